Background: an optimization exercise with open tools, aiming at small area and a short achievable clock period. Do not read the settings as production practice.
Where RTL was checked, it was by simulation tests only, not by an equivalence proof against the original.
Runs are listed by start time; runs that overlapped did not see each other's results, and the first one shown may already differ from the original design.
Not every run is shown, and edits may drop behaviour that the tests do not exercise.
No functional check of the RTL was part of runs 7 and 11.
Power and IR drop assume default switching activity.

<file path="flow/constraint.sdc">
create_clock -name core_clock -period 6.0 [get_ports {clk}]
set_input_delay 1.2000 -clock core_clock [delete_from_list [all_inputs] [get_ports {clk}]]
set_output_delay 1.2000 -clock core_clock [all_outputs]
set_load 0.01 [all_outputs]
</file>
<file path="flow/config.mk">
export PLATFORM = sky130hd
export DESIGN_NAME = datapathAndControl
export DESIGN_NICKNAME = datapathAndControl
export VERILOG_FILES = /design/flow/design.v
export SDC_FILE = /design/flow/constraint.sdc
export NUM_CORES = 4
export LEC_CHECK = 0
export CAP_MARGIN = 20
export CORE_MARGIN = 2
export CORE_UTILIZATION = 40
export SLEW_MARGIN = 20
</file>
<file path="flow/run.sh">
#!/bin/bash
# synth_recipe.tcl (not shown) runs the flow's synth.tcl, then flattens the netlist and writes it again
# the make line also repeats each setting of config.mk as NAME=value (left out here)
make -C /OpenROAD-flow-scripts/flow DESIGN_CONFIG=/design/flow/config.mk WORK_HOME=/design/flow/orfs CLKGATE_MAP_FILE= SYNTH_SCRIPT=/design/flow/synth_recipe.tcl finish
</file>
<file path="flow/design.v">
`timescale 1ns / 1ps
module ALU(
    input [15:0] valueBits11to8,
    input [15:0] valueBits15to12,
    input [2:0] ALUOp,
    output reg [15:0] dataOut
    );
    always @(*)
        case(ALUOp)
            3'b000: dataOut = valueBits11to8 + valueBits15to12;
            3'b001: dataOut = valueBits11to8 - valueBits15to12;
            3'b010: dataOut = valueBits11to8 & valueBits15to12;
            3'b011: dataOut = valueBits11to8 | valueBits15to12;
            3'b100: dataOut = valueBits11to8 ^ valueBits15to12;
            3'b101: dataOut = valueBits11to8 << valueBits15to12;         
            3'b110: dataOut = valueBits11to8 >> valueBits15to12;         
            3'b111: dataOut = $signed(valueBits11to8) >>> valueBits15to12;        
            default: dataOut = valueBits11to8 + 0;
        endcase
endmodule
`timescale 1ns / 1ps
module PC(
    input clk,
    input rst,               
    input reset,             
    input [15:0] PCin,
    output reg [15:0] PCout
    );
    always @(posedge clk) begin
        if (rst)
            PCout <= 16'h0000;
        else if (reset)
            PCout <= 16'h0040;
        else
            PCout <= PCin;
    end
endmodule
`timescale 1ns / 1ps
module branchUnit(
    input [3:0] controlSignals,
    input [15:0] PCin,
    input [15:0] valueBits11to8,
    input [15:0] valueBits15to12,
    output reg [15:0] PCout
    );
    always @(*)
        begin
            PCout = PCin + 1;        
            case(controlSignals)
                4'b0000:         
                    begin
                        if (valueBits11to8 == 0)
                            PCout = valueBits15to12;
                    end
                4'b0001:         
                    begin
                        PCout = 0;
                    end
                4'b0010:         
                    begin
                        if ($signed(valueBits11to8) < 0)
                            PCout = valueBits15to12;
                    end
                4'b0100:         
                    begin
                        if ($signed(valueBits11to8) >= 0)
                            PCout = valueBits15to12;
                    end
                default:         
                    PCout = PCin + 1;
            endcase
        end
endmodule
`timescale 1ns / 1ps
module controlUnit(
    input [3:0] opcode,
    output reg [3:0] branchUnitSignals,
    output reg shiftUnit,
    output reg dataMemoryFlag,
    output reg [2:0] ALUOp,
    output reg [1:0] mainSelect,
    output reg resetFlag
    );
    always @(*)
    case(opcode)
        4'b0000:     
            begin
                branchUnitSignals = 4'b1000;
                shiftUnit = 1'bx;
                dataMemoryFlag = 1'b1;
                ALUOp = 3'bxxx;
                mainSelect = 2'b00;
                resetFlag = 1'b0;
            end
        4'b0001:     
            begin
                branchUnitSignals = 4'b1000;
                shiftUnit = 1'bx;
                dataMemoryFlag = 1'b0;
                ALUOp = 3'bxxx;
                mainSelect = 2'b00;
                resetFlag = 1'b0;
            end
        4'b0010:     
            begin
                branchUnitSignals = 4'b1000;
                shiftUnit = 1'b1;
                dataMemoryFlag = 1'b0;
                ALUOp = 3'bxxx;
                mainSelect = 2'b01;
                resetFlag = 1'b0;
            end
        4'b0011:     
            begin
                branchUnitSignals = 4'b1000;
                shiftUnit = 1'b0;
                dataMemoryFlag = 1'b0;
                ALUOp = 3'bxxx;
                mainSelect = 2'b01;
                resetFlag = 1'b0;
            end
        4'b0100:     
            begin
                branchUnitSignals = 4'b1000;
                shiftUnit = 1'bx;
                dataMemoryFlag = 1'b0;
                ALUOp = 3'b000;
                mainSelect = 2'b10;
                resetFlag = 1'b0;
            end
        4'b0101:     
            begin
                branchUnitSignals = 4'b1000;
                shiftUnit = 1'bx;
                dataMemoryFlag = 1'b0;
                ALUOp = 3'b001;
                mainSelect = 2'b10;
                resetFlag = 1'b0;
            end
        4'b0110:     
            begin
                branchUnitSignals = 4'b1000;
                shiftUnit = 1'bx;
                dataMemoryFlag = 1'b0;
                ALUOp = 3'b010;
                mainSelect = 2'b10;
                resetFlag = 1'b0;
            end
        4'b0111:     
            begin
                branchUnitSignals = 4'b1000;
                shiftUnit = 1'bx;
                dataMemoryFlag = 1'b0;
                ALUOp = 3'b011;
                mainSelect = 2'b10;
                resetFlag = 1'b0;
            end
        4'b1000:     
            begin
                branchUnitSignals = 4'b1000;
                shiftUnit = 1'bx;
                dataMemoryFlag = 1'b0;
                ALUOp = 3'b100;
                mainSelect = 2'b10;
                resetFlag = 1'b0;
            end
        4'b1001:     
            begin
                branchUnitSignals = 4'b1000;
                shiftUnit = 1'bx;
                dataMemoryFlag = 1'b0;
                ALUOp = 3'b101;
                mainSelect = 2'b10;
                resetFlag = 1'b0;
            end
        4'b1010:    
            begin
                branchUnitSignals = 4'b1000;
                shiftUnit = 1'bx;
                dataMemoryFlag = 1'b0;
                ALUOp = 3'b110;
                mainSelect = 2'b10;
                resetFlag = 1'b0;
            end
        4'b1011:     
            begin
                branchUnitSignals = 4'b1000;
                shiftUnit = 1'bx;
                dataMemoryFlag = 1'b0;
                ALUOp = 3'b111;
                mainSelect = 2'b10;
                resetFlag = 1'b0;
            end
        4'b1100:     
            begin
                branchUnitSignals = 4'b0000;
                shiftUnit = 1'bx;
                dataMemoryFlag = 1'b0;
                ALUOp = 3'bxxx;
                mainSelect = 2'bxx;
                resetFlag = 1'b0;
            end
        4'b1101:     
            begin
                branchUnitSignals = 4'b0010;
                shiftUnit = 1'bx;
                dataMemoryFlag = 1'b0;
                ALUOp = 3'bxxx;
                mainSelect = 2'bxx;
                resetFlag = 1'b0;
            end
        4'b1110:     
            begin
                branchUnitSignals = 4'b0100;
                shiftUnit = 1'bx;
                dataMemoryFlag = 1'b0;
                ALUOp = 3'bxxx;
                mainSelect = 2'bxx;
                resetFlag = 1'b0;
            end
        4'b1111:     
            begin
                branchUnitSignals = 4'b0001;
                shiftUnit = 1'bx;
                dataMemoryFlag = 1'b0;
                ALUOp = 3'bxxx;
                mainSelect = 2'bxx;
                resetFlag = 1'b1;
            end
    endcase
endmodule
`timescale 1ns / 1ps
module mainSelect(
    input [15:0] shiftUnitValue,
    input [15:0] dataMemoryValue,
    input [15:0] ALUValue,
    input [1:0] selectSignal,
    output reg [15:0] valueOut
    );
    always @(*)
        case(selectSignal)
            2'b00:   
                valueOut = dataMemoryValue;
            2'b01:   
                valueOut = shiftUnitValue;
            default:   
                valueOut = ALUValue;
        endcase
endmodule
`timescale 1ns / 1ps
module registerFile(
    input clk,
    input reset,
    input [15:0] instruction,            
    input [15:0] selectedValue,          
    output reg [15:0] valueBits11to8,       
    output reg [15:0] valueBits15to12
    );
    reg [15:0] registers [1:15];         
    wire [3:0] op;
    wire [3:0] bits7to4;
    wire [3:0] bits11to8;
    wire [3:0] bits15to12;
    assign op = instruction[3:0];
    assign bits7to4 = instruction[7:4];
    assign bits11to8 = instruction[11:8];
    assign bits15to12 = instruction[15:12];
    integer i;
    always @(posedge clk)
        begin
            if (reset)       
                begin
                    for (i = 1; i < 16; i = i + 1)
                        registers[i] <= 16'b0;
                end
            else begin
                if (op >= 4'b0010 && op <= 4'b1011)      
                    begin
                        if (bits7to4 != 4'b0000)
                            registers[bits7to4] <= selectedValue;
                    end
                else if (op == 4'b0001)                              
                        begin                                   
                            if (bits15to12 != 4'b0000)
                                registers[bits15to12] <= selectedValue;
                        end
                    end                                              
            end
        always @(*)
            begin
                if (bits11to8 == 4'b0000)
                    valueBits11to8 = 16'b0;
                else
                    valueBits11to8 = registers[bits11to8];
                if (bits15to12 == 4'b0000)
                    valueBits15to12 = 16'b0;
                else
                    valueBits15to12 = registers[bits15to12];
            end
endmodule
`timescale 1ns / 1ps
module shiftUnit(
    input [3:0] bits11to8,
    input [3:0] bits15to12,
    input shiftFlag,
    output reg [15:0] dataOut
    );
    wire [7:0] immValue;
    assign immValue = {bits15to12, bits11to8};
    always @(*)
        begin
            if (shiftFlag)
                dataOut = {immValue, 8'b0};
            else 
                dataOut = {8'b0, immValue};
        end
endmodule
`timescale 1ns / 1ps
module datapathAndControl(
    input reset,
    input clk,
    output [15:0] imem_addr,
    input [15:0] imem_data,
    output [15:0] dmem_addr,
    output [15:0] dmem_wdata,
    output dmem_we,
    input [15:0] dmem_rdata
    );
    wire [15:0] instruction;
    wire [3:0] ctrlToBranchSig;
    wire ctrlToShiftSig;
    wire ctrlToDMSig;
    wire [2:0] ctrlToALUSig;
    wire [1:0] ctrlToMainSelectSig;
    wire ctrlToRegReset;
    wire [15:0] branchToPCIn;
    wire [15:0] PCToInsMemOut;
    wire [15:0] PCToBranchOut;
    wire [15:0] rFOutValBit11to8;
    wire [15:0] rFOutValBit15to12;
    wire [15:0] shiftToMSelect;
    wire [15:0] dMToShiftSelect;
    wire [15:0] ALUToShiftSelect;
    wire [15:0] mSelectToRegFile;
    PC PC(.clk(clk), .rst(reset), .reset(ctrlToRegReset), .PCin(branchToPCIn), .PCout(PCToBranchOut));
    controlUnit controlUnit(.opcode(instruction[3:0]), .branchUnitSignals(ctrlToBranchSig), .shiftUnit(ctrlToShiftSig), .dataMemoryFlag(ctrlToDMSig), 
        .ALUOp(ctrlToALUSig), .mainSelect(ctrlToMainSelectSig), .resetFlag(ctrlToRegReset));
    registerFile registerFile(.clk(clk), .reset(reset | ctrlToRegReset), .instruction(instruction), .selectedValue(mSelectToRegFile), .valueBits11to8(rFOutValBit11to8), 
        .valueBits15to12(rFOutValBit15to12));
    branchUnit branchUnit (.controlSignals(ctrlToBranchSig), .PCin(PCToBranchOut), .valueBits11to8(rFOutValBit11to8), .valueBits15to12(rFOutValBit15to12),
        .PCout(branchToPCIn));
    shiftUnit shiftUnit (.bits11to8(instruction[11:8]), .bits15to12(instruction[15:12]), .shiftFlag(ctrlToShiftSig), .dataOut(shiftToMSelect));
    ALU ALU (.valueBits11to8(rFOutValBit11to8), .valueBits15to12(rFOutValBit15to12), .ALUOp(ctrlToALUSig), .dataOut(ALUToShiftSelect));
    mainSelect mainSelect (.shiftUnitValue(shiftToMSelect), .dataMemoryValue(dMToShiftSelect), .ALUValue(ALUToShiftSelect), .selectSignal(ctrlToMainSelectSig), 
        .valueOut(mSelectToRegFile));
    assign instruction = imem_data;
    assign imem_addr = PCToBranchOut;
    assign dmem_addr = rFOutValBit15to12;
    assign dmem_wdata = rFOutValBit11to8;
    assign dmem_we = ctrlToDMSig;
    assign dMToShiftSelect = dmem_rdata;
endmodule
</file>
==> results.yml, run 1 <==
yosys:
  synth_flop_cell: "edfxtp_1"
  yosys-top-cells-area: "edfxtp_1, mux4_2, nor2_1"
  synth_top_area_share: 0.404
  ys_warn_count: 7
  syn_area_um2: 18100
  async_flop_share: 0
  synth_seq_cells: 259
  synthCells: 1686
  synth-seq-area-share: 0.421
  syn_area_per_cell_um2: 10.7
  synth_largest_area_cell: "edfxtp_1"
  yosysUniqueCellTypes: 94
  synth_edf_count: 243
layout:
  num-nets-final: 1915
  layout_commonest_cell: "nor2_1"
  n_antenna_cell: 0
  drive_above_1_share: 0.207
  area_growth_syn_to_layout_pct: 17.5
  fillerInstances: 4072
  final_cell_mix: "nor2_1, edfxtp_1, buf_4"
  instances_no_fill: 2442
worst_hold_path:
  hp-class: "reg2reg"
critical_path:
  worstSetupStartpoint: "imem_data[15]"
  endpoint: "registerFile.registers[5][12]"
  rrSetupSlack_ns: 0.96
  crit_required_ns: 6.28
  rr_endpoint: "registerFile.registers[5][12]"
  r2r.worst_path.cells: 17
  cp_max_fo: 26
  endpoint_kind: "register"
  worstSetupStartpointType: "primary input"
  arrival_ns: 5.97
  crit_type: "in2reg"
  r2r_start: "registerFile.registers[14][1]"
floorplan:
  core-area_um2: 44400
  die_area_um2: 46900
  die_w_um: 217
  start_util: 0.407
  fp-row-count: 77
  die-height_um: 217
  io_pins: 83
global_routing:
  grt_pass1_wl_mm: 100
  grt_max_degree: 42
  antenna_found_initial: 2
  gr-total-overflow: 0
  grt_pass1_vias: 15125
  track_usage: 0.285
power_and_ir_drop:
  powerDensity_nw_per_um2: 269
  irDropWorstVdd_mv: 0.220
  p_leak_nw: 8.04
route:
  wire_per_inst_um: 27.6
  drt.antenna.violating_nets: 0
  drt_iter0_drc: 1644
  via_count: 15360
  vias_per_cell: 6.29
  drc: 0
  firstDrtPassIters: 5
  wl_mm: 67.4
placement:
  portBuffers: 82
  post-dp-hpwl_mm: 51.1
  gp_congestion: 1.00
  dp.cells: 2386
sta:
  maxSlewViolCount: 0
  rsz0062_at_grt: "no"
  timing.fmax_mhz: 176
  finalCriticalPeriod_ns: 5.69
  clock_skew_ns: 0.0142
  finalSetupViolCount: 0
  fin_crit_sh: 0.948
  hold_viol_final: 0
  tightest_slew_ns: 1.12
  setup_tns_ns: 0
  slew_headroom: 0.252
cts:
  cts_resized: 0
  postCtsSetupBuffers: 0
  h-tree-depth: 1
  clockBufferDepth: 3
  cts_tree: "built"
  clock_latency_ns: 0.56
  clkTransAtPathRegs_ns: 0.06
  hold_buffers: 0
  clock-root-buffer: "clkbuf_16"
  numCtsBuffers: 30
  cts_sinks: 259
run:
  max_cap_violations: 0
outcome:
  status: "complete, no violations"
## synth_stat cells, types with 13 or more instances
cell type and count:
xor2_1 14, nor2b_1 18, o31ai_1 24, dfxtp_1 16, a22o_1 14, nand2b_1 21, ha_1 54, a21oi_1 48
mux4_2 90, nand3_1 25, a22oi_1 37, mux2i_1 72, inv_1 44, o22ai_1 20, o211ai_1 19, o21ai_0 39
edfxtp_1 243, xnor2_1 28, nor2_1 346, buf_6 14, buf_2 35, nor3_1 23, clkbuf_1 62, mux2_2 49
buf_4 13, nand2_1 88, a221oi_1 28
## cell type report
type | count | area [µm²] | area share
clock inverters | 17 | 136 | 0.00642
flip-flops and latches | 259 | 7620 | 0.358
multi-input cells | 1246 | 9650 | 0.454
well taps | 592 | 741 | 0.0348
inverters | 51 | 196 | 0.00924
repair buffers | 238 | 2100 | 0.0990
clock buffers | 39 | 806 | 0.0379
## worst min-delay path by stage
stage / cells past startpoint / to / startpoint / slack, ns
after CTS: 4 / PC.PCout[15] / PC.PCout[15] / 0.67
after floorplan: 4 / PC.PCout[15] / PC.PCout[15] / 0.66
after global routing: 4 / PC.PCout[15] / PC.PCout[15] / 0.74
after detailed placement: 4 / PC.PCout[15] / PC.PCout[15] / 0.64
final: 4 / PC.PCout[15] / PC.PCout[15] / 0.68
after global placement: 4 / PC.PCout[15] / PC.PCout[15] / 0.62
## per-stage QoR
step                utilization  instance area (µm²)  hold WS [ns]  worst slack, ns  power [W]
floorplan                     -                18100         0.663           0.0438    0.00324
global placement          0.457                20300         0.624          -0.0802    0.00394
detailed placement        0.457                20300         0.639           -0.120    0.00396
CTS                       0.479                21300         0.672            0.468    0.00572
global route              0.479                21300         0.738           0.0516    0.00593
finish                    0.479                21300         0.677            0.311    0.00573
## report_power, final
| part | leakage, nW | switching [W] | internal [W] | total, W |
|---|---|---|---|---|
| combinational | 4.91 | 0.00113 | 0.000703 | 0.00183 |
| clock | 0.461 | 0.000738 | 0.00103 | 0.00177 |
| sequential | 2.67 | 0.0000507 | 0.00208 | 0.00213 |
## worst max-delay path: stages
cell             delay [ns]
clkdlybuf4s50_1        0.54
inv_1                  0.14
buf_4                  0.25
nor2_1                 0.11
o31ai_4                0.36
buf_4                  0.21
buf_4                  0.41
mux2i_1                0.57
mux2i_1                0.21
a21bo_1                0.29
a221oi_1               0.59
o21ai_1                0.23
o221ai_2               0.71
nor2_1                 0.13
## cell families (layout without fill, tap and decap cells)
group | after synthesis | in the layout | share of synthesized area
DFF | 259 | 259 | 0.421
muxes | 220 | 220 | 0.188
AOI/OAI and AO/OA | 328 | 328 | 0.135
xor gates and xnor gates | 43 | 43 | 0.0212
adders and majority gates | 55 | 55 | 0.0385
and+or+nand+nor | 597 | 597 | 0.147
buffers and inverters | 183 | 345 | 0.0491
other | 1 | 3 | 0.000207
## sequential cells by signal (all words and copies together), names as in the netlist
signal                  flops
PC.PCout                   16
registerFile.registers    243
## per-layer routing
| layer | wire length [µm] | GRT usage |
|---|---|---|
| met1 | 26800 | 0.377 |
| met2 | 32500 | 0.476 |
| met3 | 5110 | 0.0401 |
| met4 | 2920 | 0.110 |
| met5 | 14 | 0 |
==> run 2, diff against run 1 <==
==> flow/design.v (replaced) <==
`timescale 1ns / 1ps
module ALU(
    input [15:0] A,
    input [15:0] B,
    input sub,
    output [15:0] sum
    );
    assign sum = A + (B ^ {16{sub}}) + {15'b0, sub};
endmodule
`timescale 1ns / 1ps
module PC(
    input clk,
    input rst,
    input stop,
    input [15:0] PCin,
    output reg [15:0] PCout
    );
    always @(posedge clk)
        if (rst)
            PCout <= 16'h0000;
        else if (stop)
            PCout <= 16'h0040;
        else
            PCout <= PCin;
endmodule
`timescale 1ns / 1ps
module branchUnit(
    input [3:0] op,
    input [15:0] pc,
    input [15:0] A,
    input [15:0] B,
    output [15:0] npc
    );
    wire taken = (op == 4'hC && A == 16'h0000) |
                 (op == 4'hD && A[15]) |
                 (op == 4'hE && !A[15]);
    assign npc = taken ? B : pc + 16'd1;
endmodule
`timescale 1ns / 1ps
module controlUnit(
    input reset,
    input [3:0] op,
    input [3:0] rd,
    input [3:0] rb,
    output clear,
    output wen,
    output [3:0] waddr,
    output store
    );
    wire is_load = (op == 4'h1);
    wire writes_rd = (op >= 4'h2) && (op <= 4'hB);
    assign waddr = is_load ? rb : rd;
    assign wen   = is_load | writes_rd;
    assign clear = reset | (op == 4'hF);
    assign store = (op == 4'h0);
endmodule
`timescale 1ns / 1ps
module mainSelect(
    input [3:0] op,
    input [7:0] imm,
    input [15:0] A,
    input [15:0] B,
    input [15:0] rdata,
    output reg [15:0] result
    );
    wire [15:0] sum, sh;
    ALU ALU(.A(A), .B(B), .sub(op[0]), .sum(sum));
    shiftUnit shiftUnit(.A(A), .B(B), .left(op == 4'h9), .arith(op == 4'hB), .dataOut(sh));
    always @(*)
        case (op)
            4'h1: result = rdata;
            4'h2: result = {imm, 8'h00};
            4'h3: result = {8'h00, imm};
            4'h4, 4'h5: result = sum;
            4'h6: result = A & B;
            4'h7: result = A | B;
            4'h8: result = A ^ B;
            4'h9, 4'hA, 4'hB: result = sh;
            default: result = sum;
        endcase
endmodule
`timescale 1ns / 1ps
module registerFile(
    input clk,
    input clear,
    input wen,
    input [3:0] waddr,
    input [15:0] wdata,
    input [3:0] ra,
    input [3:0] rb,
    output [15:0] A,
    output [15:0] B
    );
    wire [15:0] d = wdata & {16{~clear}};
    wire [16*16-1:0] flat;
    assign flat[15:0] = 16'h0000;
    genvar g;
    generate
        for (g = 1; g < 16; g = g + 1) begin : r
            reg [15:0] q;
            wire en = clear | (wen && waddr == g);
            always @(posedge clk)
                if (en)
                    q <= d;
            assign flat[16*g +: 16] = q;
        end
    endgenerate
    assign A = flat[16*ra +: 16];
    assign B = flat[16*rb +: 16];
endmodule
`timescale 1ns / 1ps
module shiftUnit(
    input [15:0] A,
    input [15:0] B,
    input left,
    input arith,
    output [15:0] dataOut
    );
    function [15:0] rev(input [15:0] x);
        integer k;
        for (k = 0; k < 16; k = k + 1) rev[k] = x[15 - k];
    endfunction
    wire fill = arith & A[15];
    wire big = |B[15:4];
    wire [15:0] x = left ? rev(A) : A;
    wire [31:0] ext = {{16{fill}}, x};
    wire [15:0] s = big ? {16{fill}} : (ext >> B[3:0]);
    assign dataOut = left ? rev(s) : s;
endmodule
`timescale 1ns / 1ps
module datapathAndControl(
    input reset,
    input clk,
    output [15:0] imem_addr,
    input [15:0] imem_data,
    output [15:0] dmem_addr,
    output [15:0] dmem_wdata,
    output dmem_we,
    input [15:0] dmem_rdata
    );
    wire [3:0] op = imem_data[3:0];
    wire [3:0] rd = imem_data[7:4];
    wire [3:0] ra = imem_data[11:8];
    wire [3:0] rb = imem_data[15:12];
    wire [15:0] A, B, result, pc, npc;
    wire        clear, wen;
    wire [3:0]  waddr;
    controlUnit controlUnit(.reset(reset), .op(op), .rd(rd), .rb(rb),
        .clear(clear), .wen(wen), .waddr(waddr), .store(dmem_we));
    registerFile registerFile(.clk(clk), .clear(clear), .wen(wen), .waddr(waddr),
        .wdata(result), .ra(ra), .rb(rb), .A(A), .B(B));
    mainSelect mainSelect(.op(op), .imm(imem_data[15:8]), .A(A), .B(B),
        .rdata(dmem_rdata), .result(result));
    branchUnit branchUnit(.op(op), .pc(pc), .A(A), .B(B), .npc(npc));
    PC PC(.clk(clk), .rst(reset), .stop(op == 4'hF), .PCin(npc), .PCout(pc));
    assign imem_addr  = pc;
    assign dmem_addr  = B;
    assign dmem_wdata = A;
endmodule
==> run 2 against run 1 <==
Die area decreased by 12%. Register-to-register slack improved by 0.68 ns. Sequential share of layout area is 4.0 points higher. Clock power fell by 2%. Critical endpoint is now dmem_addr[1]. Largest cell class unchanged. Highest routed layer is now met4.
==> results.yml, run 2 <==
cts:
  numCtsBuffers: 28
  clockBufferDepth: 3
  hold_buffers: 0
  cts_tree: "built"
  postCtsSetupBuffers: 0
  cts_sinks: 256
  cts_resized: 0
  h-tree-depth: 1
  clock-root-buffer: "clkbuf_16"
  clock_latency_ns: 0.58
  clkTransAtPathRegs_ns: 0.06
power_and_ir_drop:
  p_leak_nw: 7.04
  irDropWorstVdd_mv: 0.300
  powerDensity_nw_per_um2: 327
route:
  via_count: 12178
  wl_met2_mm: 25.7
  drt_iter0_drc: 1289
  drt.antenna.violating_nets: 0
  top_layer: "met4"
  wl_met3_mm: 4.00
  drc: 0
  vias_per_cell: 6.37
  wire_per_inst_um: 28.2
  firstDrtPassIters: 6
  wl_met1_mm: 22.3
  wl_mm: 53.8
global_routing:
  grt_pass1_vias: 11729
  grt_max_degree: 43
  antenna_found_initial: 0
  gr-total-overflow: 0
  track_usage: 0.259
  grt_pass1_wl_mm: 79.3
layout:
  final_cell_area_um2: 18900
  final_cell_mix: "edfxtp_1, buf_4, mux4_2"
  drive_above_1_share: 0.237
  layout_commonest_cell: "edfxtp_1"
  num-nets-final: 1447
  regMostFlops: "registerFile.r.q"
  final_util: 0.478
  largest_register_ffs: 240
  area_growth_syn_to_layout_pct: 18.5
  largest_registers: "registerFile.r.q (240), PC.PCout (16)"
yosys:
  async_flop_share: 0
  synthCells: 1235
  synth_largest_area_cell: "edfxtp_1"
  yosysUniqueCellTypes: 76
  synth_flop_cell: "edfxtp_1"
  synth_top_family_by_area: "multiplexers"
  synth_common_cells: "edfxtp_1, mux4_2, nand2_1"
  synthMuxAreaShare: 0.213
  synth-seq-area-share: 0.472
  synth.most_common_cell: "edfxtp_1"
  synth_xor_area_frac: 0.0236
  syn_area_um2: 16000
  synth_seq_cells: 256
  synth_top_area_share: 0.452
  yosys-top-cells-area: "edfxtp_1, mux4_2, mux2i_1"
  ys_warn_count: 4
  synthAdderAreaFrac: 0.0389
  syn_area_per_cell_um2: 12.9
  synth_compound_area_frac: 0.135
  synthSimpleGateAreaFrac: 0.0777
  synth_edf_count: 240
critical_path:
  cp_max_fo: 15
  worstSetupStartpointType: "primary input"
  crit_required_ns: 4.80
  r2r.worst_path.cells: 16
  crit_type: "in2out"
  r2r_start: "registerFile.r[3].q[1]"
  arrival_ns: 4.23
  rr_endpoint: "registerFile.r[2].q[14]"
  endpoint_kind: "output port"
  rrSetupSlack_ns: 1.64
placement:
  placed_cell_area_um2: 18000
  dp_slack_ns: 0.245
  post-dp-hpwl_mm: 38.8
  gp_congestion: 0.995
  portBuffers: 82
run:
  max_cap_violations: 0
floorplan:
  fp-row-count: 73
  die_w_um: 204
  core-area_um2: 39500
  die-height_um: 204
  die_area_um2: 41500
  start_util: 0.403
  io_pins: 83
worst_hold_path:
  whs_path_depth: 1
  hp-class: "reg2reg"
  hold_path_end: "PC.PCout[0]"
  min-delay-start: "PC.PCout[0]"
sta:
  finalCriticalPeriod_ns: 5.43
  rsz0062_at_grt: "no"
  clock_skew_ns: 0.0331
  hold-worst-slack_ns: 0.568
  setup_tns_ns: 0
  timing.final.ws_setup_ns: 0.566
  timing.fmax_mhz: 184
  maxSlewViolCount: 0
  hold_viol_final: 0
  finalSetupViolCount: 0
  tightest_slew_ns: 1.16
  fin_crit_sh: 0.906
  slew_headroom: 0.225
outcome:
  status: "complete, no violations"
run 2: cell count changes after synthesis, moves of 14 or more:
cell and change:
nor2_1 -269, clkbuf_1 -28, a221oi_1 +24, mux2_2 -21
a21oi_1 -15, a22oi_1 -15, a22o_1 -14
run 2: layout make-up:
class | instances | area (µm²)
tap | 525 | 657
clock buffer | 34 | 723
sequential | 256 | 7530
antenna | 1 | 2.50
inverter | 42 | 158
timing repair buffer | 189 | 1710
clock inverter | 17 | 211
multi-input combinational | 847 | 7920
fill | 3487 | 20600
run 2: cells by family after synthesis:
| group | after synthesis |
|---|---|
| adder cells (fa/ha/maj) | 49 |
| XOR/XNOR | 43 |
| buffers and inverters | 132 |
| flip-flops | 256 |
| AND/OR/NAND/NOR | 257 |
| multiplexers | 213 |
| AO/OA/AOI/OAI | 285 |
run 2: stage by stage:
stage	instances	power, W
after floorplan	1235	0.00369
after global placement	1859	0.00444
after detailed placement	1859	0.00446
after CTS	1910	0.00620
after global routing	1910	0.00645
final	1911	0.00619
run 2: worst max path at each step:
stage                     cells past startpoint  slack (ns)     startpoint                        to
final                                         7        0.57  imem_data[14]              dmem_addr[1]
after global routing                          7        0.47  imem_data[14]              dmem_addr[1]
after CTS                                     7        0.59  imem_data[14]              dmem_addr[1]
after detailed placement                     17        0.25  imem_data[14]  registerFile.r[10].q[14]
after global placement                       17        0.25  imem_data[14]  registerFile.r[10].q[14]
after floorplan                              20        0.06  imem_data[12]  registerFile.r[10].q[15]
run 2: routing by layer:
metal	track usage	vias up
met4	0.0785	0
met1	0.361	6174
met3	0.0288	101
met2	0.427	659
li1	-	5244
met5	0	-
run 2: power by group:
group	internal, W	switching [W]	total [W]
sequential	0.00235	0.000137	0.00249
combinational	0.000832	0.00113	0.00197
clock	0.00103	0.000702	0.00173
run 2: critical path, stage by stage:
cell and delay, ns:
clkdlybuf4s50_1 0.57, nor2b_2 0.78, a22oi_1 0.15, o31a_1 0.20
inv_1 0.53, buf_4 0.26, clkdlybuf4s50_1 0.54
==> run 3, diff against run 2 <==
--- a/flow/config.mk
+++ b/flow/config.mk
@@ -8,4 +8,6 @@
 export CAP_MARGIN = 20
 export CORE_MARGIN = 2
 export CORE_UTILIZATION = 40
+export SETUP_SLACK_MARGIN = 2.5
 export SLEW_MARGIN = 20
+export TNS_END_PERCENT = 100
==> run 3 against run 2 <==
Routed wire length grew 17%. Critical endpoint is now registerFile.r[12].q[14]. Still clean on timing, DRC and antenna. Global-route usage grew 3.8 points. Combinational power grew 47%. Clock power shrank 9%. Area after synthesis is the same.
==> results.yml, run 3 <==
cts:
  hold_buffers: 0
  h-tree-depth: 1
  numCtsBuffers: 27
  clkTransAtPathRegs_ns: 0.07
  cts_sinks: 256
  clock_latency_ns: 0.58
  clockBufferDepth: 3
  cts_tree: "built"
  clock-root-buffer: "clkbuf_16"
critical_path:
  endpoint_kind: "register"
  crit_type: "in2reg"
  path_common_cell: "a21oi_2"
  endpoint: "registerFile.r[12].q[14]"
  cpPeakStageDelay_ns: 0.52
  worstSetupStartpointType: "primary input"
  worstSetupStartpoint: "imem_data[12]"
  arrival_ns: 4.80
  r2r.worst_path.cells: 17
  timing.critical_path.slowest_stage_cell: "mux4_2"
  rrSetupSlack_ns: 2.14
  r2r_start: "registerFile.r[14].q[1]"
  path_delay_family: "compound AO/OA/AOI/OAI gates"
  crit_chain: "buf_16 > buf_6 > mux4_2 > a22oi_2 > o31a_1 > buf_6 > xnor2_4 > fa_2 > a21oi_2 > o21ai_2 > a21oi_2 > o21ai_2 > a41oi_2 > a21oi_2 > a31oi_1 > xnor2_1 > a21oi_2 > o22ai_4 > buf_12"
  rr_endpoint: "registerFile.r[12].q[14]"
  crit_buf_inv: 4
  cp_max_fo: 8
  crit_required_ns: 6.44
  worst-path-stages: 19
layout:
  largest_registers: "registerFile.r.q (240), PC.PCout (16)"
  area_growth_syn_to_layout_pct: 44.3
  largest_register_ffs: 240
  layout_commonest_cell: "edfxtp_1"
  num-nets-final: 1638
  drive_above_1_share: 0.487
  final_cell_mix: "edfxtp_1, buf_4, buf_6"
  regMostFlops: "registerFile.r.q"
  final_cell_area_um2: 23000
  n_antenna_cell: 0
  fillerInstances: 3112
global_routing:
  track_usage: 0.297
  antenna_found_initial: 0
  grt_max_degree: 31
  grt_pass1_vias: 13011
  grt_pass1_wl_mm: 89.5
  gr-total-overflow: 0
sta:
  slew_headroom: 0.246
  tightest_slew_ns: 1.13
  clock_skew_ns: 0.0135
  rsz0062_at_grt: "yes"
  maxSlewViolCount: 0
  finalSetupViolCount: 0
  timing.fmax_mhz: 230
  setup_tns_ns: 0
  hold_viol_final: 0
  fin_crit_sh: 0.726
  finalCriticalPeriod_ns: 4.36
power_and_ir_drop:
  p_leak_nw: 8.76
  powerDensity_nw_per_um2: 304
  irDropWorstVdd_mv: 0.294
yosys:
  async_flop_share: 0
  synthCells: 1235
  yosys-top-cells-area: "edfxtp_1, mux4_2, mux2i_1"
  synth_edf_count: 240
  synth-seq-area-share: 0.472
  syn_area_um2: 16000
  yosysUniqueCellTypes: 76
  synth_common_cells: "edfxtp_1, mux4_2, nand2_1"
  synth_flop_cell: "edfxtp_1"
  ys_warn_count: 4
  synth_top_area_share: 0.452
  synth.most_common_cell: "edfxtp_1"
  synth_largest_area_cell: "edfxtp_1"
  synth_seq_cells: 256
  syn_area_per_cell_um2: 12.9
floorplan:
  io_pins: 83
  die_w_um: 204
  start_util: 0.403
  core-area_um2: 39500
  fp-row-count: 73
  die_area_um2: 41500
  die-height_um: 204
outcome:
  status: "complete, no violations"
route:
  drt_iter0_drc: 1519
  firstDrtPassIters: 6
  drt.antenna.violating_nets: 0
  via_count: 13439
  wl_mm: 62.7
  vias_per_cell: 6.40
  wire_per_inst_um: 29.9
  drc: 0
placement:
  placed_cell_area_um2: 18300
  post-dp-hpwl_mm: 39.8
  gp_congestion: 1.03
  portBuffers: 82
run:
  max_cap_violations: 0
worst_hold_path:
  hp-class: "reg2reg"
==> run 3: changes by cell type in the layout (fill, tap and decap cells not counted), moves of 21 or more <==
cell | previous run | this run
a221oi_1 | 52 | 20
buf_12 | 8 | 29
buf_16 | 0 | 21
buf_4 | 102 | 163
buf_6 | 0 | 98
clkdlybuf4s50_1 | 77 | 39
nand2_1 | 88 | 60
nand2_2 | 0 | 22
==> run 3: final cells by class <==
class | instances | area, µm² | share of cell area
well taps | 525 | 657 | 0.0285
multi-input cells | 848 | 9530 | 0.414
clock inverters | 19 | 138 | 0.00598
inverters | 42 | 188 | 0.00815
flip-flops and latches | 256 | 7530 | 0.327
repair buffers | 380 | 4290 | 0.187
clock buffers | 30 | 687 | 0.0298
==> run 3: kinds of logic (layout without fill, tap and decap cells) <==
kind of cell | Yosys count | count (layout) | share of synthesized area
AOI/OAI and AO/OA | 285 | 286 | 0.135
and+or+nand+nor | 257 | 257 | 0.0777
DFF | 256 | 256 | 0.472
muxes | 213 | 213 | 0.213
buffers and inverters | 132 | 471 | 0.0392
adders and majority gates | 49 | 49 | 0.0389
xor gates and xnor gates | 43 | 43 | 0.0236
==> run 3: worst min path at each step <==
stage                           start           to  slack (ns)  cells past startpoint
after floorplan           PC.PCout[0]  PC.PCout[0]        0.53                      1
after global placement    PC.PCout[0]  PC.PCout[0]        0.54                      1
after detailed placement  PC.PCout[0]  PC.PCout[0]        0.55                      1
after CTS                 PC.PCout[0]  PC.PCout[0]        0.56                      1
after global routing      PC.PCout[0]  PC.PCout[0]        0.57                      1
final                     PC.PCout[0]  PC.PCout[0]        0.56                      1
==> run 3: what timing repair did <==
| item | in CTS | in global routing |
|---|---|---|
| buffers inserted | 134 | 32 |
| gates resized for setup | 461 | 121 |
| pin swaps | 67 | 55 |
| gates cloned | 24 | 4 |
| setup endpoints to repair | 374 | 513 |
==> run 3: per-layer routing <==
layer | routed length [µm] | GRT usage | vias to the layer above
met5 | 0 | 0 | -
met4 | 3330 | 0.126 | 0
met3 | 5010 | 0.0390 | 187
met2 | 28700 | 0.468 | 784
met1 | 25700 | 0.415 | 6821
li1 | - | - | 5647
==> run 3: metrics by stage <==
step	total power, W	utilization	hold WS (ns)	setup slack (ns)	instances
global route	0.00723	0.582	0.573	1.54	2100
CTS	0.00678	0.561	0.560	1.73	2064
detailed placement	0.00457	0.463	0.548	0.354	1857
global placement	0.00455	0.463	0.536	0.344	1857
floorplan	0.00381	-	0.530	0.969	1235
finish	0.00699	0.582	0.561	1.64	2100
==> run 3: report_power, final <==
part	leakage (nW)	switching, W	internal [W]	total (W)
Clock	0.401	0.000715	0.000869	0.00158
Sequential	2.62	0.000155	0.00235	0.00251
Combinational	5.74	0.00153	0.00137	0.00290
==> run 4, diff against run 3 <==
--- a/flow/config.mk
+++ b/flow/config.mk
@@ -8,6 +8,6 @@
 export CAP_MARGIN = 20
 export CORE_MARGIN = 2
 export CORE_UTILIZATION = 40
-export SETUP_SLACK_MARGIN = 2.5
+export SETUP_SLACK_MARGIN = 2.0
 export SLEW_MARGIN = 20
 export TNS_END_PERCENT = 100
==> run 4 against run 3 <==
Sequential power about the same. Clock power increased by 21%. Core utilization increased by 0.87 points. Hold slack is essentially flat. Count of clock-buffer cells in the layout is 2 higher. Global-route usage is 0.088 points higher. First-iteration DRC count shrank 6.4%. Critical path type unchanged. Critical endpoint is now registerFile.r[5].q[15].
==> results.yml, run 4 <==
outcome:
  status: "complete, no violations"
sta:
  finalCriticalPeriod_ns: 4.42
  finalSetupViolCount: 0
  timing.final.ws_setup_ns: 1.58
  tightest_slew_ns: 0.855
  slew_headroom: 0.427
  fin_crit_sh: 0.736
  maxSlewViolCount: 0
  setup_tns_ns: 0
  timing.fmax_mhz: 226
  hold_viol_final: 0
  rsz0062_at_grt: "yes"
  clock_skew_ns: 0.0269
route:
  drt.antenna.violating_nets: 0
  wl_met3_mm: 6.20
  via_count: 13745
  drt_iter0_drc: 1422
  top_layer: "met5"
  wl_met2_mm: 30.4
  vias_per_cell: 6.44
  wl_mm: 64.4
  wl_met1_mm: 23.5
  wire_per_inst_um: 30.2
  firstDrtPassIters: 7
  drc: 0
cts:
  clock_latency_ns: 0.59
  numCtsBuffers: 29
  hold_buffers: 0
  cts_tree: "built"
  cts_sinks: 256
  clkTransAtPathRegs_ns: 0.06
  clock-root-buffer: "clkbuf_16"
  h-tree-depth: 1
  clockBufferDepth: 3
critical_path:
  crit_required_ns: 6.34
  crit_type: "in2reg"
  arrival_ns: 4.75
  rrSetupSlack_ns: 2.07
  endpoint_kind: "register"
  worstSetupStartpointType: "primary input"
  cp_max_fo: 8
yosys:
  yosys-top-cells-area: "edfxtp_1, mux4_2, mux2i_1"
  synth_flop_cell: "edfxtp_1"
  syn_area_um2: 16000
  synth.most_common_cell: "edfxtp_1"
  synth_edf_count: 240
  synth_largest_area_cell: "edfxtp_1"
  synth-seq-area-share: 0.472
  ys_warn_count: 4
  synthCells: 1235
  syn_area_per_cell_um2: 12.9
  synth_seq_cells: 256
  async_flop_share: 0
  synth_top_area_share: 0.452
  yosysUniqueCellTypes: 76
  synth_common_cells: "edfxtp_1, mux4_2, nand2_1"
layout:
  layout_commonest_cell: "edfxtp_1"
  fillerInstances: 2952
  regMostFlops: "registerFile.r.q"
  n_antenna_cell: 0
  largest_registers: "registerFile.r.q (240), PC.PCout (16)"
  multi_input_area_um2: 9450
  final_cell_mix: "edfxtp_1, buf_4, mux4_2"
  drive_above_1_share: 0.484
  register_area_um2: 7530
  num-nets-final: 1669
  largest_register_ffs: 240
  area_growth_syn_to_layout_pct: 46.5
floorplan:
  die_area_um2: 41500
  fp-row-count: 73
  core-area_um2: 39500
  die_w_um: 204
  io_pins: 83
  start_util: 0.403
  die-height_um: 204
power_and_ir_drop:
  irDropWorstVdd_mv: 0.260
  p_total_w: 0.00742
  p_leak_nw: 8.98
  powerDensity_nw_per_um2: 317
  p_clk_frac: 0.257
  intPower_w: 0.00493
  seq_power_share: 0.341
  power.switching_w: 0.00249
  swShare: 0.335
  combPwrFrac: 0.402
placement:
  post-dp-hpwl_mm: 39.2
  portBuffers: 82
  gp_congestion: 0.961
  dp_slack_ns: 0.221
worst_hold_path:
  hp-class: "reg2reg"
global_routing:
  grt_pass1_wl_mm: 90.2
  grt_pass1_vias: 13451
  track_usage: 0.298
  antenna_found_initial: 1
  gr-total-overflow: 0
  grt_max_degree: 31
run:
  max_cap_violations: 0
==> run 4: stage by stage <==
stage           util  std cells  hold WS [ns]  area (µm²)
2_1_floorplan      -       1235         0.530       16200
3_3_place_gp   0.457       1857         0.555       18100
3_5_place_dp   0.457       1857         0.557       18100
4_1_cts        0.563       2068         0.564       22300
5_1_grt        0.591       2134         0.579       23400
6_report       0.591       2134         0.561       23400
==> run 4: path summary, 6_finish.rpt <==
path	cells after the start	start	endpoint
worst max-delay path	17	imem_data[9]	registerFile.r[5].q[15]
worst min-delay path	1	PC.PCout[0]	PC.PCout[0]
worst max register to register	15	registerFile.r[6].q[0]	registerFile.r[5].q[15]
worst min register to register	1	PC.PCout[0]	PC.PCout[0]
==> run 4: cell type report <==
class,count,area share
Timing Repair Buffer,409,0.193
Inverter,42,0.00809
Tap cell,525,0.0281
Clock inverter,22,0.0123
Clock buffer,32,0.0315
Multi-Input combinational cell,848,0.405
Sequential cell,256,0.322
==> run 4: power by group through the flow <==
stage | clock network [W] | logic, W | registers [W]
2_1_floorplan | 0 | 0.00127 | 0.00248
3_3_place_gp | 0 | 0.00199 | 0.00252
3_5_place_dp | 0 | 0.00200 | 0.00253
4_1_cts | 0.00193 | 0.00266 | 0.00250
5_1_grt | 0.00200 | 0.00309 | 0.00255
6_report | 0.00191 | 0.00298 | 0.00253
==> run 4: what timing repair did <==
action / 4_1_cts / 5_1_grt
endpoints found under the setup margin: 273 / 270
resized for setup: 403 / 146
pin swaps: 69 / 64
cloned: 20 / 3
setup buffers: 137 / 63
==> run 4: routing by layer <==
layer  GRT usage  up-vias
li1            -     5707
met1       0.370     6898
met2       0.484      877
met3      0.0671      261
met4       0.164        2
met5           0        -
==> run 4: critical path, cell delays in order <==
cell,delay [ns]
buf_16,0.15
buf_16,0.15
buf_4,0.16
buf_16,0.14
mux2i_2,0.22
a221oi_2,0.08
buf_4,0.17
mux4_2,0.55
mux4_2,0.56
buf_6,0.15
mux2_4,0.29
a32oi_4,0.21
a221oi_2,0.11
o21ai_2,0.22
nor3_4,0.08
buf_4,0.14
buf_8,0.13
==> run 4: cell families (layout without fill, tap and decap cells) <==
logic type,Yosys count,after routing,synth area share
AO/OA/AOI/OAI,285,286,0.135
AND/OR/NAND/NOR,257,257,0.0777
flip-flops,256,256,0.472
multiplexers,213,213,0.213
buffers and inverters,132,505,0.0392
adder cells (fa/ha/maj),49,49,0.0389
XOR/XNOR,43,43,0.0236
==> run 5, diff against run 4 <==
--- a/flow/design.v
+++ b/flow/design.v
@@ -5,7 +5,42 @@
     input sub,
     output [15:0] sum
     );
-    assign sum = A + (B ^ {16{sub}}) + {15'b0, sub};
+    wire [15:0] b = B ^ {16{sub}};
+    wire [15:0] p0 = A ^ b;
+    wire [15:0] g0 = A & b;
+    wire [15:0] g1, p1, g2, p2, g3, p3, g4;
+    wire [15:0] gi = {g0[15:1], g0[0] | (p0[0] & sub)};
+    genvar i;
+    generate
+        for (i = 0; i < 16; i = i + 1) begin : ks
+            if (i >= 1) begin
+                assign g1[i] = gi[i] | (p0[i] & gi[i-1]);
+                assign p1[i] = p0[i] & p0[i-1];
+            end else begin
+                assign g1[i] = gi[i];
+                assign p1[i] = p0[i];
+            end
+            if (i >= 2) begin
+                assign g2[i] = g1[i] | (p1[i] & g1[i-2]);
+                assign p2[i] = p1[i] & p1[i-2];
+            end else begin
+                assign g2[i] = g1[i];
+                assign p2[i] = p1[i];
+            end
+            if (i >= 4) begin
+                assign g3[i] = g2[i] | (p2[i] & g2[i-4]);
+                assign p3[i] = p2[i] & p2[i-4];
+            end else begin
+                assign g3[i] = g2[i];
+                assign p3[i] = p2[i];
+            end
+            if (i >= 8)
+                assign g4[i] = g3[i] | (p3[i] & g3[i-8]);
+            else
+                assign g4[i] = g3[i];
+        end
+    endgenerate
+    assign sum = p0 ^ {g4[14:0], sub};
 endmodule
 `timescale 1ns / 1ps
 module PC(
@@ -108,23 +143,19 @@
     assign A = flat[16*ra +: 16];
     assign B = flat[16*rb +: 16];
 endmodule
-`timescale 1ns / 1ps
-module shiftUnit(
-    input [15:0] A,
-    input [15:0] B,
-    input left,
-    input arith,
-    output [15:0] dataOut
-    );
+module shiftUnit(input [15:0] A, input [15:0] B, input left, input arith, output [15:0] dataOut);
     function [15:0] rev(input [15:0] x);
         integer k;
         for (k = 0; k < 16; k = k + 1) rev[k] = x[15 - k];
     endfunction
     wire fill = arith & A[15];
     wire big = |B[15:4];
-    wire [15:0] x = left ? rev(A) : A;
-    wire [31:0] ext = {{16{fill}}, x};
-    wire [15:0] s = big ? {16{fill}} : (ext >> B[3:0]);
+    wire [15:0] x0 = left ? rev(A) : A;
+    wire [15:0] x1 = B[3] ? {{8{fill}}, x0[15:8]} : x0;
+    wire [15:0] x2 = B[2] ? {{4{fill}}, x1[15:4]} : x1;
+    wire [15:0] x3 = B[1] ? {{2{fill}}, x2[15:2]} : x2;
+    wire [15:0] x4 = B[0] ? {fill, x3[15:1]} : x3;
+    wire [15:0] s = big ? {16{fill}} : x4;
     assign dataOut = left ? rev(s) : s;
 endmodule
 `timescale 1ns / 1ps
--- a/flow/config.mk
+++ b/flow/config.mk
@@ -8,6 +8,6 @@
 export CAP_MARGIN = 20
 export CORE_MARGIN = 2
 export CORE_UTILIZATION = 40
-export SETUP_SLACK_MARGIN = 2.0
+export SETUP_SLACK_MARGIN = 2.5
 export SLEW_MARGIN = 20
 export TNS_END_PERCENT = 100
==> run 5 against run 4 <==
Area after synthesis grew 0.61%. Critical path type unchanged. Still clean on timing, DRC and antenna. Highest routed layer is now met4. Cell count grew 2.8%. Final area grew 2.7%. Core utilization grew 1.4 points. Die area grew 0.60%. Sequential cell count is the same. Sequential power shrank 4%. Critical path depth is the same. Combinational power grew 1%. Clock skew grew 0.0050 ns.
==> results.yml, run 5 <==
cts:
  clockBufferDepth: 3
  numCtsBuffers: 27
  cts_tree: "built"
  clock_latency_ns: 0.57
  hold_buffers: 0
  clock-root-buffer: "clkbuf_16"
  h-tree-depth: 1
  clkTransAtPathRegs_ns: 0.06
  cts_sinks: 256
sta:
  timing.fmax_mhz: 220
  maxSlewViolCount: 0
  fin_crit_sh: 0.757
  rsz0062_at_grt: "yes"
  slew_headroom: 0.367
  tightest_slew_ns: 0.943
  setup_tns_ns: 0
  hold_viol_final: 0
  finalCriticalPeriod_ns: 4.54
  clock_skew_ns: 0.0319
  finalSetupViolCount: 0
critical_path:
  r2r_start: "registerFile.r[11].q[1]"
  crit_required_ns: 6.31
  cpPeakStageDelay_ns: 0.54
  r2r.worst_path.cells: 16
  path_common_cell: "a21oi_2"
  rr_endpoint: "registerFile.r[9].q[14]"
  endpoint_kind: "register"
  crit_chain: "buf_16 > mux4_2 > a22oi_2 > o41a_1 > buf_6 > xnor2_4 > fa_2 > a21o_1 > a21oi_4 > o21bai_1 > a21oi_2 > o21bai_4 > a2111oi_4 > nor4_2 > o41ai_2 > a21oi_2 > buf_12"
  timing.critical_path.slowest_stage_cell: "mux4_2"
  cp_max_fo: 15
  crit_type: "in2reg"
  worstSetupStartpointType: "primary input"
  rrSetupSlack_ns: 1.89
  arrival_ns: 4.85
global_routing:
  track_usage: 0.302
  grt_max_degree: 31
  gr-total-overflow: 0
  grt_pass1_wl_mm: 92.6
  antenna_found_initial: 1
  grt_pass1_vias: 13759
route:
  drt.antenna.violating_nets: 0
  via_count: 14281
  wl_mm: 65.0
  vias_per_cell: 6.51
  drc: 0
  firstDrtPassIters: 6
  drt_iter0_drc: 1735
  wire_per_inst_um: 29.6
run:
  max_cap_violations: 0
yosys:
  yosysUniqueCellTypes: 76
  synth.most_common_cell: "edfxtp_1"
  synth_seq_cells: 256
  synthCells: 1292
  synth_common_cells: "edfxtp_1, mux2_2, mux4_2"
  syn_area_um2: 16000
  async_flop_share: 0
  synth_largest_area_cell: "edfxtp_1"
  synth-seq-area-share: 0.469
  syn_area_per_cell_um2: 12.4
  synth_top_area_share: 0.449
  yosys-top-cells-area: "edfxtp_1, mux4_2, mux2_2"
  synth_edf_count: 240
  ys_warn_count: 4
  synth_flop_cell: "edfxtp_1"
worst_hold_path:
  whs_path_depth: 1
  hold_path_end: "PC.PCout[0]"
  min-delay-start: "PC.PCout[0]"
  hp-class: "reg2reg"
floorplan:
  die_w_um: 204
  die_area_um2: 41700
  io_pins: 83
  core-area_um2: 39600
  start_util: 0.405
  fp-row-count: 73
  die-height_um: 204
layout:
  largest_registers: "registerFile.r.q (240), PC.PCout (16)"
  largest_register_ffs: 240
  drive_above_1_share: 0.528
  final_cell_mix: "edfxtp_1, buf_4, buf_6"
  regMostFlops: "registerFile.r.q"
  area_growth_syn_to_layout_pct: 49.4
  num-nets-final: 1730
  fillerInstances: 3002
  layout_commonest_cell: "edfxtp_1"
  final_cell_area_um2: 24000
power_and_ir_drop:
  p_total_w: 0.00704
  p_leak_nw: 9.02
  powerDensity_nw_per_um2: 294
  irDropWorstVdd_mv: 0.221
placement:
  placed_cell_area_um2: 18500
  portBuffers: 82
  gp_congestion: 1.02
  post-dp-hpwl_mm: 41.3
outcome:
  status: "complete, no violations"
## run 5: cell count changes after synthesis, moves of 12 or more
cell and delta:
mux2_2 +74, mux2i_1 -52, nand2_1 -38, a221oi_1 -30, o22ai_1 +22, a21oi_1 +16
mux4_2 -14, o2111ai_1 +13, o221ai_1 +13, mux2_1 -12
## run 5: critical path, delay by kind of cell
kind	cells	cell delay, ns
AO/OA/AOI/OAI	10	2.14
multiplexers	1	0.54
buffers and inverters	3	0.44
adder cells (fa/ha/maj)	1	0.37
AND/OR/NAND/NOR	1	0.09
XOR/XNOR	1	0.07
## run 5: repair_timing
item | 4_1_cts | 5_1_grt
pin swaps | 78 | 58
gates resized for setup | 503 | 147
endpoints found under the setup margin | 481 | 344
setup buffers | 155 | 61
cloned | 19 | 4
## run 5: worst max-delay path by stage
stage	from	end	slack, ns	depth (start not counted)
after floorplan	imem_data[12]	registerFile.r[10].q[14]	0.86	19
after global placement	imem_data[12]	registerFile.r[10].q[13]	0.40	12
after detailed placement	imem_data[9]	registerFile.r[9].q[14]	0.36	17
after CTS	imem_data[15]	dmem_addr[15]	1.54	6
after global routing	imem_data[12]	registerFile.r[13].q[14]	1.37	17
final	imem_data[12]	registerFile.r[9].q[14]	1.46	17
## run 5: layout make-up
type | count | area, µm² | area share
Antenna cell | 2 | 5.00 | 0.000209
Inverter | 42 | 263 | 0.0110
Clock buffer | 33 | 698 | 0.0291
Sequential cell | 256 | 7530 | 0.314
Multi-Input combinational cell | 899 | 10000 | 0.419
Clock inverter | 15 | 110 | 0.00459
Tap cell | 525 | 657 | 0.0274
Timing Repair Buffer | 421 | 4680 | 0.195
## run 5: logic make-up after synthesis
kind of cell             share of synthesized area
XOR/XNOR                                    0.0213
buffers and inverters                       0.0391
adder cells (fa/ha/maj)                     0.0387
multiplexers                                 0.196
AND/OR/NAND/NOR                             0.0821
AO/OA/AOI/OAI                                0.154
flip-flops                                   0.469
## run 5: through the flow
stage,instances,util,hold slack [ns],setup slack (ns)
detailed placement,1904,0.467,0.528,0.361
global placement,1904,0.467,0.517,0.401
floorplan,1292,-,0.542,0.857
finish,2193,0.605,0.534,1.46
CTS,2126,0.576,0.537,1.54
global route,2191,0.605,0.550,1.37
## run 5: layer usage
metal	track usage	vias to the layer above	wire, µm
li1	-	5941	-
met1	0.408	7165	25500
met2	0.472	945	29400
met3	0.0595	230	6580
met4	0.137	0	3520
met5	0	-	0
## run 5: power by group
part           switching [W]  internal [W]  leakage (nW)
clock network       0.000710      0.000870         0.391
logic                0.00159       0.00142          6.00
registers           0.000138       0.00230          2.62
total                0.00244       0.00460          9.02
==> run 6, diff against run 5 <==
--- a/flow/config.mk
+++ b/flow/config.mk
@@ -8,6 +8,6 @@
 export CAP_MARGIN = 20
 export CORE_MARGIN = 2
 export CORE_UTILIZATION = 40
-export SETUP_SLACK_MARGIN = 2.5
+export SETUP_SLACK_MARGIN = 1.5
 export SLEW_MARGIN = 20
 export TNS_END_PERCENT = 100
==> run 6 against run 5 <==
Maximum frequency shrank 1.0%. Synthesized cell count is the same. Combinational power shrank 22%. Sequential cell count is the same. Total power shrank 8.0%. Largest cell class unchanged. Highest routed layer unchanged.
==> results.yml, run 6 <==
outcome:
  status: "complete, no violations"
yosys:
  synthCells: 1292
  synth_seq_cells: 256
  synth_common_cells: "edfxtp_1, mux2_2, mux4_2"
  synth_flop_cell: "edfxtp_1"
  synthMuxAreaShare: 0.196
  synth_xor_area_frac: 0.0213
  synthSimpleGateAreaFrac: 0.0821
  synth_compound_area_frac: 0.154
  synthAdderAreaFrac: 0.0387
  synth-seq-area-share: 0.469
  ys_warn_count: 4
  synth_top_family_by_area: "multiplexers"
  yosys-top-cells-area: "edfxtp_1, mux4_2, mux2_2"
  syn_area_per_cell_um2: 12.4
  async_flop_share: 0
  synth_edf_count: 240
  synth_largest_area_cell: "edfxtp_1"
  synth_top_area_share: 0.449
  yosysUniqueCellTypes: 76
  synth.most_common_cell: "edfxtp_1"
  syn_area_um2: 16000
critical_path:
  cp_max_fo: 15
  rrSetupSlack_ns: 1.89
  rr_endpoint: "registerFile.r[9].q[14]"
  crit_chain: "buf_16 > buf_12 > buf_6 > mux4_2 > a22oi_2 > o31ai_4 > xor2_1 > ha_1 > a21o_1 > a21o_1 > a21o_1 > a21o_1 > nand3_1 > nand2_1 > a41o_2 > a221o_1 > a21oi_4 > buf_12"
  timing.critical_path.slowest_stage_cell: "mux4_2"
  r2r_start: "registerFile.r[12].q[0]"
  worstSetupStartpointType: "primary input"
  crit_buf_inv: 4
  r2r.worst_path.cells: 16
  endpoint_kind: "register"
  path_delay_family: "compound AO/OA/AOI/OAI gates"
  path_common_cell: "a21o_1"
  worstSetupStartpoint: "imem_data[12]"
  cpPeakStageDelay_ns: 0.56
  crit_required_ns: 6.41
  crit_type: "in2reg"
  arrival_ns: 5.00
layout:
  layout_commonest_cell: "edfxtp_1"
  largest_registers: "registerFile.r.q (240), PC.PCout (16)"
  regMostFlops: "registerFile.r.q"
  drive_above_1_share: 0.380
  multi_input_area_um2: 8800
  fillerInstances: 3340
  num-nets-final: 1587
  register_area_um2: 7530
  area_growth_syn_to_layout_pct: 29.9
  largest_register_ffs: 240
  final_cell_mix: "edfxtp_1, buf_4, mux2_2"
  n_antenna_cell: 0
floorplan:
  die-height_um: 204
  core-area_um2: 39600
  die_w_um: 204
  io_pins: 83
  die_area_um2: 41700
  fp-row-count: 73
  start_util: 0.405
power_and_ir_drop:
  intPower_w: 0.00429
  seq_power_share: 0.377
  irDropWorstVdd_mv: 0.214
  p_total_w: 0.00648
  swShare: 0.337
  p_leak_nw: 7.76
  p_clk_frac: 0.260
  power.switching_w: 0.00218
  powerDensity_nw_per_um2: 311
  combPwrFrac: 0.363
sta:
  timing.fmax_mhz: 218
  setup_tns_ns: 0
  tightest_slew_ns: 0.996
  slew_headroom: 0.332
  rsz0062_at_grt: "yes"
  finalSetupViolCount: 0
  clock_skew_ns: 0.0356
  hold_viol_final: 0
  maxSlewViolCount: 0
  fin_crit_sh: 0.765
  finalCriticalPeriod_ns: 4.59
cts:
  clockBufferDepth: 3
  clock-root-buffer: "clkbuf_16"
  cts_sinks: 256
  clkTransAtPathRegs_ns: 0.09
  clock_latency_ns: 0.58
  h-tree-depth: 1
  cts_tree: "built"
  numCtsBuffers: 27
worst_hold_path:
  min-delay-start: "PC.PCout[0]"
  whs_path_depth: 1
  hold_path_end: "PC.PCout[0]"
  hp-class: "reg2reg"
placement:
  gp_congestion: 0.998
  post-dp-hpwl_mm: 42.5
  portBuffers: 82
route:
  drt_iter0_drc: 1596
  drc: 0
  wl_mm: 59.6
  vias_per_cell: 6.47
  wire_per_inst_um: 29.1
  via_count: 13265
  firstDrtPassIters: 6
  drt.antenna.violating_nets: 0
global_routing:
  track_usage: 0.281
  grt_max_degree: 31
  antenna_found_initial: 0
  grt_pass1_wl_mm: 85.9
  grt_pass1_vias: 12628
  gr-total-overflow: 0
run:
  max_cap_violations: 0
run 6: cell counts after synthesis:
No cell type changed its count.
run 6: kinds of logic after synthesis:
logic type	Yosys count
AOI/OAI and AO/OA	346
and+or+nand+nor	261
DFF	256
muxes	204
buffers and inverters	137
adders and majority gates	49
xor gates and xnor gates	39
run 6: power groups by stage:
stage / registers, W / logic (W) / clock network (W)
2_1_floorplan: 0.00242 / 0.00123 / 0
3_3_place_gp: 0.00246 / 0.00201 / 0
3_5_place_dp: 0.00247 / 0.00199 / 0
4_1_cts: 0.00243 / 0.00220 / 0.00171
5_1_grt: 0.00246 / 0.00247 / 0.00179
6_report: 0.00244 / 0.00235 / 0.00169
run 6: final cells by class:
type / instances / share of cell area
Timing Repair Buffer: 277 / 0.135
Clock inverter: 21 / 0.00948
Inverter: 42 / 0.00870
Clock buffer: 29 / 0.0328
Tap cell: 525 / 0.0315
Multi-Input combinational cell: 900 / 0.422
Sequential cell: 256 / 0.361
run 6: worst register-to-register path: cells and delay by family, from the launching register on:
family,cells,cell delay (ns)
AOI/OAI and AO/OA,10,1.84
muxes,3,0.92
DFF,1,0.40
buffers and inverters,2,0.40
adders and majority gates,1,0.35
run 6: through the flow:
stage | utilization | area (µm²) | hold WS (ns) | instances | setup slack, ns
after global routing | 0.526 | 20800 | 0.552 | 2050 | 1.34
after CTS | 0.510 | 20200 | 0.518 | 2021 | 1.41
after detailed placement | 0.464 | 18400 | 0.506 | 1934 | 0.168
final | 0.526 | 20800 | 0.524 | 2050 | 1.41
after floorplan | - | 16300 | 0.530 | 1292 | 0.857
after global placement | 0.464 | 18400 | 0.505 | 1934 | 0.140
run 6: metal layers:
metal | track usage | wire, µm
met2 | 0.457 | 27700
met4 | 0.115 | 2710
met1 | 0.377 | 23500
met5 | 0 | 0
met3 | 0.0430 | 5710
run 6: how the worst max path moves through the flow:
stage,endpoint,slack (ns),cells after the start
2_1_floorplan,registerFile.r[10].q[14],0.86,19
3_3_place_gp,registerFile.r[15].q[14],0.14,16
3_5_place_dp,registerFile.r[9].q[14],0.17,16
4_1_cts,registerFile.r[2].q[14],1.41,18
5_1_grt,registerFile.r[9].q[14],1.34,17
6_report,registerFile.r[13].q[13],1.41,18
run 6: timing repair:
item	in CTS	in global routing
pin swaps	15	26
hold endpoints to repair	0	0
setup buffers	33	26
setup endpoints to repair	257	239
resized for setup	137	72
hold buffers	0	0
cloned	4	3
==> run 7, diff against run 6 <==
--- a/flow/design.v
+++ b/flow/design.v
@@ -85,17 +85,15 @@
     wire is_load = (op == 4'h1);
     wire writes_rd = (op >= 4'h2) && (op <= 4'hB);
     assign waddr = is_load ? rb : rd;
-    assign wen   = is_load | writes_rd;
+    assign wen   = (is_load | writes_rd) && (waddr != 4'h0);
     assign clear = reset | (op == 4'hF);
     assign store = (op == 4'h0);
 endmodule
 `timescale 1ns / 1ps
 module mainSelect(
     input [3:0] op,
-    input [7:0] imm,
     input [15:0] A,
     input [15:0] B,
-    input [15:0] rdata,
     output reg [15:0] result
     );
     wire [15:0] sum, sh;
@@ -103,15 +101,12 @@
     shiftUnit shiftUnit(.A(A), .B(B), .left(op == 4'h9), .arith(op == 4'hB), .dataOut(sh));
     always @(*)
         case (op)
-            4'h1: result = rdata;
-            4'h2: result = {imm, 8'h00};
-            4'h3: result = {8'h00, imm};
             4'h4, 4'h5: result = sum;
             4'h6: result = A & B;
             4'h7: result = A | B;
             4'h8: result = A ^ B;
             4'h9, 4'hA, 4'hB: result = sh;
-            default: result = sum;
+            default: result = A;       
         endcase
 endmodule
 `timescale 1ns / 1ps
@@ -140,8 +135,10 @@
             assign flat[16*g +: 16] = q;
         end
     endgenerate
-    assign A = flat[16*ra +: 16];
-    assign B = flat[16*rb +: 16];
+    wire fa = wen && (waddr == ra);
+    wire fb = wen && (waddr == rb);
+    assign A = fa ? wdata : flat[16*ra +: 16];
+    assign B = fb ? wdata : flat[16*rb +: 16];
 endmodule
 module shiftUnit(input [15:0] A, input [15:0] B, input left, input arith, output [15:0] dataOut);
     function [15:0] rev(input [15:0] x);
@@ -173,17 +170,32 @@
     wire [3:0] rd = imem_data[7:4];
     wire [3:0] ra = imem_data[11:8];
     wire [3:0] rb = imem_data[15:12];
-    wire [15:0] A, B, result, pc, npc;
+    wire [15:0] A, B, res, pc, npc;
     wire        clear, wen;
     wire [3:0]  waddr;
+    reg         pv;
+    reg  [3:0]  pd;
+    reg  [3:0]  pk;
+    reg  [15:0] pa, pb;
     controlUnit controlUnit(.reset(reset), .op(op), .rd(rd), .rb(rb),
         .clear(clear), .wen(wen), .waddr(waddr), .store(dmem_we));
-    registerFile registerFile(.clk(clk), .clear(clear), .wen(wen), .waddr(waddr),
-        .wdata(result), .ra(ra), .rb(rb), .A(A), .B(B));
-    mainSelect mainSelect(.op(op), .imm(imem_data[15:8]), .A(A), .B(B),
-        .rdata(dmem_rdata), .result(result));
+    registerFile registerFile(.clk(clk), .clear(clear), .wen(pv), .waddr(pd),
+        .wdata(res), .ra(ra), .rb(rb), .A(A), .B(B));
+    mainSelect mainSelect(.op(pk), .A(pa), .B(pb), .result(res));
     branchUnit branchUnit(.op(op), .pc(pc), .A(A), .B(B), .npc(npc));
     PC PC(.clk(clk), .rst(reset), .stop(op == 4'hF), .PCin(npc), .PCout(pc));
+    always @(posedge clk) begin
+        pv <= wen & ~clear;
+        pd <= waddr;
+        pk <= op;
+        pb <= B;
+        case (op)
+            4'h1:    pa <= dmem_rdata;
+            4'h2:    pa <= {imem_data[15:8], 8'h00};
+            4'h3:    pa <= {8'h00, imem_data[15:8]};
+            default: pa <= A;
+        endcase
+    end
     assign imem_addr  = pc;
     assign dmem_addr  = B;
     assign dmem_wdata = A;
==> run 7 against run 6 <==
Maximum frequency down 8.5%. Largest cell class unchanged. Critical path depth is 5 lower. Sequential power rose by 13%. Final area increased by 9.1%. Area after synthesis increased by 9.4%. Sequential share of layout area increased by 0.66 points. Routed wire length is 6.5% higher. Global-route usage is 0.12 points lower. Worst setup slack lost 0.42 ns. Clock power is about 20% higher. Count of clock-buffer cells in the layout grew 13. Cell count increased by 8.6%.
==> results.yml, run 7 <==
outcome:
  status: "complete, no violations"
route:
  via_count: 14031
  drt_iter0_drc: 1534
  firstDrtPassIters: 5
  drt.antenna.violating_nets: 0
  vias_per_cell: 6.30
  wl_mm: 63.5
  wire_per_inst_um: 28.5
  drc: 0
layout:
  final_cell_mix: "edfxtp_1, buf_4, mux4_2"
  num-nets-final: 1698
  regMostFlops: "registerFile.r.q"
  fillerInstances: 3667
  area_growth_syn_to_layout_pct: 29.5
  largest_register_ffs: 240
  drive_above_1_share: 0.385
  layout_commonest_cell: "edfxtp_1"
critical_path:
  cp_max_fo: 4
  r2r_start: "pk[0]"
  arrival_ns: 3.82
  crit_required_ns: 4.80
  timing.critical_path.slowest_stage_cell: "dfxtp_4"
  rr_endpoint: "PC.PCout[14]"
  rrSetupSlack_ns: 1.37
  crit_type: "reg2out"
  crit_chain: "buf_16 > mux2_4 > fa_2 > a211o_1 > a21o_1 > o2111ai_2 > a31oi_2 > buf_4 > a31oi_4 > and3_4 > o32ai_4 > a21oi_4 > buf_6"
  endpoint_kind: "output port"
  r2r.worst_path.cells: 21
  worstSetupStartpointType: "register"
  cpPeakStageDelay_ns: 0.39
floorplan:
  die_w_um: 214
  die_area_um2: 45600
  die-height_um: 214
  fp-row-count: 76
  io_pins: 83
  core-area_um2: 43200
  start_util: 0.407
sta:
  setup_tns_ns: 0
  clock_skew_ns: 0.0213
  timing.fmax_mhz: 199
  maxSlewViolCount: 0
  hold_viol_final: 0
  finalSetupViolCount: 0
  finalCriticalPeriod_ns: 5.02
  tightest_slew_ns: 1.10
  slew_headroom: 0.265
  fin_crit_sh: 0.836
  rsz0062_at_grt: "yes"
yosys:
  synth_top_family_by_area: "multiplexers"
  async_flop_share: 0
  synth_edf_count: 240
  synth_flop_cell: "edfxtp_1"
  synth_common_cells: "edfxtp_1, mux4_2, nand2_1"
  synth_top_area_share: 0.410
  syn_area_per_cell_um2: 12.6
  synth_xor_area_frac: 0.0249
  synthCells: 1391
  synth.most_common_cell: "edfxtp_1"
  synthMuxAreaShare: 0.216
  synth-seq-area-share: 0.475
  synthSimpleGateAreaFrac: 0.0933
  synth_seq_cells: 297
  syn_area_um2: 17600
  synth_compound_area_frac: 0.122
  synth_largest_area_cell: "edfxtp_1"
  ys_warn_count: 5
  yosysUniqueCellTypes: 89
  yosys-top-cells-area: "edfxtp_1, mux4_2, dfxtp_1"
  synthAdderAreaFrac: 0.0346
cts:
  numCtsBuffers: 35
  h-tree-depth: 2
  clockBufferDepth: 3
  clkTransAtPathRegs_ns: 0.06
  clock_latency_ns: 0.56
  clock-root-buffer: "clkbuf_16"
  hold_buffers: 0
  cts_tree: "built"
  cts_sinks: 297
power_and_ir_drop:
  powerDensity_nw_per_um2: 327
  p_leak_nw: 8.37
  irDropWorstVdd_mv: 0.245
  power.switching_w: 0.00254
  swShare: 0.342
  intPower_w: 0.00490
  p_clk_frac: 0.271
  combPwrFrac: 0.357
  p_total_w: 0.00744
  seq_power_share: 0.372
placement:
  portBuffers: 82
  gp_congestion: 1.08
  post-dp-hpwl_mm: 42.2
global_routing:
  track_usage: 0.280
  grt_max_degree: 38
  grt_pass1_vias: 13868
  grt_pass1_wl_mm: 91.8
  antenna_found_initial: 0
  gr-total-overflow: 0
worst_hold_path:
  hold_path_end: "PC.PCout[15]"
  hp-class: "reg2reg"
  whs_path_depth: 3
  min-delay-start: "PC.PCout[15]"
run:
  max_cap_violations: 0
run 7: changes by cell type after synthesis, moves of 20 or more:
cell	previous run	this run
mux2_2	102	28
mux4_2	78	133
nand2_1	50	98
dfxtp_1	16	57
nor2_1	72	97
a21oi_1	49	73
mux2i_1	23	47
a211oi_1	28	8
run 7: power by group through the flow:
stage	combinational, W	clock [W]	sequential, W
after global placement	0.00196	0	0.00277
after global routing	0.00278	0.00213	0.00279
final	0.00266	0.00202	0.00276
after detailed placement	0.00198	0	0.00279
after CTS	0.00241	0.00205	0.00275
after floorplan	0.00123	0	0.00271
run 7: logic make-up after synthesis:
logic type | Yosys count
muxes | 209
xor gates and xnor gates | 50
buffers and inverters | 142
AOI/OAI and AO/OA | 309
and+or+nand+nor | 336
DFF | 297
adders and majority gates | 48
run 7: how the worst max path moves through the flow:
stage / from / endpoint / slack, ns / cells after the start
finish: pk[0] / dmem_wdata[14] / 0.98 / 13
global route: pk[0] / dmem_wdata[13] / 0.88 / 15
global placement: imem_data[8] / dmem_wdata[12] / 0.58 / 8
floorplan: pb[1] / dmem_wdata[10] / 1.50 / 15
CTS: pk[0] / dmem_wdata[14] / 1.06 / 13
detailed placement: imem_data[8] / dmem_wdata[12] / 0.56 / 8
run 7: cell type report:
type / count / area, µm² / area share
multi-input combinational: 952 / 9740 / 0.428
sequential: 297 / 8360 / 0.368
timing repair buffer: 284 / 2670 / 0.117
clock buffer: 42 / 912 / 0.0401
tap: 585 / 732 / 0.0322
inverter: 46 / 173 / 0.00759
clock inverter: 19 / 149 / 0.00655
antenna: 1 / 2.50 / 0.000110
run 7: layer usage:
metal  track usage  up-vias  part of all wire
met3        0.0480      221             0.075
met2         0.460      778              0.48
li1              -     5975                 -
met4         0.171        0             0.070
met1         0.347     7057              0.37
met5             0        -                 0
run 7: worst max-delay path: cells and delay by family, from the launching register on:
kind	cells	cell delay [ns]
buf+inv	3	0.46
flops	1	0.39
fa+ha+maj	1	0.36
simple gates	1	0.22
mux	1	0.29
compound gates	7	1.54
run 7: metrics by stage:
step / worst slack [ns] / utilization / instances / hold WS, ns / instance area [µm²]
final: 0.984 / 0.527 / 2226 / 0.587 / 22700
after global routing: 0.883 / 0.527 / 2225 / 0.620 / 22700
after CTS: 1.06 / 0.515 / 2201 / 0.589 / 22200
after detailed placement: 0.562 / 0.451 / 2049 / 0.567 / 19500
after global placement: 0.583 / 0.451 / 2049 / 0.573 / 19500
after floorplan: 1.50 / - / 1391 / 0.607 / 17600
run 7: what timing repair did:
item,CTS,global route
endpoints found under the setup margin,48,48
hold endpoints to repair,0,0
pin swaps,80,52
gates resized for setup,320,72
setup buffers,87,24
gates cloned,4,0
==> run 8, diff against run 7 <==
==> flow/design.v: back to that of run 5 <==
--- a/flow/config.mk
+++ b/flow/config.mk
@@ -8,6 +8,6 @@
 export CAP_MARGIN = 20
 export CORE_MARGIN = 2
 export CORE_UTILIZATION = 40
-export SETUP_SLACK_MARGIN = 1.5
+export SETUP_SLACK_MARGIN = 1.0
 export SLEW_MARGIN = 20
 export TNS_END_PERCENT = 100
==> run 8 against run 7 <==
Clock skew down 0.011 ns. Die area down 8.4%. Non-clock buffer count down 87. Synthesized cell count down 7.1%. Via count down 9.1%. Critical path type is now in2out. Largest cell class unchanged.
==> results.yml, run 8 <==
cts:
  clockBufferDepth: 3
  clock_latency_ns: 0.56
  clock-root-buffer: "clkbuf_16"
  cts_tree: "built"
  numCtsBuffers: 29
  hold_buffers: 0
  h-tree-depth: 1
  cts_sinks: 256
  clkTransAtPathRegs_ns: 0.05
yosys:
  syn_area_um2: 16000
  async_flop_share: 0
  synth_flop_cell: "edfxtp_1"
  synth-seq-area-share: 0.469
  synth_edf_count: 240
  synthCells: 1292
  yosysUniqueCellTypes: 76
  synth_largest_area_cell: "edfxtp_1"
  synth_top_area_share: 0.449
  syn_area_per_cell_um2: 12.4
  synth_seq_cells: 256
  synth.most_common_cell: "edfxtp_1"
  synth_common_cells: "edfxtp_1, mux2_2, mux4_2"
  yosys-top-cells-area: "edfxtp_1, mux4_2, mux2_2"
  ys_warn_count: 4
critical_path:
  rr_endpoint: "registerFile.r[8].q[14]"
  worstSetupStartpointType: "primary input"
  endpoint_kind: "output port"
  worstSetupStartpoint: "imem_data[8]"
  arrival_ns: 3.79
  rrSetupSlack_ns: 1.70
  crit_required_ns: 4.80
  cp_max_fo: 26
  crit_type: "in2out"
  r2r.worst_path.cells: 16
  r2r_start: "registerFile.r[14].q[0]"
  endpoint: "dmem_wdata[15]"
worst_hold_path:
  whs_path_depth: 1
  hp-class: "reg2reg"
power_and_ir_drop:
  intPower_w: 0.00408
  power.switching_w: 0.00200
  seq_power_share: 0.401
  irDropWorstVdd_mv: 0.207
  p_clk_frac: 0.266
  powerDensity_nw_per_um2: 315
  p_leak_nw: 6.97
  combPwrFrac: 0.334
  swShare: 0.329
  p_total_w: 0.00608
sta:
  finalSetupViolCount: 0
  clock_skew_ns: 0.0106
  hold_viol_final: 0
  rsz0062_at_grt: "yes"
  maxSlewViolCount: 0
  slew_headroom: 0.310
  finalCriticalPeriod_ns: 4.99
  tightest_slew_ns: 1.03
  timing.fmax_mhz: 200
  setup_tns_ns: 0
  fin_crit_sh: 0.831
placement:
  post-dp-hpwl_mm: 41.7
  gp_congestion: 1.02
  portBuffers: 82
layout:
  layout_commonest_cell: "edfxtp_1"
  area_growth_syn_to_layout_pct: 20.1
  final_cell_mix: "edfxtp_1, buf_4, mux2_2"
  regMostFlops: "registerFile.r.q"
  num-nets-final: 1508
  n_antenna_cell: 0
  largest_registers: "registerFile.r.q (240), PC.PCout (16)"
  drive_above_1_share: 0.290
  largest_register_ffs: 240
floorplan:
  die_w_um: 204
  die-height_um: 204
  start_util: 0.405
  io_pins: 83
  core-area_um2: 39600
  die_area_um2: 41700
  fp-row-count: 73
route:
  firstDrtPassIters: 6
  drt_iter0_drc: 1556
  drt.antenna.violating_nets: 0
  wl_mm: 58.2
  vias_per_cell: 6.48
  drc: 0
  wire_per_inst_um: 29.6
  via_count: 12760
global_routing:
  track_usage: 0.277
  antenna_found_initial: 0
  gr-total-overflow: 0
  grt_pass1_vias: 12479
  grt_max_degree: 34
  grt_pass1_wl_mm: 84.2
run:
  max_cap_violations: 0
outcome:
  status: "complete, no violations"
==> run 8: cell types whose count changed in the layout (fill, tap and decap cells not counted), moves of 19 or more <==
cell             change
nand2_1             -45
mux4_2              -55
mux2_2              +74
a211oi_1            +21
buf_6               -34
dfxtp_1             -36
clkdlybuf4s50_1     +30
mux2i_1             -21
buf_4               -64
nor2_1              -19
o22ai_1             +21
==> run 8: power groups by stage <==
stage	Combinational (W)	Sequential [W]	Clock, W
after floorplan	0.00122	0.00242	0
after global placement	0.00191	0.00246	0
after detailed placement	0.00192	0.00246	0
after CTS	0.00195	0.00243	0.00165
after global routing	0.00215	0.00246	0.00171
final	0.00203	0.00243	0.00161
==> run 8: timing repair <==
item,in CTS,in global routing
pin swaps,2,2
cloned,0,1
buffers inserted,2,3
endpoints found under the setup margin,86,173
gates resized for setup,19,24
==> run 8: worst min path at each step <==
stage	start	end	slack [ns]
finish	PC.PCout[0]	PC.PCout[0]	0.51
global route	PC.PCout[0]	PC.PCout[0]	0.54
CTS	PC.PCout[0]	PC.PCout[0]	0.51
detailed placement	PC.PCout[0]	PC.PCout[0]	0.50
global placement	PC.PCout[0]	PC.PCout[0]	0.50
floorplan	PC.PCout[0]	PC.PCout[0]	0.53
==> run 8: layout make-up <==
cell class | count | area (µm²)
fillers | 3497 | 20400
clock inverters | 13 | 97.6
inverters | 42 | 166
clock buffers | 37 | 756
multi-input cells | 899 | 8220
well taps | 525 | 657
flip-flops and latches | 256 | 7530
repair buffers | 197 | 1860
==> run 8: logic make-up (layout without fill, tap and decap cells) <==
family	after synthesis	count (layout)	share of synthesized area
AO/OA/AOI/OAI	346	346	0.154
AND/OR/NAND/NOR	261	261	0.0821
flip-flops	256	256	0.469
multiplexers	204	204	0.196
buffers and inverters	137	289	0.0391
adder cells (fa/ha/maj)	49	49	0.0387
XOR/XNOR	39	39	0.0213
==> run 8: stage by stage <==
| step | util | instance area (µm²) | setup WS, ns | hold WS, ns | instances |
|---|---|---|---|---|---|
| 2_1_floorplan | - | 16200 | 0.857 | 0.530 | 1292 |
| 3_3_place_gp | 0.458 | 18200 | 0.242 | 0.497 | 1913 |
| 3_5_place_dp | 0.458 | 18200 | 0.196 | 0.501 | 1913 |
| 4_1_cts | 0.482 | 19100 | 1.00 | 0.513 | 1965 |
| 5_1_grt | 0.486 | 19300 | 0.981 | 0.540 | 1969 |
| 6_report | 0.486 | 19300 | 1.01 | 0.512 | 1969 |
==> run 8: critical path: stages <==
cell             delay [ns]
clkbuf_4               0.23
buf_12                 0.22
nand2b_1               0.30
buf_4                  0.24
o22ai_1                0.31
nor3_1                 0.09
nor2_1                 0.47
inv_1                  0.18
clkdlybuf4s50_1        0.52
==> run 8: per-layer routing <==
layer  vias to the layer above  GRT usage  share of wire
met5                         -          0              0
met4                         0      0.115          0.044
met3                       131     0.0448          0.097
met2                       737      0.418           0.44
met1                      6395      0.397           0.42
li1                       5497          -              -
==> run 9, diff against run 8 <==
==> flow/flow/run.sh (new file) <==
#!/bin/bash
# Own layout flow: the standard ORFS flow, with only the ABC technology-mapping script
# replaced (flow/abc_speed.script). Registers are mapped before ABC runs, so they are the
# standard synthesis's. Each tool's output goes to a log of its own in this folder and under
# orfs/logs/.
set -euo pipefail
WORK="$(cd "$(dirname "${BASH_SOURCE[0]}")/.." && pwd)"
cd "$WORK"
rm -rf "$WORK/scripts_own"
cp -r "$FLOW_HOME/scripts" "$WORK/scripts_own"
cp "$WORK/flow/abc_speed.script" "$WORK/scripts_own/abc_speed.script"
bash "$WORK/standard.sh" "SCRIPTS_DIR=$WORK/scripts_own" finish > "$WORK/make_finish.log" 2>&1
test -s "$WORK/out/final.def"
==> flow/flow/abc_speed.script (new file) <==
strash
&get -n
&syn2
&dch
&put
map -D 1500
topo
buffer
upsize
dnsize
==> flow/standard.sh (new file) <==
#!/bin/bash
# synth_recipe.tcl (not shown) runs the flow's synth.tcl, then flattens the netlist and writes it again
# the make line also repeats each setting of config.mk as NAME=value (left out here)
make -C /OpenROAD-flow-scripts/flow DESIGN_CONFIG=/design/flow/config.mk WORK_HOME=/design/flow/orfs CLKGATE_MAP_FILE= SYNTH_SCRIPT=/design/flow/synth_recipe.tcl "${@:-finish}"
--- a/flow/config.mk
+++ b/flow/config.mk
@@ -8,6 +8,6 @@
 export CAP_MARGIN = 20
 export CORE_MARGIN = 2
 export CORE_UTILIZATION = 40
-export SETUP_SLACK_MARGIN = 1.0
+export SETUP_SLACK_MARGIN = 1.5
 export SLEW_MARGIN = 20
 export TNS_END_PERCENT = 100
removed: flow/run.sh
==> run 9 against run 8 <==
Sequential share of layout area down 0.10 points. Still clean. Synthesized cell count up 30%. Cell count up 21%. Critical path depth up 13. Global-route usage up 0.85 points. Combinational power down 15%. Total power down 2.5%. Core utilization up 1.5 points. Worst setup slack better by 0.49 ns.
==> results.yml, run 9 <==
critical_path:
  worstSetupStartpoint: "imem_data[13]"
  endpoint_kind: "register"
  crit_type: "in2reg"
  cpPeakStageDelay_ns: 0.35
  arrival_ns: 4.93
  path_delay_family: "compound AO/OA/AOI/OAI gates"
  crit_buf_inv: 4
  worstSetupStartpointType: "primary input"
  crit_chain: "buf_8 > buf_6 > nor2_2 > buf_6 > a22oi_1 > o221ai_1 > a21oi_1 > nand3_2 > xor2_1 > ha_1 > a21oi_1 > o21bai_1 > a221o_1 > a21o_1 > nand2_2 > a21boi_2 > a31oi_1 > o21ai_2 > a21oi_2 > o21ai_2 > a31oi_4 > clkbuf_16"
  worst-path-stages: 22
  crit_required_ns: 6.44
  r2r.worst_path.cells: 19
  cp_max_fo: 7
  timing.critical_path.slowest_stage_cell: "ha_1"
  r2r_start: "registerFile.r[4].q[1]"
  rrSetupSlack_ns: 2.21
layout:
  largest_register_ffs: 240
  fillerInstances: 3608
  final_util: 0.501
  regMostFlops: "registerFile.r.q"
  n_antenna_cell: 0
  num-nets-final: 1929
  multi_input_area_um2: 7160
  area_growth_syn_to_layout_pct: 24.0
  register_area_um2: 7530
  final_cell_mix: "nand2_1, edfxtp_1, nand3_1"
  layout_commonest_cell: "nand2_1"
  largest_registers: "registerFile.r.q (240), PC.PCout (16)"
  drive_above_1_share: 0.171
power_and_ir_drop:
  irDropWorstVdd_mv: 0.213
  seq_power_share: 0.411
  powerDensity_nw_per_um2: 306
  intPower_w: 0.00398
  p_total_w: 0.00592
  p_leak_nw: 7.35
  power.switching_w: 0.00194
  combPwrFrac: 0.292
  swShare: 0.328
  p_clk_frac: 0.297
yosys:
  synth_edf_count: 240
  synth_flop_cell: "edfxtp_1"
  yosys-top-cells-area: "edfxtp_1, nand2_1, nand3_1"
  ys_warn_count: 4
  synth_top_area_share: 0.462
  async_flop_share: 0
  synth-seq-area-share: 0.483
  synth_seq_cells: 256
  synth.most_common_cell: "nand2_1"
  syn_area_um2: 15600
  syn_area_per_cell_um2: 9.27
  synth_largest_area_cell: "edfxtp_1"
  synth_common_cells: "nand2_1, edfxtp_1, nand3_1"
  synthCells: 1682
  yosysUniqueCellTypes: 56
sta:
  setup_tns_ns: 0
  fin_crit_sh: 0.749
  tightest_slew_ns: 0.675
  finalSetupViolCount: 0
  hold_viol_final: 0
  maxSlewViolCount: 0
  rsz0062_at_grt: "no"
  timing.final.ws_setup_ns: 1.50
  timing.fmax_mhz: 222
  hold-worst-slack_ns: 0.481
  slew_headroom: 0.550
  clock_skew_ns: 0.0314
  finalCriticalPeriod_ns: 4.50
cts:
  numCtsBuffers: 28
  clock-root-buffer: "clkbuf_16"
  cts_tree: "built"
  h-tree-depth: 1
  cts_sinks: 256
  clock_latency_ns: 0.58
  hold_buffers: 0
  clockBufferDepth: 3
  clkTransAtPathRegs_ns: 0.06
route:
  drt.antenna.violating_nets: 0
  wl_mm: 60.8
  firstDrtPassIters: 6
  drc: 0
  vias_per_cell: 6.18
  drt_iter0_drc: 1575
  wire_per_inst_um: 25.5
  via_count: 14735
floorplan:
  fp-row-count: 72
  die_area_um2: 40600
  die_w_um: 201
  die-height_um: 201
  start_util: 0.404
  core-area_um2: 38600
  io_pins: 83
global_routing:
  gr-total-overflow: 0
  track_usage: 0.285
  grt_max_degree: 73
  grt_pass1_wl_mm: 87.5
  antenna_found_initial: 0
  grt_pass1_vias: 13764
outcome:
  status: "complete, no violations"
worst_hold_path:
  hp-class: "reg2reg"
  whs_path_depth: 1
  min-delay-start: "PC.PCout[0]"
placement:
  portBuffers: 82
  post-dp-hpwl_mm: 38.9
  gp_congestion: 0.957
  dp_slack_ns: 0.181
run:
  max_cap_violations: 0
## run 9: layout make-up
cell class	instances	share of cell area
Sequential cell	256	0.389
Multi-Input combinational cell	1176	0.370
Timing Repair Buffer	245	0.128
Clock buffer	34	0.0374
Tap cell	518	0.0335
Inverter	139	0.0302
Clock inverter	17	0.0107
## run 9: cells by family after synthesis
logic type | Yosys count | share of synthesized area
compound gates | 505 | 0.206
fa+ha+maj | 49 | 0.0398
buf+inv | 250 | 0.0733
simple gates | 589 | 0.179
xor+xnor | 33 | 0.0185
flops | 256 | 0.483
## run 9: worst reg2reg max path: stages, from the launching register on
cell,delay (ns)
edfxtp_1,0.32
inv_1,0.06
a22oi_1,0.18
o221ai_1,0.15
a21oi_1,0.20
nand3_2,0.16
xor2_2,0.20
fa_2,0.43
a21oi_2,0.17
o21ai_2,0.08
a221o_1,0.33
a21o_1,0.18
nand2_2,0.07
a21boi_2,0.07
a31oi_1,0.20
o21ai_2,0.11
a21oi_2,0.17
o21ai_2,0.10
a31oi_4,0.30
clkbuf_16,0.22
## run 9: per-layer routing
layer  share of wire  global-route usage  routed length [µm]
met1            0.39               0.377               23700
met2            0.46               0.465               27700
met3            0.10              0.0408                6260
met4           0.050               0.132                3020
met5               0                   0                   0
## run 9: power by group through the flow
stage	clock network [W]	logic (W)	registers, W
2_1_floorplan	0	0.000952	0.00243
3_3_place_gp	0	0.00154	0.00246
3_5_place_dp	0	0.00155	0.00246
4_1_cts	0.00179	0.00162	0.00242
5_1_grt	0.00185	0.00186	0.00245
6_report	0.00176	0.00173	0.00243
## run 9: repair_timing
item,4_1_cts,5_1_grt
pin swaps,11,23
endpoints found under the setup margin,272,112
resized for setup,76,45
setup buffers,19,25
gates cloned,4,5
## run 9: path summary, 6_finish.rpt
check / end
min reg2reg: PC.PCout[0]
min: PC.PCout[0]
max reg2reg: registerFile.r[9].q[14]
max: registerFile.r[9].q[14]
## run 9: metrics by stage
stage	cell area (µm²)	std cells
detailed placement	17500	2281
CTS	18900	2355
finish	19300	2385
global placement	17500	2281
global route	19300	2385
floorplan	15700	1682
==> run 10, diff against run 9 <==
==> flow/flow/run.sh (replaced) <==
#!/bin/bash
# Own layout flow: the standard ORFS flow (hierarchical synthesis), with only the ABC
# technology mapping changed. The arithmetic modules (ALU, shiftUnit) are mapped with
# flow/abc_fast.script, which keeps their parallel structure; every other module with
# flow/abc_speed.script. Registers are mapped before ABC runs, so they are the standard
# synthesis's. Each tool's output goes to a log of its own in this folder and under orfs/logs/.
set -euo pipefail
WORK="$(cd "$(dirname "${BASH_SOURCE[0]}")/.." && pwd)"
cd "$WORK"
rm -rf "$WORK/scripts_own"
cp -r "$FLOW_HOME/scripts" "$WORK/scripts_own"
cp "$WORK/flow/abc_speed.script" "$WORK/scripts_own/abc_speed.script"
cp "$WORK/flow/abc_fast.script" "$WORK/scripts_own/abc_fast.script"
# map the arithmetic modules first with the structure-keeping script, then the rest
python3 - "$WORK/scripts_own/synth.tcl" <<'PY'
import sys
p = sys.argv[1]
s = open(p).read()
old = "  log_cmd abc {*}$abc_args\n"
assert s.count(old) == 1
new = ("  set fast_args [lreplace $abc_args 1 1 $::env(SCRIPTS_DIR)/abc_fast.script]\n"
       "  foreach m {ALU shiftUnit} {\n"
       "    if {[llength [tee -q -s result.string select -list $m]] > 0} { log_cmd abc {*}$fast_args $m }\n"
       "  }\n"
       + old)
open(p, "w").write(s.replace(old, new))
PY
bash "$WORK/standard.sh" "SCRIPTS_DIR=$WORK/scripts_own" finish > "$WORK/make_finish.log" 2>&1
test -s "$WORK/out/final.def"
==> flow/flow/abc_fast.script (new file) <==
strash
map -D 1500
topo
buffer
upsize
dnsize
--- a/flow/config.mk
+++ b/flow/config.mk
@@ -10,4 +10,5 @@
 export CORE_UTILIZATION = 40
 export SETUP_SLACK_MARGIN = 1.5
 export SLEW_MARGIN = 20
+export SYNTH_HIERARCHICAL = 1
 export TNS_END_PERCENT = 100
==> run 10 against run 9 <==
Sequential cell count did not move. Synthesized cell count rose by 8.0%. Non-clock buffer count fell by 21. Worst setup slack got worse by 0.024 ns. Critical path type unchanged. Still clean. Combinational power barely moved. Core utilization fell by 0.21 points.
==> results.yml, run 10 <==
floorplan:
  core-area_um2: 39800
  start_util: 0.407
  die-height_um: 205
  fp-row-count: 73
  io_pins: 83
  die_w_um: 205
  die_area_um2: 42100
power_and_ir_drop:
  powerDensity_nw_per_um2: 299
  irDropWorstVdd_mv: 0.239
  p_leak_nw: 7.71
sta:
  clock_skew_ns: 0.0407
  maxSlewViolCount: 0
  setup_tns_ns: 0
  timing.fmax_mhz: 221
  rsz0062_at_grt: "yes"
  finalCriticalPeriod_ns: 4.52
  hold_viol_final: 0
  slew_headroom: 0.466
  tightest_slew_ns: 0.800
  finalSetupViolCount: 0
  fin_crit_sh: 0.753
yosys:
  synth-seq-area-share: 0.465
  synthAdderAreaFrac: 0.0391
  synthCells: 1817
  synth.most_common_cell: "edfxtp_1"
  yosysUniqueCellTypes: 62
  synth_seq_cells: 256
  synthMuxAreaShare: 0.0281
  async_flop_share: 0
  synth_top_family_by_area: "compound AO/OA/AOI/OAI gates"
  syn_area_per_cell_um2: 8.92
  synth_edf_count: 240
  yosys-top-cells-area: "edfxtp_1, a21oi_1, nand2_1"
  ys_warn_count: 10
  synth_xor_area_frac: 0.0232
  synth_top_area_share: 0.445
  synth_common_cells: "edfxtp_1, nand2_1, a21oi_1"
  synthSimpleGateAreaFrac: 0.152
  synth_compound_area_frac: 0.222
  synth_flop_cell: "edfxtp_1"
  synth_largest_area_cell: "edfxtp_1"
  syn_area_um2: 16200
cts:
  clock-root-buffer: "clkbuf_16"
  cts_tree: "built"
  cts_sinks: 256
  clkTransAtPathRegs_ns: 0.06
  h-tree-depth: 1
  numCtsBuffers: 29
  clockBufferDepth: 3
  clock_latency_ns: 0.59
  hold_buffers: 0
critical_path:
  rrSetupSlack_ns: 2.31
  worstSetupStartpointType: "primary input"
  timing.critical_path.slowest_stage_cell: "nor4_1"
  r2r.worst_path.cells: 15
  endpoint_kind: "register"
  crit_required_ns: 6.41
  crit_type: "in2reg"
  arrival_ns: 4.93
  endpoint: "registerFile.r[3].q[10]"
  cp_max_fo: 24
  r2r_start: "registerFile.r[7].q[4]"
  worstSetupStartpoint: "imem_data[13]"
  cpPeakStageDelay_ns: 0.48
  crit_chain: "buf_2 > buf_12 > inv_4 > bufbuf_16 > a31oi_1 > nand3_1 > a32o_2 > nor4_1 > nand3_1 > inv_1 > buf_4 > a21oi_1 > mux2i_1 > nand2_1 > a41oi_2 > inv_1 > nor2_2 > buf_6"
  rr_endpoint: "registerFile.r[3].q[10]"
layout:
  regMostFlops: "registerFile.r.q"
  final_cell_mix: "edfxtp_1, nand2_1, a21oi_1"
  layout_commonest_cell: "edfxtp_1"
  num-nets-final: 2026
  drive_above_1_share: 0.160
  largest_register_ffs: 240
  final_util: 0.499
  instances_no_fill: 2488
  n_antenna_cell: 0
  area_growth_syn_to_layout_pct: 22.7
  largest_registers: "registerFile.r.q (240), PC.PCout (16)"
global_routing:
  grt_pass1_wl_mm: 89.9
  grt_max_degree: 99
  grt_pass1_vias: 14446
  gr-total-overflow: 0
  track_usage: 0.286
  antenna_found_initial: 0
route:
  drc: 0
  wire_per_inst_um: 25.1
  firstDrtPassIters: 6
  drt_iter0_drc: 1944
  vias_per_cell: 6.23
  via_count: 15501
  wl_mm: 62.4
  drt.antenna.violating_nets: 0
run:
  max_cap_violations: 0
placement:
  post-dp-hpwl_mm: 36.9
  portBuffers: 82
  dp.cells: 2393
  gp_congestion: 0.966
outcome:
  status: "complete, no violations"
worst_hold_path:
  hp-class: "reg2reg"
[run 10: critical path, delay by kind of cell]
family / cells / cell delay, ns
compound gates: 4 / 0.88
buf+inv: 8 / 1.44
mux: 1 / 0.19
simple gates: 5 / 1.19
[run 10: logic make-up (layout without fill, tap and decap cells)]
kind of cell / Yosys count / after routing
xor+xnor: 43 / 43
fa+ha+maj: 50 / 50
buf+inv: 271 / 417
compound gates: 582 / 582
flops: 256 / 256
mux: 43 / 43
simple gates: 572 / 572
[run 10: per-stage QoR]
step | worst slack [ns] | power (W) | hold slack (ns) | instance area [µm²]
detailed placement | 0.221 | 0.00399 | 0.612 | 18000
global placement | 0.313 | 0.00397 | 0.612 | 18000
floorplan | 1.50 | 0.00335 | 0.610 | 16200
finish | 1.48 | 0.00594 | 0.622 | 19900
global route | 1.45 | 0.00618 | 0.669 | 19900
CTS | 1.50 | 0.00586 | 0.622 | 19500
[run 10: worst min-delay path by stage]
stage	start	endpoint	slack [ns]	cells past startpoint
after detailed placement	PC.PCout[0]	PC.PCout[0]	0.61	3
after CTS	PC.PCout[0]	PC.PCout[0]	0.62	3
after global routing	PC.PCout[11]	PC.PCout[11]	0.67	4
after global placement	PC.PCout[11]	PC.PCout[11]	0.61	4
after floorplan	PC.PCout[11]	PC.PCout[11]	0.61	4
final	PC.PCout[11]	PC.PCout[11]	0.62	4
[run 10: metal layers]
metal / part of all wire / global-route usage
met1: 0.39 / 0.373
met4: 0.054 / 0.148
met2: 0.45 / 0.453
met5: 0 / 0
met3: 0.11 / 0.0538
[run 10: where the power goes]
| part | leakage [nW] | internal [W] | switching, W | total [W] |
|---|---|---|---|---|
| combinational | 4.62 | 0.000654 | 0.00109 | 0.00175 |
| clock | 0.474 | 0.00106 | 0.000743 | 0.00181 |
| sequential | 2.62 | 0.00227 | 0.000112 | 0.00238 |
| total | 7.71 | 0.00399 | 0.00195 | 0.00594 |
[run 10: Yosys stat by module, one instance, submodules excluded]
module | cell area (µm²) | cells | flip-flops and latches | times used
ALU | 952 | 131 | 0 | 1
mainSelect | 1520 | 252 | 0 | 1
PC | 474 | 51 | 16 | 1
shiftUnit | 1170 | 204 | 0 | 1
controlUnit | 98.8 | 9 | 0 | 1
datapathAndControl | 11.3 | 3 | 0 | 1
registerFile | 11400 | 1073 | 240 | 1
branchUnit | 520 | 94 | 0 | 1
[run 10: timing repair]
item                       in CTS  in global routing
setup buffers                  19                 16
hold endpoints to repair        0                  0
gates resized for setup        66                 49
gates cloned                    5                  3
setup endpoints to repair     279                253
pin swaps                      11                 23
[run 10: layout make-up]
| class | instances | area, µm² |
|---|---|---|
| fill | 3681 | 19900 |
| multi-input combinational | 1290 | 7750 |
| sequential | 256 | 7530 |
| timing repair buffer | 224 | 2430 |
| clock buffer | 33 | 741 |
| tap | 525 | 657 |
| inverter | 140 | 557 |
| clock inverter | 19 | 218 |
| timing repair inverter | 1 | 8.76 |
==> run 11, diff against run 10 <==
--- a/flow/design.v
+++ b/flow/design.v
@@ -123,12 +123,12 @@
     input [15:0] wdata,
     input [3:0] ra,
     input [3:0] rb,
-    output [15:0] A,
-    output [15:0] B
+    output reg [15:0] A,
+    output reg [15:0] B
     );
     wire [15:0] d = wdata & {16{~clear}};
-    wire [16*16-1:0] flat;
-    assign flat[15:0] = 16'h0000;
+    wire [16*16-1:0] qs;
+    assign qs[15:0] = 16'h0000;
     genvar g;
     generate
         for (g = 1; g < 16; g = g + 1) begin : r
@@ -137,11 +137,33 @@
             always @(posedge clk)
                 if (en)
                     q <= d;
-            assign flat[16*g +: 16] = q;
+            assign qs[16*g +: 16] = q;
         end
     endgenerate
-    assign A = flat[16*ra +: 16];
-    assign B = flat[16*rb +: 16];
+    wire [15:0] sa, sb;
+    generate
+        for (g = 0; g < 16; g = g + 1) begin : dec
+            assign sa[g] = (ra == g);
+            assign sb[g] = (rb == g);
+        end
+    endgenerate
+    function [15:0] sel15(input [15:0] s, input [16*16-1:0] v);
+        integer j, t;
+        reg [15:0] grp;
+        begin
+            sel15 = 16'h0;
+            for (t = 0; t < 5; t = t + 1) begin
+                grp = 16'h0;
+                for (j = 1; j <= 3; j = j + 1)
+                    grp = grp | (v[16*(3*t+j) +: 16] & {16{s[3*t+j]}});
+                sel15 = sel15 | grp;
+            end
+        end
+    endfunction
+    always @(*) begin
+        A = sel15(sa, qs);
+        B = sel15(sb, qs);
+    end
 endmodule
 module shiftUnit(input [15:0] A, input [15:0] B, input left, input arith, output [15:0] dataOut);
     function [15:0] rev(input [15:0] x);
==> flow/flow/run.sh (replaced) <==
#!/bin/bash
# Own layout flow: the standard ORFS flow (hierarchical synthesis), with only the ABC
# technology mapping changed: the register file is mapped with
# flow/abc_struct.script, which keeps its one-hot AND-OR read selects; every other module
# with flow/abc_speed.script. Registers are mapped before ABC runs, so they are the standard
# synthesis's. Each tool's output goes to a log of its own in this folder and under orfs/logs/.
set -euo pipefail
WORK="$(cd "$(dirname "${BASH_SOURCE[0]}")/.." && pwd)"
cd "$WORK"
rm -rf "$WORK/scripts_own"
cp -r "$FLOW_HOME/scripts" "$WORK/scripts_own"
cp "$WORK/flow/abc_speed.script" "$WORK/scripts_own/abc_speed.script"
cp "$WORK/flow/abc_struct.script" "$WORK/scripts_own/abc_struct.script"
# map the register file first with the structure-keeping script, then the rest
python3 - "$WORK/scripts_own/synth.tcl" <<'PY'
import sys
p = sys.argv[1]
s = open(p).read()
old = "  log_cmd abc {*}$abc_args\n"
assert s.count(old) == 1
new = ("  set struct_args [lreplace $abc_args 1 1 $::env(SCRIPTS_DIR)/abc_struct.script]\n"
       "  foreach m {registerFile} {\n"
       "    if {[llength [tee -q -s result.string select -list $m]] > 0} { log_cmd abc {*}$struct_args $m }\n"
       "  }\n"
       + old)
open(p, "w").write(s.replace(old, new))
PY
bash "$WORK/standard.sh" "SCRIPTS_DIR=$WORK/scripts_own" finish > "$WORK/make_finish.log" 2>&1
test -s "$WORK/out/final.def"
==> flow/flow/abc_struct.script (new file) <==
strash
&get -n
&nf
&put
topo
buffer
upsize
dnsize
--- a/flow/config.mk
+++ b/flow/config.mk
@@ -8,6 +8,8 @@
 export CAP_MARGIN = 20
 export CORE_MARGIN = 2
 export CORE_UTILIZATION = 40
+export CTS_BUF_LIST = sky130_fd_sc_hd__clkbuf_4 sky130_fd_sc_hd__clkbuf_8
+export CTS_CLUSTER_SIZE = 20
 export SETUP_SLACK_MARGIN = 1.5
 export SLEW_MARGIN = 20
 export SYNTH_HIERARCHICAL = 1
removed: flow/flow/abc_fast.script
==> run 11 against run 10 <==
Die area decreased by 9.5%. Via count decreased by 9.3%. Sequential power increased by 3%. Synthesized cell count decreased by 27%. Combinational power increased by 29%. Routed wire length decreased by 5.9%. Area after synthesis decreased by 9.7%. Cell count decreased by 14%. Largest cell class is now sequential cells. Count of clock-buffer cells in the layout increased by 21. Critical endpoint is now registerFile.r[6].q[12]. Sequential share of layout area decreased by 1.1 points.
==> results.yml, run 11 <==
outcome:
  status: "complete, no violations"
layout:
  layout_commonest_cell: "edfxtp_1"
  num-nets-final: 1710
  register_area_um2: 7530
  largest_register_ffs: 240
  n_antenna_cell: 0
  final_util: 0.564
  final_cell_area_um2: 20500
  multi_input_area_um2: 7480
  final_cell_mix: "edfxtp_1, buf_4, a222oi_1"
  regMostFlops: "registerFile.r.q"
  largest_registers: "registerFile.r.q (240), PC.PCout (16)"
  area_growth_syn_to_layout_pct: 40.1
  drive_above_1_share: 0.348
  fillerInstances: 2970
floorplan:
  io_pins: 83
  start_util: 0.402
  die-height_um: 195
  fp-row-count: 70
  die_w_um: 195
  core-area_um2: 36300
  die_area_um2: 38100
global_routing:
  track_usage: 0.296
  grt_pass1_wl_mm: 84.8
  gr-total-overflow: 0
  grt_max_degree: 46
  grt_pass1_vias: 13259
  antenna_found_initial: 0
yosys:
  async_flop_share: 0
  syn_area_per_cell_um2: 11.1
  synth_seq_cells: 256
  synth_common_cells: "edfxtp_1, a222oi_1, nand2_1"
  synth_largest_area_cell: "edfxtp_1"
  synth-seq-area-share: 0.515
  ys_warn_count: 10
  synthCells: 1320
  yosysUniqueCellTypes: 72
  synth_flop_cell: "edfxtp_1"
  synth.most_common_cell: "edfxtp_1"
  synth_edf_count: 240
  synth_top_area_share: 0.493
  yosys-top-cells-area: "edfxtp_1, a222oi_1, ha_1"
  syn_area_um2: 14600
sta:
  rsz0062_at_grt: "yes"
  setup_tns_ns: 0
  fin_crit_sh: 0.782
  slew_headroom: 0.275
  timing.fmax_mhz: 213
  finalCriticalPeriod_ns: 4.69
  maxSlewViolCount: 0
  hold_viol_final: 0
  tightest_slew_ns: 1.09
  finalSetupViolCount: 0
  clock_skew_ns: 0.0528
route:
  via_count: 14065
  firstDrtPassIters: 8
  drt.antenna.violating_nets: 0
  drc: 0
  wl_mm: 58.7
  drt_iter0_drc: 2640
  wire_per_inst_um: 27.6
  vias_per_cell: 6.60
cts:
  clockBufferDepth: 3
  h-tree-depth: 2
  hold_buffers: 0
  clkTransAtPathRegs_ns: 0.06
  cts_tree: "built"
  numCtsBuffers: 44
  cts_sinks: 256
  clock-root-buffer: "clkbuf_8"
  clock_latency_ns: 0.58
power_and_ir_drop:
  irDropWorstVdd_mv: 0.177
  p_leak_nw: 7.95
  powerDensity_nw_per_um2: 314
placement:
  portBuffers: 82
  post-dp-hpwl_mm: 35.7
  placed_cell_area_um2: 16800
  gp_congestion: 0.988
critical_path:
  endpoint_kind: "register"
  arrival_ns: 5.01
  cp_max_fo: 8
  crit_required_ns: 6.32
  crit_type: "in2reg"
  worstSetupStartpointType: "primary input"
worst_hold_path:
  hp-class: "reg2reg"
run:
  max_cap_violations: 0
[run 11: worst max-delay path, stage by stage]
cell and delay (ns):
buf_8 0.13, buf_16 0.14, buf_4 0.14, and4bb_4 0.27, a222oi_1 0.36, and3_1 0.26, nand3_2 0.17, or4_4 0.57
nor2_4 0.15, inv_2 0.08, nor2_4 0.17, inv_2 0.09, nor2_2 0.12, nor2_2 0.07, o21ai_4 0.09, o21ai_2 0.11
a32oi_1 0.19, buf_4 0.16, a31oi_4 0.08, nor2b_4 0.16, buf_6 0.14, buf_12 0.12
[run 11: worst paths after layout]
path	start	to	slack [ns]	cells after the start
max	imem_data[12]	registerFile.r[6].q[12]	1.31	22
min	PC.PCout[0]	PC.PCout[0]	0.64	3
max reg2reg	registerFile.r[3].q[15]	registerFile.r[6].q[12]	2.16	18
min reg2reg	PC.PCout[0]	PC.PCout[0]	0.64	3
[run 11: per-stage QoR]
step	worst slack (ns)	cells	hold slack [ns]	total power (W)
final	1.31	2130	0.642	0.00643
after global routing	1.22	2130	0.667	0.00667
after CTS	1.35	2108	0.646	0.00617
after detailed placement	-0.127	1912	0.626	0.00417
after global placement	-0.141	1912	0.610	0.00414
after floorplan	1.43	1320	0.610	0.00341
[run 11: final cells by class]
class                   instances  area share
flip-flops and latches        256       0.367
inverters                      87      0.0168
clock buffers                  54      0.0332
multi-input cells             900       0.365
clock inverters                28      0.0132
repair buffers                337       0.176
well taps                     468      0.0286
[run 11: kinds of logic after synthesis]
family / count (synthesis) / synth area share
muxes: 8 / 0.00719
DFF: 256 / 0.515
adders and majority gates: 50 / 0.0433
and+or+nand+nor: 435 / 0.155
buffers and inverters: 171 / 0.0536
xor gates and xnor gates: 41 / 0.0246
AOI/OAI and AO/OA: 359 / 0.202
[run 11: modules after synthesis, one instance, submodules excluded]
module	cell area (µm²)	cells inside
shiftUnit	1100	214
branchUnit	520	94
registerFile	10000	584
datapathAndControl	11.3	3
PC	474	51
ALU	873	113
mainSelect	1520	252
controlUnit	98.8	9
[run 11: what timing repair did]
item                                    CTS  global route
setup buffers                            92            22
endpoints found under the hold margin     0             0
endpoints found under the setup margin  288           251
gates cloned                             22             0
gates resized for setup                 287           104
pin swaps                                96            76
[run 11: report_power, final]
part | switching, W | internal, W | leakage (nW)
logic | 0.00126 | 0.000998 | 4.83
registers | 0.000147 | 0.00231 | 2.62
clock network | 0.000737 | 0.000978 | 0.501
total | 0.00215 | 0.00428 | 7.95
[run 11: layer usage]
| metal | vias up | routed length (µm) | track usage | share of wire |
|---|---|---|---|---|
| met1 | 6753 | 21400 | 0.383 | 0.36 |
| li1 | 5944 | - | - | - |
| met2 | 1136 | 26900 | 0.483 | 0.46 |
| met5 | - | 0 | 0 | 0 |
| met3 | 232 | 6950 | 0.0509 | 0.12 |
| met4 | 0 | 3470 | 0.144 | 0.059 |
==> run 12, diff against run 11 <==
--- a/flow/design.v
+++ b/flow/design.v
@@ -123,12 +123,12 @@
     input [15:0] wdata,
     input [3:0] ra,
     input [3:0] rb,
-    output reg [15:0] A,
-    output reg [15:0] B
+    output [15:0] A,
+    output [15:0] B
     );
     wire [15:0] d = wdata & {16{~clear}};
-    wire [16*16-1:0] qs;
-    assign qs[15:0] = 16'h0000;
+    wire [16*16-1:0] flat;
+    assign flat[15:0] = 16'h0000;
     genvar g;
     generate
         for (g = 1; g < 16; g = g + 1) begin : r
@@ -137,33 +137,11 @@
             always @(posedge clk)
                 if (en)
                     q <= d;
-            assign qs[16*g +: 16] = q;
+            assign flat[16*g +: 16] = q;
         end
     endgenerate
-    wire [15:0] sa, sb;
-    generate
-        for (g = 0; g < 16; g = g + 1) begin : dec
-            assign sa[g] = (ra == g);
-            assign sb[g] = (rb == g);
-        end
-    endgenerate
-    function [15:0] sel15(input [15:0] s, input [16*16-1:0] v);
-        integer j, t;
-        reg [15:0] grp;
-        begin
-            sel15 = 16'h0;
-            for (t = 0; t < 5; t = t + 1) begin
-                grp = 16'h0;
-                for (j = 1; j <= 3; j = j + 1)
-                    grp = grp | (v[16*(3*t+j) +: 16] & {16{s[3*t+j]}});
-                sel15 = sel15 | grp;
-            end
-        end
-    endfunction
-    always @(*) begin
-        A = sel15(sa, qs);
-        B = sel15(sb, qs);
-    end
+    assign A = flat[16*ra +: 16];
+    assign B = flat[16*rb +: 16];
 endmodule
 module shiftUnit(input [15:0] A, input [15:0] B, input left, input arith, output [15:0] dataOut);
     function [15:0] rev(input [15:0] x);
==> flow/flow/run.sh (replaced) <==
#!/bin/bash
# Own layout flow: the standard ORFS flow with two changes:
#  - the ABC technology-mapping script is flow/abc_speed.script. Registers are mapped
#    before ABC runs, so they are the standard synthesis's.
#  - every input and output port still gets a buffer, but a sky130_fd_sc_hd__buf_1
#    (the resizer upsizes it where timing needs) instead of the default delay-cell pick.
# Each tool's output goes to a log of its own in this folder and under orfs/logs/.
set -euo pipefail
WORK="$(cd "$(dirname "${BASH_SOURCE[0]}")/.." && pwd)"
cd "$WORK"
rm -rf "$WORK/scripts_own"
cp -r "$FLOW_HOME/scripts" "$WORK/scripts_own"
cp "$WORK/flow/abc_speed.script" "$WORK/scripts_own/abc_speed.script"
bash "$WORK/standard.sh" "SCRIPTS_DIR=$WORK/scripts_own" \
  "BUFFER_PORTS_ARGS=-buffer_cell sky130_fd_sc_hd__buf_1" \
  finish > "$WORK/make_finish.log" 2>&1
test -s "$WORK/out/final.def"
--- a/flow/config.mk
+++ b/flow/config.mk
@@ -12,5 +12,4 @@
 export CTS_CLUSTER_SIZE = 20
 export SETUP_SLACK_MARGIN = 1.5
 export SLEW_MARGIN = 20
-export SYNTH_HIERARCHICAL = 1
 export TNS_END_PERCENT = 100
removed: flow/flow/abc_struct.script
==> run 12 against run 11 <==
Still clean. Area after synthesis grew 6.6%. Worst setup slack improved by 0.28 ns. Cell count increased by 12%. Global-route usage down 1.6 points. Core utilization decreased by 8.2 points. Hold slack worse by 0.16 ns. Routed wire length grew 2.1%. Sequential power is essentially flat. Non-clock buffer count fell by 110. Total power shrank 13%. Highest routed layer is now met5.
==> results.yml, run 12 <==
outcome:
  status: "complete, no violations"
floorplan:
  die_area_um2: 40600
  die_w_um: 201
  core-area_um2: 38600
  io_pins: 83
  start_util: 0.404
  fp-row-count: 72
  die-height_um: 201
power_and_ir_drop:
  seq_power_share: 0.433
  combPwrFrac: 0.293
  intPower_w: 0.00367
  power.switching_w: 0.00193
  p_clk_frac: 0.274
  swShare: 0.345
  p_leak_nw: 6.99
  powerDensity_nw_per_um2: 302
  irDropWorstVdd_mv: 0.123
route:
  drt.antenna.violating_nets: 0
  vias_per_cell: 6.13
  drt_iter0_drc: 1816
  via_count: 14663
  wl_mm: 59.9
  firstDrtPassIters: 6
  wire_per_inst_um: 25.0
  drc: 0
sta:
  fin_crit_sh: 0.735
  finalSetupViolCount: 0
  rsz0062_at_grt: "no"
  tightest_slew_ns: 1.20
  setup_tns_ns: 0
  clock_skew_ns: 0.0392
  hold_viol_final: 0
  maxSlewViolCount: 0
  hold-worst-slack_ns: 0.487
  slew_headroom: 0.202
  finalCriticalPeriod_ns: 4.41
  timing.fmax_mhz: 227
critical_path:
  crit_type: "in2out"
  cpPeakStageDelay_ns: 0.26
  crit_chain: "buf_6 > buf_6 > nor2_1 > buf_6 > a22oi_1 > o221ai_1 > a22oi_1 > nand2_2 > buf_4 > inv_1 > buf_4 > buf_1"
  path_common_cell: "buf_6"
  r2r_start: "registerFile.r[4].q[0]"
  worstSetupStartpointType: "primary input"
  timing.critical_path.slowest_stage_cell: "buf_4"
  worstSetupStartpoint: "imem_data[12]"
  endpoint_kind: "output port"
  crit_required_ns: 4.80
  cp_max_fo: 20
  arrival_ns: 3.21
layout:
  largest_registers: "registerFile.r.q (240), PC.PCout (16)"
  fillerInstances: 3638
  final_cell_area_um2: 18600
  register_area_um2: 7530
  area_growth_syn_to_layout_pct: 19.3
  layout_commonest_cell: "nand2_1"
  drive_above_1_share: 0.170
  n_antenna_cell: 0
  multi_input_area_um2: 7260
  largest_register_ffs: 240
  final_util: 0.482
  regMostFlops: "registerFile.r.q"
  num-nets-final: 1926
  final_cell_mix: "nand2_1, edfxtp_1, nand3_1"
yosys:
  synth_edf_count: 240
  yosys-top-cells-area: "edfxtp_1, nand2_1, nand3_1"
  synth_flop_cell: "edfxtp_1"
  synth_seq_cells: 256
  synth-seq-area-share: 0.483
  synth_common_cells: "nand2_1, edfxtp_1, nand3_1"
  synth_largest_area_cell: "edfxtp_1"
  ys_warn_count: 4
  syn_area_um2: 15600
  synthCells: 1682
  syn_area_per_cell_um2: 9.27
  yosysUniqueCellTypes: 56
  synth.most_common_cell: "nand2_1"
  synth_top_area_share: 0.462
  async_flop_share: 0
cts:
  numCtsBuffers: 43
  h-tree-depth: 2
  clkTransAtPathRegs_ns: 0.06
  clock-root-buffer: "clkbuf_8"
  clock_latency_ns: 0.59
  cts_sinks: 256
  clockBufferDepth: 3
  cts_tree: "built"
  hold_buffers: 0
global_routing:
  gr-usage-met1: 0.358
  grt_pass1_vias: 13821
  grt_pass1_wl_mm: 85.8
  use_met2: 0.456
  grt.busiest_layer: "met2"
  track_usage: 0.280
  grt_max_degree: 51
  gr-total-overflow: 0
  antenna_found_initial: 1
  met3_usage: 0.0543
run:
  max_cap_violations: 0
placement:
  placed_cell_area_um2: 16900
  gp_congestion: 0.994
  post-dp-hpwl_mm: 38.8
  portBuffers: 82
worst_hold_path:
  min-delay-start: "PC.PCout[0]"
  hp-class: "reg2reg"
## run 12: final cells by class
class                      count  share of cell area
timing repair buffer         227              0.0958
tap                          518              0.0349
multi-input combinational   1176               0.391
clock inverter                24             0.00895
clock buffer                  52              0.0355
sequential                   256               0.405
inverter                     139              0.0293
## run 12: kinds of logic after synthesis
group	count (synthesis)	share of synthesized area
AO/OA/AOI/OAI	505	0.206
buffers and inverters	250	0.0733
AND/OR/NAND/NOR	589	0.179
flip-flops	256	0.483
XOR/XNOR	33	0.0185
adder cells (fa/ha/maj)	49	0.0398
## run 12: power groups by stage
stage | combinational, W | sequential [W] | clock [W]
2_1_floorplan | 0.000952 | 0.00243 | 0
3_3_place_gp | 0.00145 | 0.00245 | 0
3_5_place_dp | 0.00147 | 0.00246 | 0
4_1_cts | 0.00152 | 0.00242 | 0.00157
5_1_grt | 0.00176 | 0.00245 | 0.00163
6_report | 0.00164 | 0.00243 | 0.00154
## run 12: worst max-delay path: cells and delay by family
kind / cells / cell delay, ns
AND/OR/NAND/NOR: 2 / 0.22
AO/OA/AOI/OAI: 3 / 0.53
buffers and inverters: 7 / 1.23
## run 12: timing repair
action / CTS / global route
gates resized for setup: 15 / 69
endpoints found under the hold margin: 0 / 0
endpoints found under the setup margin: 188 / 179
gates cloned: 1 / 6
pin swaps: 6 / 20
buffers inserted: 10 / 29
## run 12: worst paths after layout
path / slack (ns) / to / depth (start not counted)
worst max-delay path: 1.59 / dmem_addr[2] / 12
worst max register to register: 2.26 / registerFile.r[14].q[14] / 21
worst min register to register: 0.49 / PC.PCout[0] / 1
worst min-delay path: 0.49 / PC.PCout[0] / 1
## run 12: layer usage
layer,share of wire,up-vias
met5,0.00018,-
met4,0.045,2
met3,0.096,175
met2,0.47,944
met1,0.39,6971
li1,-,6571
## run 12: metrics by stage
| stage | setup WS, ns | power (W) | cells |
|---|---|---|---|
| after floorplan | 1.50 | 0.00338 | 1682 |
| after global placement | 0.488 | 0.00391 | 2269 |
| after global routing | 1.45 | 0.00584 | 2392 |
| final | 1.59 | 0.00561 | 2392 |
| after CTS | 1.50 | 0.00550 | 2357 |
| after detailed placement | 0.418 | 0.00393 | 2270 |
==> run 13, diff against run 12 <==
==> flow/flow/run.sh (replaced) <==
#!/bin/bash
set -euo pipefail
WORK="$(cd "$(dirname "${BASH_SOURCE[0]}")/.." && pwd)"
cd "$WORK"
rm -rf "$WORK/scripts_own"
cp -r "$FLOW_HOME/scripts" "$WORK/scripts_own"
cp "$WORK/flow/abc_speed.script" "$WORK/scripts_own/abc_speed.script"
bash "$WORK/standard.sh" "SCRIPTS_DIR=$WORK/scripts_own" \
  "BUFFER_PORTS_ARGS=-buffer_cell sky130_fd_sc_hd__buf_1" \
  "CTS_ARGS=-sink_clustering_enable -repair_clock_nets -sink_clustering_size 16 -sink_clustering_max_diameter 50 -buf_list {sky130_fd_sc_hd__clkbuf_4 sky130_fd_sc_hd__clkbuf_8} -dont_use_dummy_load" \
  finish > "$WORK/make_finish.log" 2>&1
test -s "$WORK/out/final.def"
--- a/flow/config.mk
+++ b/flow/config.mk
@@ -8,8 +8,6 @@
 export CAP_MARGIN = 20
 export CORE_MARGIN = 2
 export CORE_UTILIZATION = 40
-export CTS_BUF_LIST = sky130_fd_sc_hd__clkbuf_4 sky130_fd_sc_hd__clkbuf_8
-export CTS_CLUSTER_SIZE = 20
 export SETUP_SLACK_MARGIN = 1.5
 export SLEW_MARGIN = 20
 export TNS_END_PERCENT = 100
==> run 13 against run 12 <==
Still clean on timing, DRC and antenna. Sequential cell count is the same. Hold slack is essentially flat. Critical path depth is the same. Combinational power shrank 3%. Worst setup slack lost 0.058 ns. Clock skew grew 0.055 ns. Routed wire length shrank 1.8%. Die area is the same. Critical path type unchanged.
==> results.yml, run 13 <==
sta:
  maxSlewViolCount: 0
  rsz0062_at_grt: "yes"
  hold-worst-slack_ns: 0.487
  tightest_slew_ns: 1.19
  hold_viol_final: 0
  setup_tns_ns: 0
  clock_skew_ns: 0.0938
  timing.fmax_mhz: 224
  slew_headroom: 0.205
  fin_crit_sh: 0.744
  finalSetupViolCount: 0
  finalCriticalPeriod_ns: 4.47
route:
  drt_iter0_drc: 1683
  wl_mm: 58.8
  wire_per_inst_um: 25.3
  drc: 0
  firstDrtPassIters: 6
  drt.antenna.violating_nets: 0
  vias_per_cell: 6.19
  via_count: 14382
critical_path:
  cpPeakStageDelay_ns: 0.26
  rr_endpoint: "registerFile.r[11].q[14]"
  worstSetupStartpointType: "primary input"
  arrival_ns: 3.27
  r2r.worst_path.cells: 19
  r2r_start: "registerFile.r[4].q[5]"
  path_delay_family: "buffers and inverters"
  crit_buf_inv: 7
  crit_required_ns: 4.80
  rrSetupSlack_ns: 2.30
  crit_type: "in2out"
  endpoint_kind: "output port"
  path_common_cell: "buf_4"
  cp_max_fo: 20
  crit_chain: "buf_6 > buf_4 > nor2_1 > buf_4 > a22oi_1 > o221ai_1 > a22oi_1 > nand2_2 > buf_4 > inv_1 > buf_4 > buf_1"
  timing.critical_path.slowest_stage_cell: "buf_4"
layout:
  largest_register_ffs: 240
  layout_commonest_cell: "nand2_1"
  final_cell_mix: "nand2_1, edfxtp_1, nand3_1"
  drive_above_1_share: 0.142
  num-nets-final: 1890
  final_util: 0.463
  fillerInstances: 3689
  n_antenna_cell: 0
  area_growth_syn_to_layout_pct: 14.5
  largest_registers: "registerFile.r.q (240), PC.PCout (16)"
  regMostFlops: "registerFile.r.q"
worst_hold_path:
  min-delay-start: "PC.PCout[0]"
  whs_path_depth: 1
  hold_path_end: "PC.PCout[0]"
  hp-class: "reg2reg"
floorplan:
  die_area_um2: 40600
  io_pins: 83
  die_w_um: 201
  die-height_um: 201
  core-area_um2: 38600
  start_util: 0.404
  fp-row-count: 72
yosys:
  synth_largest_area_cell: "edfxtp_1"
  yosys-top-cells-area: "edfxtp_1, nand2_1, nand3_1"
  synth_flop_cell: "edfxtp_1"
  async_flop_share: 0
  synth_common_cells: "nand2_1, edfxtp_1, nand3_1"
  synth.most_common_cell: "nand2_1"
  synthCells: 1682
  syn_area_um2: 15600
  synth_seq_cells: 256
  ys_warn_count: 4
  syn_area_per_cell_um2: 9.27
  synth_top_area_share: 0.462
  synth-seq-area-share: 0.483
  yosysUniqueCellTypes: 56
  synth_edf_count: 240
outcome:
  status: "complete, no violations"
cts:
  h-tree-depth: 1
  cts_tree: "built"
  hold_buffers: 0
  numCtsBuffers: 29
  clkTransAtPathRegs_ns: 0.06
  cts_sinks: 256
  clock-root-buffer: "clkbuf_8"
  clock_latency_ns: 0.65
  clockBufferDepth: 3
placement:
  gp_congestion: 0.994
  post-dp-hpwl_mm: 38.8
  portBuffers: 82
global_routing:
  track_usage: 0.277
  antenna_found_initial: 1
  grt_pass1_wl_mm: 85.3
  grt_pass1_vias: 13700
  grt_max_degree: 51
  gr-total-overflow: 0
power_and_ir_drop:
  powerDensity_nw_per_um2: 282
  irDropWorstVdd_mv: 0.159
  p_leak_nw: 6.60
run:
  max_cap_violations: 0
-- run 13: per-layer routing --
layer | up-vias | wire (µm) | global-route usage
met2 | 841 | 27100 | 0.451
met3 | 177 | 5620 | 0.0509
li1 | 6448 | - | -
met4 | 2 | 2920 | 0.132
met5 | - | 12 | 0
met1 | 6914 | 23100 | 0.359
-- run 13: cells by family (layout without fill, tap and decap cells) --
family	Yosys count	count (layout)	share of synthesized area
simple gates	589	589	0.179
compound gates	505	505	0.206
flops	256	256	0.483
buf+inv	250	373	0.0733
fa+ha+maj	49	49	0.0398
xor+xnor	33	33	0.0185
-- run 13: metrics by stage --
step	total power, W	setup WS (ns)	instances	area [µm²]
finish	0.00503	1.53	2323	17800
global placement	0.00391	0.488	2269	16900
CTS	0.00496	1.49	2304	17500
floorplan	0.00338	1.50	1682	15700
global route	0.00525	1.45	2323	17800
detailed placement	0.00393	0.418	2270	16900
-- run 13: what timing repair did --
item / CTS / global route
buffers inserted: 4 / 16
endpoints found under the setup margin: 158 / 186
pin swaps: 4 / 5
resized for setup: 15 / 40
gates cloned: 1 / 3
-- run 13: layout make-up --
cell class	instances	area, µm²	share of cell area
clock buffer	29	399	0.0224
tap	518	648	0.0363
sequential	256	7530	0.422
multi-input combinational	1176	7220	0.405
timing repair buffer	205	1510	0.0846
inverter	139	541	0.0303
-- run 13: power breakdown --
part	internal [W]	switching, W	total (W)	leakage, nW
Clock	0.000425	0.000583	0.00101	0.209
Sequential	0.00230	0.000130	0.00243	2.61
Combinational	0.000531	0.00106	0.00159	3.77
-- run 13: worst max-delay path by stage --
stage	start	endpoint	slack [ns]	cells after the start
5_1_grt	imem_data[15]	registerFile.r[11].q[14]	1.45	22
3_5_place_dp	imem_data[9]	registerFile.r[14].q[6]	0.42	14
6_report	imem_data[12]	dmem_addr[2]	1.53	12
4_1_cts	imem_data[13]	registerFile.r[1].q[14]	1.49	22
2_1_floorplan	imem_data[12]	registerFile.r[10].q[14]	1.50	21
3_3_place_gp	imem_data[9]	registerFile.r[15].q[6]	0.49	14
-- run 13: worst register-to-register path, delay by kind of cell, from the launching register on --
| family | cells | cell delay, ns |
|---|---|---|
| adders and majority gates | 1 | 0.40 |
| buffers and inverters | 3 | 0.38 |
| DFF | 1 | 0.33 |
| and+or+nand+nor | 3 | 0.50 |
| xor gates and xnor gates | 1 | 0.18 |
| AOI/OAI and AO/OA | 11 | 1.64 |
==> run 14, diff against run 13 <==
--- a/flow/config.mk
+++ b/flow/config.mk
@@ -5,9 +5,9 @@
 export SDC_FILE = /design/flow/constraint.sdc
 export NUM_CORES = 4
 export LEC_CHECK = 0
-export CAP_MARGIN = 20
+export CAP_MARGIN = 5
 export CORE_MARGIN = 2
-export CORE_UTILIZATION = 40
+export CORE_UTILIZATION = 50
 export SETUP_SLACK_MARGIN = 1.5
-export SLEW_MARGIN = 20
+export SLEW_MARGIN = 5
 export TNS_END_PERCENT = 100
==> run 14 against run 13 <==
Sequential cell count did not move. Via count is 1.3% higher. Area after synthesis stayed put. Cell count down 5.6%. Clock power hardly changed. Largest power group unchanged.
==> results.yml, run 14 <==
power_and_ir_drop:
  irDropWorstVdd_mv: 0.179
  powerDensity_nw_per_um2: 284
  p_leak_nw: 6.54
  p_total_w: 0.00498
critical_path:
  endpoint_kind: "output port"
  r2r.worst_path.cells: 18
  cp_max_fo: 7
  arrival_ns: 3.22
  worstSetupStartpointType: "primary input"
  crit_required_ns: 4.80
  crit_type: "in2out"
route:
  drc: 0
  vias_per_cell: 6.64
  firstDrtPassIters: 6
  drt_iter0_drc: 1905
  wire_per_inst_um: 26.6
  drt.antenna.violating_nets: 0
  wl_mm: 58.3
  via_count: 14575
global_routing:
  track_usage: 0.341
  grt_pass1_vias: 13074
  antenna_found_initial: 0
  grt_pass1_wl_mm: 83.6
  gr-total-overflow: 0
  grt_max_degree: 85
layout:
  final_cell_mix: "nand2_1, edfxtp_1, nand3_1"
  regMostFlops: "registerFile.r.q"
  area_growth_syn_to_layout_pct: 12.5
  num-nets-final: 1883
  instances_no_fill: 2194
  layout_commonest_cell: "nand2_1"
  n_antenna_cell: 0
  largest_registers: "registerFile.r.q (240), PC.PCout (16)"
  drive_above_1_share: 0.139
  largest_register_ffs: 240
yosys:
  synth-seq-area-share: 0.483
  yosys-top-cells-area: "edfxtp_1, nand2_1, nand3_1"
  synth_flop_cell: "edfxtp_1"
  synth_largest_area_cell: "edfxtp_1"
  synth_seq_cells: 256
  async_flop_share: 0
  syn_area_um2: 15600
  ys_warn_count: 4
  syn_area_per_cell_um2: 9.27
  synth_top_area_share: 0.462
  synthCells: 1682
  synth_common_cells: "nand2_1, edfxtp_1, nand3_1"
  synth.most_common_cell: "nand2_1"
  yosysUniqueCellTypes: 56
  synth_edf_count: 240
sta:
  fin_crit_sh: 0.737
  timing.fmax_mhz: 226
  clock_skew_ns: 0.0694
  timing.final.ws_setup_ns: 1.58
  finalSetupViolCount: 0
  finalCriticalPeriod_ns: 4.42
  maxSlewViolCount: 0
  tightest_slew_ns: 1.14
  hold_viol_final: 0
  rsz0062_at_grt: "no"
  slew_headroom: 0.239
  setup_tns_ns: 0
cts:
  cts_tree: "built"
  numCtsBuffers: 28
  h-tree-depth: 1
  clock-root-buffer: "clkbuf_8"
  hold_buffers: 0
  cts_sinks: 256
  clkTransAtPathRegs_ns: 0.07
  clockBufferDepth: 3
  clock_latency_ns: 0.60
floorplan:
  io_pins: 83
  start_util: 0.508
  die_w_um: 181
  die-height_um: 181
  core-area_um2: 30700
  fp-row-count: 64
  die_area_um2: 32600
run:
  max_cap_violations: 0
worst_hold_path:
  hp-class: "reg2reg"
  whs_path_depth: 1
placement:
  post-dp-hpwl_mm: 38.1
  portBuffers: 82
  dp.cells: 2146
  gp_congestion: 0.997
  dp_slack_ns: 0.232
outcome:
  status: "complete, no violations"
[run 14: cell counts after synthesis]
No cell type changed its count.
[run 14: metrics by stage]
step / util / hold slack (ns) / instance area [µm²]
final: 0.572 / 0.515 / 17500
after global routing: 0.572 / 0.518 / 17500
after CTS: 0.560 / 0.507 / 17200
after detailed placement: 0.544 / 0.492 / 16700
after global placement: 0.544 / 0.469 / 16700
after floorplan: - / 0.491 / 15700
[run 14: final timing paths]
check	startpoint	end	slack [ns]
max	imem_data[12]	dmem_addr[9]	1.58
min	PC.PCout[0]	PC.PCout[0]	0.51
max reg2reg	registerFile.r[6].q[1]	registerFile.r[9].q[14]	2.36
min reg2reg	PC.PCout[0]	PC.PCout[0]	0.51
[run 14: layer usage]
metal  routed length (µm)  up-vias  GRT usage
met5                    0        -          0
met4                 2860        0      0.152
met3                 6670      169     0.0562
met2                25400     1023      0.520
met1                23300     6940      0.479
li1                     -     6443          -
[run 14: cell type report]
| type | instances | area (µm²) |
|---|---|---|
| fillers | 2729 | 13100 |
| repair inverters | 1 | 8.76 |
| multi-input cells | 1176 | 7160 |
| inverters | 139 | 557 |
| flip-flops and latches | 256 | 7530 |
| clock buffers | 28 | 385 |
| repair buffers | 198 | 1410 |
| well taps | 396 | 495 |
[run 14: worst max-delay path, stage by stage]
cell	delay, ns
buf_6	0.14
inv_8	0.09
nor2_4	0.07
buf_4	0.17
buf_4	0.16
a22oi_1	0.13
o221ai_1	0.14
a21oi_1	0.35
nand3_2	0.28
buf_4	0.24
inv_1	0.08
buf_1	0.15
[run 14: logic make-up (layout without fill, tap and decap cells)]
group | count (synthesis) | after routing | share of synthesized area
flops | 256 | 256 | 0.483
xor+xnor | 33 | 33 | 0.0185
simple gates | 589 | 589 | 0.179
fa+ha+maj | 49 | 49 | 0.0398
compound gates | 505 | 505 | 0.206
buf+inv | 250 | 366 | 0.0733
[run 14: report_power, final]
| group | internal, W | switching [W] |
|---|---|---|
| sequential | 0.00229 | 0.000128 |
| combinational | 0.000515 | 0.00107 |
| clock | 0.000411 | 0.000567 |
| total | 0.00322 | 0.00176 |
[run 14: repair_timing]
item | 4_1_cts | 5_1_grt
buffers inserted | 6 | 9
resized for setup | 11 | 48
cloned | 0 | 5
setup endpoints to repair | 246 | 134
pin swaps | 3 | 12

## re-timing with driven ports
In the flow no input, the clock included, has a driving cell. The finished layouts below were timed again as built, in two steps.
Step 1, drivers: a clkbuf_16 drives clk and a buf_2 each remaining input, both assumed.
Step 2, shift: input delay + t, output delay - t, t = (earliest + latest rising clock arrival at the registers) / 2. This alone moves slack from input paths to output paths.
Three values: ideal, step 1, step 2; two values: the first two.
run | shift t [ns] | slack for setup (ns) | latest minus earliest clock arrival (ns) | worst slew at a driven data input, ns | cell pins on the clock port's net
run 1 | 0.611 | 0.311 / 0.341 / -0.270 | 0.014 / 0.014 | 0.06 | 1
run 2 | 0.623 | 0.566 / 0.545 / 0.178 | 0.033 / 0.033 | 0.06 | 1
run 3 | 0.629 | 1.643 / 1.409 / 0.781 | 0.013 / 0.013 | 0.31 | 1
run 4 | 0.630 | 1.584 / 1.391 / 0.761 | 0.027 / 0.026 | 0.33 | 1
run 5 | 0.613 | 1.456 / 1.253 / 0.640 | 0.032 / 0.032 | 0.33 | 1
run 6 | 0.620 | 1.409 / 1.241 / 0.621 | 0.035 / 0.036 | 0.23 | 1
run 7 | 0.599 | 0.984 / 0.932 / 1.085 | 0.021 / 0.021 | 0.15 | 1
run 8 | 0.611 | 1.012 / 0.992 / 0.537 | 0.011 / 0.010 | 0.09 | 1
run 9 | 0.620 | 1.504 / 1.498 / 0.878 | 0.031 / 0.032 | 0.06 | 1
run 10 | 0.627 | 1.480 / 1.466 / 0.886 | 0.040 / 0.041 | 0.05 | 1
run 11 | 0.603 | 1.307 / 1.310 / 0.708 | 0.053 / 0.053 | 0.07 | 1
run 12 | 0.623 | 1.592 / 1.481 / 0.858 | 0.039 / 0.040 | 0.16 | 1
run 13 | 0.653 | 1.534 / 1.485 / 0.865 | 0.094 / 0.093 | 0.17 | 1
run 14 | 0.619 | 1.579 / 1.547 / 1.068 | 0.069 / 0.070 | 0.04 | 1
With both steps, setup timing fails in run 1, where it was met with ideal ports. The setup slack of run 3, which loses most, moves by -0.234 ns with the drivers and by -0.862 ns with both steps.
